What follows belongs to an exercise in optimizing a design on an open flow for small area; a production flow would make more cautious choices.
The RTL was checked by simulation tests, not by an equivalence proof against the original design.
The runs stand in the order in which they began. Some may have run side by side, so a run need not build on the results above it, and the first need not be the original design.
The series may have gaps, and a smaller design here may also do less where the tests do not look.
The flow treats the clock pin as an ideal source, which a real chip does not have.
Power and IR drop assume default switching activity.

### flow/run.sh
#!/bin/bash
# synth_recipe.tcl (not shown) runs the flow's synth.tcl, then flattens the netlist and writes it again
# the make line also repeats each setting of config.mk as NAME=value (left out here)
make -C /OpenROAD-flow-scripts/flow DESIGN_CONFIG=/design/flow/config.mk WORK_HOME=/design/flow/orfs CLKGATE_MAP_FILE= SYNTH_SCRIPT=/design/flow/synth_recipe.tcl finish
### flow/config.mk
export PLATFORM = sky130hd
export DESIGN_NAME = battleship
export DESIGN_NICKNAME = battleship
export VERILOG_FILES = /design/flow/design.v
export SDC_FILE = /design/flow/constraint.sdc
export NUM_CORES = 4
export LEC_CHECK = 0
export CAP_MARGIN = 20
export CORE_MARGIN = 2
export CORE_UTILIZATION = 40
export SLEW_MARGIN = 20
### flow/constraint.sdc
create_clock -name core_clock -period 10.0 [get_ports {clk}]
set_input_delay 2.0000 -clock core_clock [delete_from_list [all_inputs] [get_ports {clk}]]
set_output_delay 2.0000 -clock core_clock [all_outputs]
set_load 0.01 [all_outputs]
### flow/design.v
module battleship (
  input            clk,
  input            rst,
  input            start,
  input      [1:0] X,
  input      [1:0] Y,
  input            pAb,
  input            pBb,
  output reg [7:0] disp0,
  output reg [7:0] disp1,
  output reg [7:0] disp2,
  output reg [7:0] disp3,
  output reg [7:0] led
);
parameter IDLE = 8'd0;         
parameter SHOW_A = 8'd1;       
parameter A_IN = 8'd2;         
parameter ERROR_A = 8'd3;      
parameter SHOW_B = 8'd4;       
parameter B_IN = 8'd5;         
parameter ERROR_B = 8'd6;      
parameter SHOW_SCORE = 8'd7;   
parameter A_SHOOT = 8'd8;      
parameter A_SINK = 8'd9;      
parameter A_WIN = 8'd10;       
parameter B_SHOOT = 8'd11;     
parameter B_SINK = 8'd12;      
parameter B_WIN = 8'd13;       
parameter ROUND_SCORE = 8'd14; 
parameter A_GAME_OVER = 8'd15; 
parameter A_GAME_OVER1 = 8'd16;
parameter B_GAME_OVER = 8'd17; 
parameter B_GAME_OVER1 = 8'd18;
reg [1:0] z;
reg [4:0] state; 
reg [4:0] next_state;
reg [15:0]mapA;
reg [15:0]mapB;
reg [2:0] score_A; 
reg [2:0]score_B;
reg [15:0] timer;  
reg [15:0] timer_winner;
reg [1:0] input_count_A;
reg [1:0] input_count_B;
reg [3:0] index; 
reg [2:0] A_game;        
reg [2:0] B_game;        
reg [2:0] player_will_start;   
always @(*) begin
disp0 = 8'b00000000;
disp1 = 8'b00000000;
disp2 = 8'b00000000;
disp3 = 8'b00000000;
led = 8'b00000000;
case (state)
  IDLE: begin
    disp3 = 8'b00000110;  
    disp2 = 8'b01011110;  
    disp1 = 8'b00111000; 
    disp0 = 8'b01111001;  
    led = 8'b10011001;
  end
  SHOW_A: begin
    disp3 = 8'b01110111; 
    led = 8'b10011001;
  end
  A_IN: begin
    led = 8'b10000000;
    led[7:4] = {1'b1,1'b0, input_count_A};
    case (X)
      2'b00: disp1 = 8'b00111111; 
      2'b01: disp1 = 8'b00000110; 
      2'b10: disp1 = 8'b01011011; 
      2'b11: disp1 = 8'b01001111; 
      default: disp1 = 8'b11111111; 
    endcase
    case (Y)
      2'b00: disp0 = 8'b00111111; 
      2'b01: disp0 = 8'b00000110; 
      2'b10: disp0 = 8'b01011011; 
      2'b11: disp0 = 8'b01001111; 
      default: disp0 = 8'b11111111; 
    endcase
  end
  ERROR_A: begin
    disp3 = 8'b01111001;  
    disp2 = 8'b01010000;  
    disp1 = 8'b01010000;  
    disp0 = 8'b01011100;  
    led = 8'b10011001;
  end
  SHOW_B: begin
    disp3 = 8'b01111100;  
    led = 8'b10011001;
  end
  B_IN: begin
    led[4:0] = {input_count_B,1'b0,1'b1};
    case (X)
      2'b00: disp1 = 8'b00111111; 
      2'b01: disp1 = 8'b00000110; 
      2'b10: disp1 = 8'b01011011; 
      2'b11: disp1 = 8'b01001111; 
      default: disp1 = 8'b11111111; 
    endcase
    case (Y)
      2'b00: disp0 = 8'b00111111; 
      2'b01: disp0 = 8'b00000110; 
      2'b10: disp0 = 8'b01011011; 
      2'b11: disp0 = 8'b01001111;
      default: disp0 = 8'b11111111; 
    endcase
  end
  ERROR_B: begin
    disp3 = 8'b01111001;  
    disp2 = 8'b01010000;  
    disp1 = 8'b01010000;  
    disp0 = 8'b01011100;  
    led = 8'b10011001;
  end
  SHOW_SCORE: begin
    case (A_game)
    3'b000: disp2 = 8'b00111111; 
    3'b001: disp2 = 8'b00000110;
    3'b010: disp2 = 8'b01011011; 
    default: disp2 = 8'b11111111; 
  endcase
  disp1 = 8'b01000000;  
  case (B_game)
  3'b000: disp0 = 8'b00111111; 
  3'b001: disp0 = 8'b00000110; 
  3'b010: disp0 = 8'b01011011; 
    default: disp0 = 8'b11111111; 
  endcase
  led = 8'b10101010;
  end
  A_SHOOT:begin
    led[7]={1'b1};
    led[6:4] = {1'b0,score_A};
    led[3:2]={score_B};
    case (X)
      2'b00: disp1 = 8'b00111111; 
      2'b01: disp1 = 8'b00000110; 
      2'b10: disp1 = 8'b01011011; 
      2'b11: disp1 = 8'b01001111; 
      default: disp1 = 8'b11111111; 
    endcase
    case (Y)
      2'b00: disp0 = 8'b00111111; 
      2'b01: disp0 = 8'b00000110; 
      2'b10: disp0 = 8'b01011011; 
      2'b11: disp0 = 8'b01001111; 
      default: disp0 = 8'b11111111; 
    endcase
  end
  A_SINK:begin
    if (z) begin
      led = 8'b11111111; 
    end
else begin
  led = 8'b00000000; 
end
    case (score_A)
    3'b000: disp2 = 8'b00111111; 
    3'b001: disp2 = 8'b00000110; 
    3'b010: disp2 = 8'b01011011; 
    3'b011: disp2 = 8'b01001111; 
    3'b100: disp2 = 8'b01100110; 
    default: disp2 = 8'b11111111; 
  endcase
  disp1 = 8'b01000000;  
  case (score_B)
  3'b000: disp0 = 8'b00111111; 
  3'b001: disp0 = 8'b00000110; 
  3'b010: disp0 = 8'b01011011;
  3'b011: disp0 = 8'b01001111; 
  3'b100: disp0 = 8'b01100110; 
    default: disp0 = 8'b11111111; 
  endcase
end
  B_SINK:begin
    if (z) begin
      led = 8'b11111111; 
    end
else begin
  led = 8'b00000000; 
end
    case (score_A)
    3'b000: disp2 = 8'b00111111; 
    3'b001: disp2 = 8'b00000110; 
    3'b010: disp2 = 8'b01011011; 
    3'b011: disp2 = 8'b01001111; 
    3'b100: disp2 = 8'b01100110;
    default: disp2 = 8'b11111111; 
  endcase
  disp1 = 8'b01000000;  
  case (score_B)
  3'b000: disp0 = 8'b00111111; 
  3'b001: disp0 = 8'b00000110; 
  3'b010: disp0 = 8'b01011011; 
  3'b011: disp0 = 8'b01001111; 
  3'b100: disp0 = 8'b01100110; 
    default: disp0 = 8'b11111111; 
  endcase
  end
  B_SHOOT:begin
    led[0]={1'b1};
    led[1]={1'b0};
    led[3:2]={score_B};
    led[5:4]={score_A}; 
    case (X)
      2'b00: disp1 = 8'b00111111; 
      2'b01: disp1 = 8'b00000110; 
      2'b10: disp1 = 8'b01011011; 
      2'b11: disp1 = 8'b01001111; 
      default: disp1 = 8'b11111111; 
    endcase
    case (Y)
      2'b00: disp0 = 8'b00111111; 
      2'b01: disp0 = 8'b00000110; 
      2'b10: disp0 = 8'b01011011; 
      2'b11: disp0 = 8'b01001111; 
      default: disp0 = 8'b11111111;
    endcase
  end
  A_WIN: begin
  disp3 = 8'b01110111;  
  case (score_A)
    3'b000: disp2 = 8'b00111111; 
    3'b001: disp2 = 8'b00000110;
    3'b010: disp2 = 8'b01011011; 
    3'b011: disp2 = 8'b01001111; 
    3'b100: disp2 = 8'b01100110; 
    default: disp2 = 8'b11111111; 
  endcase
  disp1 = 8'b01000000;  
  case (score_B)
  3'b000: disp0 = 8'b00111111; 
  3'b001: disp0 = 8'b00000110; 
  3'b010: disp0 = 8'b01011011; 
  3'b011: disp0 = 8'b01001111; 
  3'b100: disp0 = 8'b01100110; 
    default: disp0 = 8'b11111111; 
  endcase
  led = 8'b10101010;
  end
  B_WIN: begin
    disp3 = 8'b01111100;  
    case (score_A)
      3'b000: disp2 = 8'b00111111; 
      3'b001: disp2 = 8'b00000110;
      3'b010: disp2 = 8'b01011011; 
      3'b011: disp2 = 8'b01001111; 
      3'b100: disp2 = 8'b01100110; 
      default: disp2 = 8'b11111111; 
    endcase
    disp1 = 8'b01000000;  
    case (score_B)
    3'b000: disp0 = 8'b00111111; 
    3'b001: disp0 = 8'b00000110; 
    3'b010: disp0 = 8'b01011011; 
    3'b011: disp0 = 8'b01001111; 
    3'b100: disp0 = 8'b01100110; 
      default: disp0 = 8'b11111111; 
    endcase
    led = 8'b10101010;
    end
    ROUND_SCORE:begin
      if(player_will_start==0)begin
        disp3 = 8'b01110111; 
      end
       else begin
        disp3 = 8'b01111100;  
      end
      case (A_game)
        3'b000: disp2 = 8'b00111111; 
        3'b001: disp2 = 8'b00000110;
        3'b010: disp2 = 8'b01011011; 
        default: disp2 = 8'b11111111; 
      endcase
      disp1 = 8'b01000000;  
      case (B_game)
      3'b000: disp0 = 8'b00111111; 
      3'b001: disp0 = 8'b00000110; 
      3'b010: disp0 = 8'b01011011; 
        default: disp0 = 8'b11111111; 
      endcase
      led = 8'b10101010;
    end
  A_GAME_OVER: begin
    disp3 = 8'b01110111;  
    case (A_game)
      3'b000: disp2 = 8'b00111111; 
      3'b001: disp2 = 8'b00000110;
      3'b010: disp2 = 8'b01011011;
      default: disp2 = 8'b11111111; 
    endcase
    disp1 = 8'b01000000;  
    case (B_game)
    3'b000: disp0 = 8'b00111111; 
    3'b001: disp0 = 8'b00000110; 
    3'b010: disp0 = 8'b01011011; 
      default: disp0 = 8'b11111111; 
    endcase
    led = 8'b10101010;
    end
    A_GAME_OVER1:begin
      disp3 = 8'b01110111;  
      case (A_game)
        3'b000: disp2 = 8'b00111111; 
        3'b001: disp2 = 8'b00000110; 
        3'b010: disp2 = 8'b01011011;  
        default: disp2 = 8'b11111111; 
      endcase
      disp1 = 8'b01000000;  
      case (B_game)
      3'b000: disp0 = 8'b00111111; 
      3'b001: disp0 = 8'b00000110; 
      3'b010: disp0 = 8'b01011011; 
        default: disp0 = 8'b11111111; 
      endcase
      led = 8'b01010101;
    end
    B_GAME_OVER: begin
    disp3 = 8'b01111100;  
    case (A_game)
      3'b000: disp2 = 8'b00111111; 
      3'b001: disp2 = 8'b00000110; 
      3'b010: disp2 = 8'b01011011; 
      default: disp2 = 8'b11111111; 
    endcase
    disp1 = 8'b01000000;  
    case (B_game)
      3'b000: disp0 = 8'b00111111; 
      3'b001: disp0 = 8'b00000110; 
      3'b010: disp0 = 8'b01011011; 
      default: disp0 = 8'b11111111; 
    endcase
    led = 8'b10101010;
end
  B_GAME_OVER1:begin
    disp3 = 8'b01111100;  
    case (A_game)
      3'b000: disp2 = 8'b00111111; 
      3'b001: disp2 = 8'b00000110; 
      3'b010: disp2 = 8'b01011011;
      default: disp2 = 8'b11111111; 
    endcase
    disp1 = 8'b01000000;  
    case (B_game)
      3'b000: disp0 = 8'b00111111; 
      3'b001: disp0 = 8'b00000110; 
      3'b010: disp0 = 8'b01011011; 
      default: disp0 = 8'b11111111; 
    endcase
    led = 8'b01010101;
  end
  endcase
end
always @(posedge clk or posedge rst) begin
if (rst) begin
  state <= IDLE;
  next_state <= IDLE;
  score_A <= 0;
  A_game<=0;
  score_B <= 0;
  B_game<=0;
  input_count_A <= 0;
  input_count_B <= 0;
  timer <= 0;
  timer_winner<= 0;
  player_will_start<=0;
  mapA[0] <= 0; mapA[1] <= 0; mapA[2] <= 0; mapA[3] <= 0;
  mapA[4] <= 0; mapA[5] <= 0; mapA[6] <= 0; mapA[7] <= 0;
  mapA[8] <= 0; mapA[9] <= 0; mapA[10] <= 0; mapA[11] <= 0;
  mapA[12] <= 0; mapA[13] <= 0; mapA[14] <= 0; mapA[15] <= 0;
  mapB[0] <= 0; mapB[1] <= 0; mapB[2] <= 0; mapB[3] <= 0;
  mapB[4] <= 0; mapB[5] <= 0; mapB[6] <= 0; mapB[7] <= 0;
  mapB[8] <= 0; mapB[9] <= 0; mapB[10] <= 0; mapB[11] <= 0;
  mapB[12] <= 0; mapB[13] <= 0; mapB[14] <= 0; mapB[15] <= 0;
end else begin
  state <= next_state;
  index <= Y * 4 + X;
  case (state)
  IDLE: if (start) begin
    player_will_start<=0;
    timer <= 0;
    next_state <= SHOW_A;
  end         
  SHOW_A: if (timer == 30) begin 
    next_state <= A_IN ;
    timer <= 0;
  end else begin
    timer <= timer + 1;
  end 
  A_IN: begin
    timer <= 0;
    if (pAb && mapA[index] == 0) begin
      mapA[index] <= 1;
      if (input_count_A == 3) 
        if (player_will_start==0)begin
          next_state <= SHOW_B;
        end
        else begin
          next_state<=SHOW_SCORE;
        end
      else 
        input_count_A <= input_count_A + 1;
    end else if (pAb && mapA[index] == 1) 
      next_state <= ERROR_A;
  end
  ERROR_A: if (timer == 30) begin 
    next_state <= A_IN;
    timer <= 0;
  end else begin
    timer <= timer + 1;
  end
  SHOW_B: if (timer == 30) begin
    next_state <= B_IN ;
    timer <= 0;
  end else begin
    timer <= timer + 1;
  end 
  B_IN: begin
    timer <= 0;
    if (pBb) begin
      if (mapB[index] == 0) begin
        mapB[index] <= 1;
        if (input_count_B < 3) begin
          input_count_B <= input_count_B + 1;
          next_state <= B_IN;
        end else begin
          input_count_B <= input_count_B + 1; 
          if(player_will_start==1)begin
            next_state<=SHOW_A;
          end else begin
            next_state <= SHOW_SCORE;
          end
        end
      end else begin
        next_state <= ERROR_B;
      end
    end
  end
  ERROR_B: if (timer == 30) begin 
    next_state <= B_IN;
    timer <= 0;
  end else begin
    timer <= timer + 1;
  end
  SHOW_SCORE: if (timer == 50)begin
    if(player_will_start==1)begin
      next_state <= B_SHOOT;
    end else begin
      next_state <= A_SHOOT;
    end 
  end
  else begin
    timer <= timer + 1;
  end 
  A_SHOOT: if (pAb) begin
    timer <= 0;
    if (mapB[index]) begin
      score_A <= score_A + 1;
      mapB[index] <= 0;
      z <= 1; 
      next_state <= A_SINK;
    end else 
      z <= 0; 
      next_state <= A_SINK;
  end
  A_SINK: if (timer == 50) begin 
    timer_winner <= timer_winner + 1;
    timer <= 0;
    if (score_A >= 4) 
      next_state <= A_WIN;
    else 
      next_state <= B_SHOOT;
  end else timer <= timer + 1;
  B_SHOOT: if (pBb) begin
    timer<=0;
    if (mapA[index]) begin
      score_B <= score_B + 1;
      mapA[index] <= 0;
      z <= 1; 
      next_state <= B_SINK;
    end else 
      z <= 0; 
      next_state <= B_SINK;
  end
  B_SINK: if (timer == 50) begin 
    timer<=0;
    timer_winner<=0;
    if (score_B >=4) 
      next_state <= B_WIN;
    else 
      next_state <= A_SHOOT;
  end else timer <= timer + 1;
    A_WIN:if(timer==50) begin
      player_will_start <= 0; 
      timer <= 0;
      if (A_game+1==2) begin 
        A_game<=A_game+1;
        next_state <= A_GAME_OVER;
      end else begin
        A_game <= A_game + 1; 
        next_state <= ROUND_SCORE;
      end
    end else begin
        timer <= timer + 1;
    end
    B_WIN: if (timer==50) begin
      player_will_start <= 1; 
      timer <= 0;
      if (B_game +1== 2) begin 
        B_game<=B_game+1;
        next_state <= B_GAME_OVER;
      end else begin
        B_game <= B_game + 1; 
        next_state <= ROUND_SCORE; 
      end
    end else begin
      timer <= timer + 1;
    end
    ROUND_SCORE: if (timer == 100) begin
      score_A <= 0;         
      score_B <= 0;
      input_count_A <= 0;   
      input_count_B <= 0;
      timer <= 0;
      mapA[0] <= 0; mapA[1] <= 0; mapA[2] <= 0; mapA[3] <= 0;
      mapA[4] <= 0; mapA[5] <= 0; mapA[6] <= 0; mapA[7] <= 0;
      mapA[8] <= 0; mapA[9] <= 0; mapA[10] <= 0; mapA[11] <= 0;
      mapA[12] <= 0; mapA[13] <= 0; mapA[14] <= 0; mapA[15] <= 0;
      mapB[0] <= 0; mapB[1] <= 0; mapB[2] <= 0; mapB[3] <= 0;
      mapB[4] <= 0; mapB[5] <= 0; mapB[6] <= 0; mapB[7] <= 0;
      mapB[8] <= 0; mapB[9] <= 0; mapB[10] <= 0; mapB[11] <= 0;
      mapB[12] <= 0; mapB[13] <= 0; mapB[14] <= 0; mapB[15] <= 0;
      if (player_will_start == 0) begin
        next_state <= SHOW_A;
      end else begin
        next_state <= SHOW_B; 
      end
    end else begin
      timer <= timer + 1;
    end
    A_GAME_OVER: if(timer==50)begin
        timer<=0;
        next_state<=A_GAME_OVER1;
      end else begin
        timer<=timer+1;
      end
      A_GAME_OVER1: if(timer==50)begin
        timer<=0;
        next_state<=A_GAME_OVER;
      end else begin
        timer<=timer+1;
      end
      B_GAME_OVER: if(timer==50)begin
        timer<=0;
        next_state<=B_GAME_OVER1;
      end else begin
        timer<=timer+1;
      end
      B_GAME_OVER1: if(timer==50)begin
        timer<=0;
        next_state<=B_GAME_OVER;
      end else begin
        timer<=timer+1;
      end
  endcase
end
end
endmodule
==> results of run 1 <==
-- cells in the final DEF, fill, tap and decap left out, types with 5 or more instances in the layout --
| master | Yosys | final |
|---|---|---|
| clkdlybuf4s50_1 | 0 | 46 |
| buf_4 | 4 | 11 |
| nor3_1 | 23 | 22 |
| a221o_1 | 6 | 6 |
| mux2_1 | 5 | 5 |
| nand3b_1 | 5 | 5 |
| ha_1 | 29 | 29 |
| clkbuf_16 | 0 | 10 |
| nand2b_1 | 12 | 12 |
| o211ai_1 | 9 | 9 |
| nand3_1 | 27 | 27 |
| o31ai_1 | 17 | 17 |
| or3_1 | 11 | 11 |
| xor2_1 | 5 | 5 |
| mux2i_1 | 14 | 14 |
| dfrtp_1 | 75 | 75 |
| xnor2_1 | 13 | 13 |
| a21o_1 | 7 | 7 |
| nand2_1 | 75 | 75 |
| edfxtp_1 | 5 | 5 |
| o22ai_1 | 8 | 8 |
| nor3b_1 | 6 | 6 |
| a31oi_1 | 9 | 9 |
| nand4_1 | 9 | 9 |
| o21ai_0 | 74 | 74 |
| inv_1 | 28 | 27 |
| nor2b_1 | 6 | 6 |
| mux4_2 | 5 | 5 |
| a21oi_1 | 48 | 48 |
| o21ai_1 | 28 | 28 |
| nor4_1 | 10 | 10 |
| nor2_1 | 66 | 66 |
-- per-layer routing --
| metal | vias to the layer above | share of wire [%] |
|---|---|---|
| met1 | 2816 | 45 |
| met5 | - | 0 |
| met4 | 0 | 2.9 |
| li1 | 2756 | - |
| met2 | 180 | 47 |
| met3 | 39 | 4.8 |
-- sequential cells by signal, indices dropped and copies added, names as in the netlist --
signal and flops:
A_game 3, z 1, mapA 16, input_count_A 2, state 5, B_game 3
timer 16, score_B 3, next_state 5, player_will_start 1, score_A 3, index 4
mapB 16, input_count_B 2
-- power by group --
part           switching [mW]  internal (mW)
clock                   0.140          0.241
combinational           0.872          0.655
sequential             0.0769          0.412
-- final timing paths --
path	end	slack, ns	cells after the start
worst max-delay path	disp1[6]	4.13	6
worst min-delay path	state[1]	0.37	0
worst max register to register	mapB[14]	6.45	8
max in group asynchronous	mapA[6]	6.97	3
worst min register to register	state[1]	0.37	0
min in group asynchronous	A_game[2]	1.90	2
-- layout make-up --
type	count	area, sq um	share of cell area (%)
timing repair buffer	57	543.0	7.852
inverter	28	106.4	1.538
sequential	80	2027	29.31
tap	188	235.2	3.401
clock inverter	4	73.82	1.067
multi-input combinational	589	3662	52.96
clock buffer	12	267.8	3.872
-- kinds of logic (layout without fill, tap and decap cells) --
| group | count (synthesis) | in the layout | synth area share [%] |
|---|---|---|---|
| mux | 26 | 26 | 5.468 |
| fa+ha+maj | 29 | 29 | 5.984 |
| xor+xnor | 18 | 18 | 2.600 |
| compound gates | 243 | 243 | 24.45 |
| flops | 80 | 80 | 33.43 |
| simple gates | 271 | 271 | 21.69 |
| other cells | 1 | 2 | 0.06185 |
| buf+inv | 88 | 101 | 6.315 |
==> flow_metrics.tcl, run 1 <==
set metrics [dict create \
    top_level_ports 49 \
    end_kind "output port" \
    synth.top_cells.by_area "dfrtp_1 (31%), o21ai_0 (6.1%), ha_1 (6.0%)" \
    grt.met2_usage_pct 37.92 \
    yosysTopAreaCellShare_pct 30.95 \
    drv_slew 0 \
    cts_setup_buffers 0 \
    rows 45 \
    yosysUniqueCellTypes 66 \
    grt_pass1_wl_um 30060 \
    worst_r2r_startpoint "index[3]" \
    cp.arrival_ns 3.87 \
    cp.required_ns 8.00 \
    layout_setup_ws_ns 4.132 \
    postCtsHoldBufs 0 \
    die_area_sq_um 16160 \
    io_buffer_count 46 \
    setup_viol 0 \
    crit_chain "clkdlybuf4s50_1 -> inv_1 -> a21oi_1 -> o21ai_0 -> a221oi_1 -> clkdlybuf4s50_1" \
    tightest_slew_ns 1.040 \
    min_from "next_state[1]" \
    grtUsageMet3_pct 5.151 \
    cts_tree "done" \
    hold_path_class "register to register" \
    ys_seq_elements 80 \
    syn_inst 756 \
    dpl-instance-area_sq_um 6569 \
    drt-wirelength-per-cell_um 19.38 \
    synth_edf_count 5 \
    dp.cells 942 \
    cts_root_buf "clkbuf_16" \
    die_h_um 127.1 \
    initial_core_util_pct 40.33 \
    grt_antenna_before_repair 0 \
    path_clk_slew_ns 0.06 \
    tns_ns 0 \
    cp_slowest_cell "clkdlybuf4s50_1" \
    p_total_mw 2.398 \
    fillers 1466 \
    antenna_left 0 \
    critical_path.top_delay_family "buffers and inverters" \
    finalNetCount 803 \
    grt_busiest_layer "met2" \
    first_iter_violations 455 \
    gp_congestion 0.9692 \
    cts_max_level 3 \
    hold_violations 0 \
    stdcell_count 958 \
    num_vias 5791 \
    synth-async-reset-ratio_pct 93.75 \
    post-route-period-util_pct 58.68 \
    synthTopCellsByCount "dfrtp_1 (75), nand2_1 (75), o21ai_0 (74)" \
    avgSynthCellArea_sq_um 8.020 \
    relSlewSlack_pct 29.94 \
    peakVddDrop_uv 169.4 \
    max_freq_mhz 170.4 \
    yosysWarnings 1 \
    hpwl_um 13470 \
    p_leak_nw 2.808 \
    postCtsResizedCells 0 \
    synth_top_area_cell "dfrtp_1" \
    cp-startpoint "X[1]" \
    rsz0062_at_grt "false" \
    netlist_area_sq_um 6063 \
    final.setup_skew_ns 0.009993 \
    crit_path_max_incr_delay_ns 0.61 \
    fin_util_pct 46.00 \
    grt_pass1_vias 5593 \
    pre_cts_slack_ns 4.170 \
    gr-total-overflow 0 \
    status "finished clean" \
    syn2layout_area_growth_pct 14.05 \
    met1_usage_pct 31.28 \
    yosysSeqAreaShare_pct 33.43 \
    clockBufferDepth 2 \
    critPathKind "input port to output port" \
    dr.pass1.iters 5 \
    whs_ns 0.3744 \
    ys.flop_type "dfrtp_1" \
    die_w_um 127.1 \
    clock_sinks 80 \
    cp_max_fo 5 \
    power_density_nw_per_um2 346.7 \
    path_buf_inv 3 \
    insertion_delay_ns 0.35 \
    startpoint_type "input port" \
    drv_cap 0 \
    core_area_sq_um 15030 \
    track_usage_pct 23.55 \
    min_period_ns 5.868 \
    layout-drive-gt1-share_pct 5.195 \
    cp_common_cell "clkdlybuf4s50_1" \
    num_antenna_cells 0 \
    grt_max_degree 73 \
    fin_area_sq_um 6915 \
    vias_per_cell 6.045 \
    drc 0 \
    drt-total-wl_um 18570 \
    numCtsBuffers 9 \
]
==> run 2: changes to the inputs <==
==> flow/design.v (replaced) <==
module battleship (
  input            clk,
  input            rst,
  input            start,
  input      [1:0] X,
  input      [1:0] Y,
  input            pAb,
  input            pBb,
  output reg [7:0] disp0,
  output reg [7:0] disp1,
  output reg [7:0] disp2,
  output reg [7:0] disp3,
  output reg [7:0] led
);
localparam [4:0] IDLE         = 5'd0;
localparam [4:0] SHOW_A       = 5'd1;
localparam [4:0] A_IN         = 5'd2;
localparam [4:0] ERROR_A      = 5'd3;
localparam [4:0] SHOW_B       = 5'd4;
localparam [4:0] B_IN         = 5'd5;
localparam [4:0] ERROR_B      = 5'd6;
localparam [4:0] SHOW_SCORE   = 5'd7;
localparam [4:0] A_SHOOT      = 5'd8;
localparam [4:0] A_SINK       = 5'd9;
localparam [4:0] A_WIN        = 5'd10;
localparam [4:0] B_SHOOT      = 5'd11;
localparam [4:0] B_SINK       = 5'd12;
localparam [4:0] B_WIN        = 5'd13;
localparam [4:0] ROUND_SCORE  = 5'd14;
localparam [4:0] A_GAME_OVER  = 5'd15;
localparam [4:0] A_GAME_OVER1 = 5'd16;
localparam [4:0] B_GAME_OVER  = 5'd17;
localparam [4:0] B_GAME_OVER1 = 5'd18;
function [7:0] seg;
  input [2:0] v;
  case (v)
    3'd0: seg = 8'b00111111;
    3'd1: seg = 8'b00000110;
    3'd2: seg = 8'b01011011;
    3'd3: seg = 8'b01001111;
    3'd4: seg = 8'b01100110;
    default: seg = 8'b11111111;
  endcase
endfunction
reg [4:0]  state;
reg [4:0]  next_state;
reg [4:0]  nxt;
reg [15:0] mapA;
reg [15:0] mapB;
reg [2:0]  score_A;
reg [2:0]  score_B;
reg [6:0]  timer;
reg [1:0]  input_count_A;
reg [1:0]  input_count_B;
reg [3:0]  index;
reg        A_won;      
reg        B_won;
reg        player_will_start;
reg        z;
wire s_idle   = state == IDLE;
wire s_show_a = state == SHOW_A;
wire s_a_in   = state == A_IN;
wire s_err_a  = state == ERROR_A;
wire s_show_b = state == SHOW_B;
wire s_b_in   = state == B_IN;
wire s_err_b  = state == ERROR_B;
wire s_score  = state == SHOW_SCORE;
wire s_a_sh   = state == A_SHOOT;
wire s_a_sink = state == A_SINK;
wire s_a_win  = state == A_WIN;
wire s_b_sh   = state == B_SHOOT;
wire s_b_sink = state == B_SINK;
wire s_b_win  = state == B_WIN;
wire s_round  = state == ROUND_SCORE;
wire s_a_go   = state == A_GAME_OVER || state == A_GAME_OVER1;
wire s_b_go   = state == B_GAME_OVER || state == B_GAME_OVER1;
wire t30  = &timer[4:1];
wire t50  = timer[5] & timer[4] & timer[1];
wire t100 = timer[6] & timer[5] & timer[2];
wire lim30 = s_show_a | s_err_a | s_show_b | s_err_b;
wire done  = s_round ? t100 : lim30 ? t30 : t50;
wire hitA = mapA[index];
wire hitB = mapB[index];
wire pressA_in = s_a_in & pAb;
wire pressB_in = s_b_in & pBb;
wire shootA = s_a_sh & pAb;
wire shootB = s_b_sh & pBb;
wire clr_round = s_round & t100;
wire clr_all = s_idle | clr_round;
wire [1:0] A_game = s_a_go ? 2'd2 : {1'b0, A_won};
wire [1:0] B_game = s_b_go ? 2'd2 : {1'b0, B_won};
always @(*) begin
  nxt = next_state;
  case (state)
    IDLE:    if (start) nxt = SHOW_A;
    SHOW_A:  if (t30) nxt = A_IN;
    A_IN:    if (pAb) begin
               if (hitA) nxt = ERROR_A;
               else if (input_count_A == 2'd3) nxt = player_will_start ? SHOW_SCORE : SHOW_B;
             end
    ERROR_A: if (t30) nxt = A_IN;
    SHOW_B:  if (t30) nxt = B_IN;
    B_IN:    if (pBb) begin
               if (hitB) nxt = ERROR_B;
               else if (input_count_B != 2'd3) nxt = B_IN;
               else nxt = player_will_start ? SHOW_A : SHOW_SCORE;
             end
    ERROR_B: if (t30) nxt = B_IN;
    SHOW_SCORE: if (t50) nxt = player_will_start ? B_SHOOT : A_SHOOT;
    A_SHOOT: if (pAb) nxt = A_SINK;
    A_SINK:  if (t50) nxt = score_A[2] ? A_WIN : B_SHOOT;
    B_SHOOT: if (pBb) nxt = B_SINK;
    B_SINK:  if (t50) nxt = score_B[2] ? B_WIN : A_SHOOT;
    A_WIN:   if (t50) nxt = A_won ? A_GAME_OVER : ROUND_SCORE;
    B_WIN:   if (t50) nxt = B_won ? B_GAME_OVER : ROUND_SCORE;
    ROUND_SCORE:  if (t100) nxt = player_will_start ? SHOW_B : SHOW_A;
    A_GAME_OVER:  if (t50) nxt = A_GAME_OVER1;
    A_GAME_OVER1: if (t50) nxt = A_GAME_OVER;
    B_GAME_OVER:  if (t50) nxt = B_GAME_OVER1;
    B_GAME_OVER1: if (t50) nxt = B_GAME_OVER;
    default: ;
  endcase
end
always @(posedge clk or posedge rst) begin
  if (rst) begin
    state <= IDLE;
    next_state <= IDLE;
  end else begin
    state <= next_state;
    next_state <= nxt;
  end
end
integer i;
always @(posedge clk) begin
  index <= {Y, X};
  if (s_idle | s_a_in | s_b_in | s_a_sh | s_b_sh | done) timer <= 7'd0;
  else timer <= timer + 7'd1;
  if (s_idle) player_will_start <= 1'b0;
  else if (s_a_win & t50) player_will_start <= 1'b0;
  else if (s_b_win & t50) player_will_start <= 1'b1;
  if (s_idle) A_won <= 1'b0;
  else if (s_a_win & t50) A_won <= 1'b1;
  if (s_idle) B_won <= 1'b0;
  else if (s_b_win & t50) B_won <= 1'b1;
  if (shootA) z <= hitB;
  else if (shootB) z <= hitA;
  if (clr_all) score_A <= 3'd0;
  else if (shootA & hitB) score_A <= score_A + 3'd1;
  if (clr_all) score_B <= 3'd0;
  else if (shootB & hitA) score_B <= score_B + 3'd1;
  if (clr_all) input_count_A <= 2'd0;
  else if (pressA_in & ~hitA & input_count_A != 2'd3) input_count_A <= input_count_A + 2'd1;
  if (clr_all) input_count_B <= 2'd0;
  else if (pressB_in & ~hitB) input_count_B <= input_count_B + 2'd1;
  for (i = 0; i < 16; i = i + 1) begin
    if (clr_all) mapA[i] <= 1'b0;
    else if (index == i) begin
      if (pressA_in) mapA[i] <= 1'b1;
      else if (shootB) mapA[i] <= 1'b0;
    end
    if (clr_all) mapB[i] <= 1'b0;
    else if (index == i) begin
      if (pressB_in) mapB[i] <= 1'b1;
      else if (shootA) mapB[i] <= 1'b0;
    end
  end
end
wire coord_st = s_a_in | s_b_in | s_a_sh | s_b_sh;
wire sc_st    = s_a_sink | s_b_sink | s_a_win | s_b_win;
wire game_st  = s_score | s_round | s_a_go | s_b_go;
always @(*) begin
  disp0 = 8'b00000000;
  disp1 = 8'b00000000;
  disp2 = 8'b00000000;
  disp3 = 8'b00000000;
  led   = 8'b00000000;
  if (coord_st) begin
    disp1 = seg({1'b0, X});
    disp0 = seg({1'b0, Y});
  end
  if (sc_st | game_st) begin
    disp1 = 8'b01000000;
    disp2 = seg(sc_st ? score_A : {1'b0, A_game});
    disp0 = seg(sc_st ? score_B : {1'b0, B_game});
  end
  if (s_idle) begin
    disp3 = 8'b00000110;
    disp2 = 8'b01011110;
    disp1 = 8'b00111000;
    disp0 = 8'b01111001;
  end
  if (s_err_a | s_err_b) begin
    disp3 = 8'b01111001;
    disp2 = 8'b01010000;
    disp1 = 8'b01010000;
    disp0 = 8'b01011100;
  end
  if (s_show_a | s_a_win | s_a_go | (s_round & ~player_will_start)) disp3 = 8'b01110111;
  if (s_show_b | s_b_win | s_b_go | (s_round & player_will_start))  disp3 = 8'b01111100;
  if (s_idle | s_show_a | s_show_b | s_err_a | s_err_b) led = 8'b10011001;
  if (s_score | s_a_win | s_b_win | s_round
      | state == A_GAME_OVER | state == B_GAME_OVER) led = 8'b10101010;
  if (state == A_GAME_OVER1 | state == B_GAME_OVER1) led = 8'b01010101;
  if (s_a_in) led = {2'b10, input_count_A, 4'b0000};
  if (s_b_in) led = {4'b0000, input_count_B, 2'b01};
  if (s_a_sh) led = {1'b1, score_A, score_B[1:0], 2'b00};
  if (s_b_sh) led = {2'b00, score_A[1:0], score_B[1:0], 2'b01};
  if (s_a_sink | s_b_sink) led = {8{z}};
end
endmodule
--- a/flow/config.mk
+++ b/flow/config.mk
@@ -7,5 +7,6 @@
 export LEC_CHECK = 0
+export ABC_AREA = 1
 export CAP_MARGIN = 20
 export CORE_MARGIN = 2
-export CORE_UTILIZATION = 40
+export CORE_UTILIZATION = 60
 export SLEW_MARGIN = 20
==> flow_metrics.tcl, run 2 <==
set metrics [dict create \
    status "finished clean" \
    fillers 594 \
    top_level_ports 49 \
    dr.pass1.iters 6 \
    netlist_area_sq_um 4198 \
    power_density_nw_per_um2 300.2 \
    synth_edf_count 1 \
    grt_pass1_wl_um 19420 \
    crit_path_max_incr_delay_ns 0.57 \
    die_h_um 87.65 \
    setup_viol 0 \
    final.setup_skew_ns 0.01263 \
    path_clk_slew_ns 0.08 \
    io_buffer_count 46 \
    dpl-instance-area_sq_um 4683 \
    min_period_ns 5.507 \
    critical_path.top_delay_family "buffers and inverters" \
    cp_max_fo 3 \
    critPathKind "input port to output port" \
    track_usage_pct 31.91 \
    drt-total-wl_um 11860 \
    reg.largest.list "mapA (16), mapB (16), timer (7)" \
    grt_max_degree 36 \
    power_frac_comb_pct 58.5 \
    drv_cap 0 \
    fin_area_sq_um 4938 \
    seqPwrFrac_pct 22.2 \
    syn2layout_area_growth_pct 17.65 \
    drc 0 \
    switchingPower_uw 641.1 \
    numCtsBuffers 9 \
    tns_ns 0 \
    ys_seq_elements 67 \
    netSwitchingFraction_pct 43.25 \
    num_antenna_cells 0 \
    max_freq_mhz 181.6 \
    clkPwrFrac_pct 19.3 \
    drt-wirelength-per-cell_um 14.43 \
    grt_antenna_before_repair 0 \
    final_common_cell "nand2_1" \
    postCtsResizedCells 0 \
    peakVddDrop_uv 292.3 \
    postCtsHoldBufs 0 \
    hpwl_um 8694 \
    syn_inst 679 \
    yosysTopAreaCellShare_pct 26.71 \
    rows 30 \
    p_leak_nw 2.394 \
    initial_core_util_pct 61.79 \
    clock_sinks 67 \
    tightest_slew_ns 0.8254 \
    path_buf_inv 2 \
    yosysUniqueCellTypes 43 \
    gp_congestion 0.9718 \
    relSlewSlack_pct 44.91 \
    yosysSeqAreaShare_pct 33.38 \
    synthTopCellsByCount "nand2_1 (238), inv_1 (75), nor2_1 (69)" \
    layout_setup_ws_ns 4.493 \
    insertion_delay_ns 0.35 \
    hold_violations 0 \
    crit_chain "clkdlybuf4s50_1 -> or2_1 -> nor2_1 -> nor2_1 -> o21ai_1 -> clkdlybuf4s50_1" \
    first_iter_violations 339 \
    synth.top_cells.by_area "dfxtp_1 (27%), nand2_1 (21%), inv_1 (6.7%)" \
    p_total_mw 1.482 \
    layout_common_cells "nand2_1 (238), inv_1 (75), nor2_1 (69)" \
    core_area_sq_um 6794 \
    finalNetCount 735 \
    cts_tree "done" \
    cts_root_buf "clkbuf_8" \
    cts_setup_buffers 0 \
    layout-drive-gt1-share_pct 7.851 \
    cp.required_ns 8.00 \
    gr-total-overflow 0 \
    drv_slew 0 \
    hold_path_class "register to register" \
    pre_cts_slack_ns 4.502 \
    synth-async-reset-ratio_pct 14.93 \
    synth_top_area_cell "dfxtp_1" \
    clockBufferDepth 2 \
    ys.flop_type "dfxtp_1" \
    vias_per_cell 5.442 \
    post-route-period-util_pct 55.07 \
    die_w_um 87.65 \
    fin_util_pct 72.69 \
    num_vias 4473 \
    end_kind "output port" \
    grt_pass1_vias 4266 \
    rsz0062_at_grt "false" \
    p_int_uw 841.2 \
    yosysWarnings 1 \
    startpoint_type "input port" \
    antenna_left 0 \
    yosysMostFrequentCell "nand2_1" \
    die_area_sq_um 7682 \
    cp_slowest_cell "clkdlybuf4s50_1" \
    avgSynthCellArea_sq_um 6.182 \
    cp.arrival_ns 3.51 \
    cts_max_level 3 \
]
-- run 2: layer usage --
metal,vias to the layer above,global-route usage [%],routed length [um]
li1,2231,-,-
met1,2029,38.20,4895
met2,178,56.75,5915
met3,35,6.221,817
met4,0,11.33,234
met5,-,0,0
-- run 2: power groups by stage --
stage	combinational, mW	clock [mW]	sequential [mW]
after floorplan	0.504	0	0.324
after global placement	0.847	0	0.332
after detailed placement	0.857	0	0.333
after CTS	0.862	0.285	0.328
after global routing	0.942	0.300	0.333
final	0.867	0.286	0.329
-- run 2: cell type report --
class,count,area (sq um),share of cell area [%]
Sequential cell,67,1401,28.38
Inverter,87,329.1,6.663
Multi-Input combinational cell,510,2372,48.04
Clock inverter,4,77.57,1.571
Clock buffer,12,177.7,3.598
Timing Repair Buffer,46,460.4,9.324
Tap cell,96,120.1,2.432
-- run 2: final timing paths --
path | from | to | slack, ns | cells past startpoint
max | Y[0] | disp0[5] | 4.49 | 6
min | next_state[3] | state[3] | 0.39 | 0
max reg2reg | state[0] | timer[2] | 7.18 | 6
min reg2reg | next_state[3] | state[3] | 0.39 | 0
max in group asynchronous | rst | next_state[3] | 7.82 | 2
min in group asynchronous | rst | state[0] | 1.91 | 2
-- run 2: stage by stage --
step / cells / hold WS, ns
2_1_floorplan: 680 / 0.3540
5_1_grt: 822 / 0.4030
4_1_cts: 822 / 0.3866
3_3_place_gp: 806 / 0.3566
3_5_place_dp: 806 / 0.3668
6_report: 822 / 0.3873
-- run 2: cell families after synthesis --
kind of cell / after synthesis / share of synthesized area, %
buf+inv: 103 / 10.19
other cells: 1 / 0.08933
compound gates: 109 / 13.98
simple gates: 390 / 40.03
xor+xnor: 4 / 0.8347
flops: 67 / 33.38
fa+ha+maj: 5 / 1.490
==> run 3: changes to the inputs <==
==> flow/design.v (replaced) <==
module battleship (
  input            clk,
  input            rst,
  input            start,
  input      [1:0] X,
  input      [1:0] Y,
  input            pAb,
  input            pBb,
  output reg [7:0] disp0,
  output reg [7:0] disp1,
  output reg [7:0] disp2,
  output reg [7:0] disp3,
  output reg [7:0] led
);
function [7:0] seg;
  input [2:0] v;
  case (v)
    3'd0: seg = 8'b00111111;
    3'd1: seg = 8'b00000110;
    3'd2: seg = 8'b01011011;
    3'd3: seg = 8'b01001111;
    3'd4: seg = 8'b01100110;
    default: seg = 8'b11111111;
  endcase
endfunction
reg [4:0]  state;
reg [4:0]  next_state;
reg [4:0]  nxt;
reg [15:0] mapA;
reg [15:0] mapB;
reg [2:0]  score_A;
reg [2:0]  score_B;
reg [6:0]  timer;
reg [1:0]  input_count_A;
reg [1:0]  input_count_B;
reg [3:0]  index;
reg        A_won;
reg        B_won;
reg        z;
reg        player_will_start;
wire       p = state[4];
wire [3:0] k = state[3:0];
wire is_IDLE = (~k[0] & ~k[1] & ~k[2] & ~k[3]);
wire is_SHOW = (k[0] & ~k[1] & ~k[2] & ~k[3]);
wire is_IN = (~k[0] & k[1] & ~k[2] & ~k[3]);
wire is_ERR = (k[0] & k[1] & ~k[2]);
wire is_SCORE = (~k[0] & ~k[1] & k[2]);
wire is_SHOOT = (k[0] & ~k[1] & k[2]);
wire is_SINK = (~k[0] & k[1] & k[2]);
wire is_WIN = (k[0] & k[1] & k[2]);
wire is_ROUND = (~k[0] & ~k[1] & k[3]);
wire is_GO = (k[0] & k[3]);
wire is_GO1 = (k[1] & k[3]);
wire g_show  = (k[0] & ~k[1] & ~k[2] & ~k[3]);
wire g_in    = (~k[0] & k[1] & ~k[2] & ~k[3]);
wire g_err   = (k[0] & k[1] & ~k[2]);
wire g_lim30 = (k[0] & ~k[2] & ~k[3]);
wire g_tz    = (~k[0] & ~k[2] & ~k[3]) | (k[0] & ~k[1] & k[2]);
wire g_act   = (~k[0] & k[1] & ~k[2] & ~k[3]) | (k[0] & ~k[1] & k[2]);
wire g_sc    = (k[1] & k[2]);
wire g_game  = (~k[0] & ~k[1] & k[2]) | (k[3]);
wire g_d140  = (~k[0] & k[2]) | (k[1] & k[2]) | (k[3]);
wire g_let   = (k[0] & ~k[1] & ~k[2]) | (k[0] & k[1] & k[2]) | (k[3]);
wire g_l99   = (k[0] & k[1] & ~k[2]) | (~k[1] & ~k[2] & ~k[3]);
wire g_lAA   = (~k[0] & ~k[1] & k[2]) | (k[0] & k[1] & k[2]) | (~k[1] & k[3]);
wire g_go    = (k[0] & k[3]) | (k[1] & k[3]);
wire t30  = &timer[4:1];
wire t50  = timer[5] & timer[4] & timer[1];
wire t100 = timer[6] & timer[5] & timer[2];
wire done = g_lim30 ? t30 : is_ROUND ? t100 : t50;
wire btn  = p ? pBb : pAb;
wire tgtB = p ^ is_SHOOT;                  
wire hit  = tgtB ? mapB[index] : mapA[index];
wire cnt3 = p ? (input_count_B == 2'd3) : (input_count_A == 2'd3);
wire act  = g_act & btn;
wire won  = p ? B_won : A_won;
wire sc2  = p ? score_B[2] : score_A[2];
wire first = player_will_start == p;
wire clr_all = is_IDLE | (is_ROUND & t100);
always @(*) begin
  nxt = next_state;
  if (is_IDLE & start) nxt = {1'b0, 4'd1};
  if (g_lim30 & t30) nxt = {p, 4'd2};
  if (g_in & btn) begin
    if (hit) nxt = {p, 4'd3};
    else if (cnt3) nxt = first ? {~p, 4'd1} : {~p, 4'd4};
    else if (p) nxt = {p, 4'd2};
  end
  if (is_SCORE & t50) nxt = {p, 4'd5};
  if (is_SHOOT & btn) nxt = {p, 4'd6};
  if (is_SINK & t50) nxt = sc2 ? {p, 4'd7} : {~p, 4'd5};
  if (is_WIN & t50) nxt = won ? {p, 4'd9} : {p, 4'd8};
  if (is_ROUND & t100) nxt = {p, 4'd1};
  if (is_GO & t50) nxt = {p, 4'd10};
  if (is_GO1 & t50) nxt = {p, 4'd9};
end
always @(posedge clk or posedge rst) begin
  if (rst) begin
    state <= 5'd0;
    next_state <= 5'd0;
  end else begin
    state <= next_state;
    next_state <= nxt;
  end
end
wire [3:0] row = clr_all ? 4'b1111 : (4'b0001 << index[3:2]);
wire [3:0] col = clr_all ? 4'b1111 : (4'b0001 << index[1:0]);
wire wA = clr_all | (act & ~tgtB);
wire wB = clr_all | (act &  tgtB);
wire vset = g_in & ~clr_all;               
integer i;
always @(posedge clk) begin
  index <= {Y, X};
  if (g_tz | done) timer <= 7'd0;
  else timer <= timer + 7'd1;
  if (is_IDLE) player_will_start <= 1'b0;
  else if (is_WIN & t50) player_will_start <= p;
  if (is_IDLE) A_won <= 1'b0;
  else if (is_WIN & t50 & ~p) A_won <= 1'b1;
  if (is_IDLE) B_won <= 1'b0;
  else if (is_WIN & t50 & p) B_won <= 1'b1;
  if (is_SHOOT & btn) z <= hit;
  if (clr_all) score_A <= 3'd0;
  else if (is_SHOOT & btn & ~p & hit) score_A <= score_A + 3'd1;
  if (clr_all) score_B <= 3'd0;
  else if (is_SHOOT & btn & p & hit) score_B <= score_B + 3'd1;
  if (clr_all) input_count_A <= 2'd0;
  else if (g_in & btn & ~p & ~hit & ~cnt3) input_count_A <= input_count_A + 2'd1;
  if (clr_all) input_count_B <= 2'd0;
  else if (g_in & btn & p & ~hit) input_count_B <= input_count_B + 2'd1;
  for (i = 0; i < 16; i = i + 1) begin
    if (wA & row[i/4] & col[i%4]) mapA[i] <= vset;
    if (wB & row[i/4] & col[i%4]) mapB[i] <= vset;
  end
end
wire [1:0] A_game = (g_go & ~p) ? 2'd2 : {1'b0, A_won};
wire [1:0] B_game = (g_go &  p) ? 2'd2 : {1'b0, B_won};
always @(*) begin
  disp0 = 8'b00000000;
  disp1 = 8'b00000000;
  disp2 = 8'b00000000;
  disp3 = 8'b00000000;
  led   = 8'b00000000;
  if (g_act) begin
    disp1 = seg({1'b0, X});
    disp0 = seg({1'b0, Y});
  end
  if (g_d140) begin
    disp1 = 8'b01000000;
    disp2 = seg(g_sc ? score_A : {1'b0, A_game});
    disp0 = seg(g_sc ? score_B : {1'b0, B_game});
  end
  if (is_IDLE) begin
    disp3 = 8'b00000110;
    disp2 = 8'b01011110;
    disp1 = 8'b00111000;
    disp0 = 8'b01111001;
  end
  if (g_err) begin
    disp3 = 8'b01111001;
    disp2 = 8'b01010000;
    disp1 = 8'b01010000;
    disp0 = 8'b01011100;
  end
  if (g_let) disp3 = p ? 8'b01111100 : 8'b01110111;
  if (g_l99) led = 8'b10011001;
  if (g_lAA) led = 8'b10101010;
  if (is_GO1) led = 8'b01010101;
  if (g_in) led = p ? {4'b0000, input_count_B, 2'b01} : {2'b10, input_count_A, 4'b0000};
  if (is_SHOOT) led = p ? {2'b00, score_A[1:0], score_B[1:0], 2'b01}
                        : {1'b1, score_A, score_B[1:0], 2'b00};
  if (is_SINK) led = {8{z}};
end
endmodule
--- a/flow/config.mk
+++ b/flow/config.mk
@@ -10,3 +10,4 @@
 export CORE_MARGIN = 2
-export CORE_UTILIZATION = 60
+export CORE_UTILIZATION = 40
+export CTS_BUF_LIST = sky130_fd_sc_hd__clkbuf_4
 export SLEW_MARGIN = 20
==> flow_metrics.tcl, run 3 <==
set metrics [dict create \
    status "finished clean" \
    drt-wirelength-per-cell_um 14.35 \
    synth.top_cells.by_area "edfxtp_1 (26%), dfxtp_1 (12%), nand2_1 (12%)" \
    ys_seq_elements 67 \
    synth_top_family_by_area "simple AND/OR/NAND/NOR gates" \
    track_usage_pct 20.21 \
    power_density_nw_per_um2 248.5 \
    die_area_sq_um 10440 \
    rr_worst_depth 7 \
    synth-async-reset-ratio_pct 14.93 \
    min_to "state[1]" \
    first_iter_violations 248 \
    insertion_delay_ns 0.43 \
    hold_violations 0 \
    layout-drive-gt1-share_pct 5.498 \
    die_h_um 102.2 \
    num_antenna_cells 0 \
    gr-total-overflow 0 \
    yosysWarnings 1 \
    grt_pass1_wl_um 16030 \
    cp_max_fo 4 \
    stdcell_count 711 \
    yosysUniqueCellTypes 41 \
    netlist_area_sq_um 3856 \
    reg2reg_slack_ns 6.53 \
    synth_compound_area_share_pct 9.734 \
    drc 0 \
    numCtsBuffers 9 \
    cp_slowest_cell "clkdlybuf4s50_1" \
    max_freq_mhz 180.4 \
    reg.largest.list "mapA (16), mapB (16), timer (7)" \
    gp_congestion 0.8531 \
    hold_path_class "register to register" \
    vias_per_cell 5.087 \
    layout_common_cells "nand2_1 (123), nor2_1 (113), inv_1 (59)" \
    initial_core_util_pct 41.54 \
    yosysMostFrequentCell "nand2_1" \
    final.setup_skew_ns 0.01758 \
    crit_chain "clkdlybuf4s50_1 -> inv_1 -> o21ai_0 -> nor3b_1 -> nor2_1 -> clkdlybuf4s50_1" \
    relSlewSlack_pct 49.23 \
    core_area_sq_um 9284 \
    tns_ns 0 \
    cp.required_ns 8.00 \
    drv_slew 0 \
    yosysSeqAreaShare_pct 44.65 \
    drt-total-wl_um 10200 \
    whs_ns 0.3837 \
    die_w_um 102.2 \
    post-route-period-util_pct 55.42 \
    startpoint_type "input port" \
    worst_r2r_startpoint "state[0]" \
    ys.flop_type "edfxtp_1" \
    end_kind "output port" \
    grt_pass1_vias 3327 \
    final_common_cell "nand2_1" \
    min_path_cells 0 \
    drv_cap 0 \
    synthTopCellsByCount "nand2_1 (123), nor2_1 (113), inv_1 (59)" \
    min_period_ns 5.542 \
    clock_sinks 67 \
    postCtsResizedCells 0 \
    cp_common_cell "clkdlybuf4s50_1" \
    io_buffer_count 46 \
    min_from "next_state[1]" \
    crit_path_max_incr_delay_ns 0.50 \
    synthSimpleGateAreaFrac_pct 34.59 \
    dr.pass1.iters 4 \
    rows 35 \
    cts_tree "done" \
    clockBufferDepth 2 \
    synth.area.mux_share_pct 0 \
    postCtsHoldBufs 0 \
    antenna_left 0 \
    finalNetCount 589 \
    synth_fa_ha_area_share_pct 0.9734 \
    avgSynthCellArea_sq_um 7.248 \
    syn_inst 532 \
    synth_edf_count 33 \
    cp.arrival_ns 3.54 \
    grt_antenna_before_repair 0 \
    synth_xor_xnor_area_share_pct 1.590 \
    peakVddDrop_uv 137.0 \
    cts_root_buf "clkbuf_4" \
    reg2reg_to "mapB[11]" \
    setup_viol 0 \
    critPathKind "input port to output port" \
    hpwl_um 7544 \
    top_level_ports 49 \
    dp.cells 695 \
    grt_max_degree 35 \
    syn2layout_area_growth_pct 17.62 \
    p_leak_nw 1.947 \
    synth_top_area_cell "edfxtp_1" \
    num_vias 3617 \
    path_clk_slew_ns 0.10 \
    rsz0062_at_grt "false" \
    tightest_slew_ns 0.7587 \
    cts_max_level 3 \
    cts_setup_buffers 0 \
    yosysTopAreaCellShare_pct 25.70 \
]
## run 3: cell types whose count changed in the layout (fill, tap and decap cells not counted), moves of 11 or more
cell / before / now
nand2_1: 238 / 123
nor2_1: 69 / 113
dfxtp_1: 56 / 24
edfxtp_1: 1 / 33
a21oi_1: 46 / 16
inv_1: 75 / 59
nand2_2: 14 / 1
clkbuf_4: 0 / 11
nand3_1: 35 / 46
## run 3: how the worst max path moves through the flow
stage | startpoint | to | slack (ns) | depth (start not counted)
after floorplan | state[2] | disp0[5] | 5.10 | 12
after global routing | state[2] | disp0[0] | 4.30 | 13
after global placement | Y[1] | disp0[0] | 4.50 | 6
final | Y[1] | disp0[0] | 4.46 | 6
after CTS | Y[1] | disp0[0] | 4.47 | 6
after detailed placement | Y[1] | disp0[0] | 4.48 | 6
## run 3: metrics by stage
step	utilization, %	area, sq um	worst slack (ns)	total power, mW
after global placement	47.47	4407	4.502	0.9532
after detailed placement	47.47	4407	4.482	0.9571
final	48.85	4536	4.458	1.127
after floorplan	-	3860	5.099	0.7182
after CTS	48.85	4536	4.465	1.130
after global routing	48.85	4536	4.304	1.204
## run 3: cell families after synthesis
| family | count (synthesis) |
|---|---|
| compound gates | 68 |
| simple gates | 309 |
| xor+xnor | 7 |
| flops | 67 |
| fa+ha+maj | 3 |
| buf+inv | 77 |
| other cells | 1 |
## run 3: where the power goes
group	internal (mW)	switching (mW)	total (mW)
Combinational	0.231	0.354	0.584
Clock	0.0794	0.0946	0.174
Sequential	0.342	0.0270	0.369
## run 3: final cells by class
cell class | instances | area (sq um)
clock inverters | 5 | 46.29
flip-flops and latches | 67 | 1722
clock buffers | 11 | 82.58
multi-input cells | 389 | 1815
inverters | 62 | 232.7
well taps | 129 | 161.4
repair buffers | 48 | 475.5
fillers | 963 | 4748
## run 3: critical path, delay by kind of cell
kind                   cells  cell delay (ns)
AOI/OAI and AO/OA          1             0.10
buffers and inverters      3             1.07
and+or+nand+nor            2             0.36
## run 3: per-layer routing
metal,up-vias,part of all wire (%),global-route usage [%]
met1,1664,48,27.59
met2,117,45,31.98
li1,1820,-,-
met5,-,0,0
met4,0,1.7,8.103
met3,16,4.9,3.557
==> run 4: changes to the inputs <==
==> flow/design.v (replaced) <==
module battleship (
  input            clk,
  input            rst,
  input            start,
  input      [1:0] X,
  input      [1:0] Y,
  input            pAb,
  input            pBb,
  output reg [7:0] disp0,
  output reg [7:0] disp1,
  output reg [7:0] disp2,
  output reg [7:0] disp3,
  output reg [7:0] led
);
function [7:0] seg;
  input [2:0] v;
  case (v)
    3'd0: seg = 8'b00111111;
    3'd1: seg = 8'b00000110;
    3'd2: seg = 8'b01011011;
    3'd3: seg = 8'b01001111;
    3'd4: seg = 8'b01100110;
    default: seg = 8'b11111111;
  endcase
endfunction
reg [4:0]  state;
reg [4:0]  next_state;
reg [4:0]  nxt;
reg [15:0] mapA;
reg [15:0] mapB;
reg [2:0]  cs_A;
reg [2:0]  cs_B;
reg [6:0]  timer;
reg [3:0]  index;
reg        A_won;
reg        B_won;
reg        z;
wire       p = state[4];
wire [3:0] k = state[3:0];
wire is_IDLE = (~k[0] & ~k[1] & ~k[2] & ~k[3]);
wire is_SHOW1 = (k[1] & ~k[2] & k[3]);
wire is_IN1 = (~k[1] & ~k[2] & k[3]);
wire is_ERR1 = (k[0] & k[1] & ~k[2]);
wire is_SHOW2 = (~k[0] & ~k[1] & k[2] & k[3]);
wire is_IN2 = (k[0] & ~k[1] & ~k[2]);
wire is_ERR2 = (k[0] & k[1] & k[3]);
wire is_SCORE = (k[0] & k[1] & k[2] & ~k[3]);
wire is_SHOOT = (k[0] & ~k[1] & k[3]);
wire is_SINK = (~k[0] & k[1] & k[2] & ~k[3]);
wire is_WIN = (~k[0] & k[1] & ~k[2] & ~k[3]);
wire is_ROUND = (k[0] & ~k[1] & k[2] & ~k[3]);
wire is_GO = (~k[0] & k[1] & k[2] & k[3]);
wire is_GO1 = (~k[0] & ~k[1] & k[2] & ~k[3]);
wire g_show  = (~k[0] & ~k[1] & k[2] & k[3]) | (k[1] & ~k[2] & k[3]);
wire g_in    = (k[0] & ~k[1] & ~k[2]) | (~k[1] & ~k[2] & k[3]);
wire g_err   = (k[0] & k[1] & ~k[2]) | (k[0] & k[1] & k[3]);
wire g_lim30 = (~k[0] & ~k[1] & k[2] & k[3]) | (k[0] & k[1] & ~k[2]) | (k[0] & k[1] & k[3]) | (k[1] & ~k[2] & k[3]);
wire g_tz    = (k[0] & ~k[1] & k[3]) | (~k[1] & ~k[2]);
wire g_act   = (k[0] & ~k[1] & ~k[2]) | (k[0] & ~k[1] & k[3]) | (~k[1] & ~k[2] & k[3]);
wire g_sc    = (~k[0] & k[1] & ~k[3]);
wire g_game  = (~k[0] & k[1] & k[2] & k[3]) | (k[0] & k[2] & ~k[3]) | (~k[1] & k[2] & ~k[3]);
wire g_d140  = (~k[0] & k[1] & k[2]) | (~k[0] & k[1] & ~k[3]) | (k[2] & ~k[3]);
wire g_let   = (~k[0] & k[1] & ~k[2]) | (~k[0] & k[2] & k[3]) | (~k[1] & k[2] & ~k[3]);
wire g_l99   = (~k[0] & ~k[1] & ~k[2] & ~k[3]) | (~k[0] & ~k[1] & k[2] & k[3]) | (k[0] & k[1] & ~k[2]) | (k[0] & k[1] & k[3]) | (k[1] & ~k[2] & k[3]);
wire g_lAA   = (~k[0] & k[1] & ~k[2] & ~k[3]) | (~k[0] & k[1] & k[2] & k[3]) | (k[0] & k[2] & ~k[3]);
wire g_go    = (~k[0] & ~k[1] & k[2] & ~k[3]) | (~k[0] & k[1] & k[2] & k[3]);
wire t30  = timer[0] & timer[3] & timer[4] & timer[5];
wire t50  = timer[0] & ~timer[1] & timer[2] & ~timer[3];
wire t100 = ~timer[0] & ~timer[1] & ~timer[2] & ~timer[3] & timer[6];
wire done = g_lim30 ? t30 : is_ROUND ? t100 : t50;
wire btn  = p ? pBb : pAb;
wire tgtB = p ^ is_SHOOT;                  
wire hit  = tgtB ? mapB[index] : mapA[index];
wire cnt3 = p ? (cs_B[1:0] == 2'd3) : (cs_A[1:0] == 2'd3);
wire act  = g_act & btn;
wire won  = p ? B_won : A_won;
wire sc2  = p ? cs_B[2] : cs_A[2];
wire first = is_IN1;
wire clr_all = is_IDLE | (is_ROUND & t100);
always @(*) begin
  nxt = next_state;
  if (is_IDLE & start) nxt = {1'b0, 4'd10};
  if ((is_SHOW1 | is_ERR1) & t30) nxt = {p, 4'd8};
  if ((is_SHOW2 | is_ERR2) & t30) nxt = {p, 4'd1};
  if (g_in & btn) begin
    if (hit) nxt = first ? {p, 4'd3} : {p, 4'd15};
    else if (cnt3) nxt = first ? {~p, 4'd12} : {~p, 4'd7};
    else if (p) nxt = first ? {p, 4'd8} : {p, 4'd1};
  end
  if (is_SCORE & t50) nxt = {p, 4'd13};
  if (is_SHOOT & btn) nxt = {p, 4'd6};
  if (is_SINK & t50) nxt = sc2 ? {p, 4'd2} : {~p, 4'd13};
  if (is_WIN & t50) nxt = won ? {p, 4'd14} : {p, 4'd5};
  if (is_ROUND & t100) nxt = {p, 4'd10};
  if (is_GO & t50) nxt = {p, 4'd4};
  if (is_GO1 & t50) nxt = {p, 4'd14};
end
always @(posedge clk or posedge rst) begin
  if (rst) begin
    state <= 5'd0;
    next_state <= 5'd0;
  end else begin
    state <= next_state;
    next_state <= nxt;
  end
end
wire [3:0] row = clr_all ? 4'b1111 : (4'b0001 << index[3:2]);
wire [3:0] col = clr_all ? 4'b1111 : (4'b0001 << index[1:0]);
wire wA = clr_all | (act & ~tgtB);
wire wB = clr_all | (act &  tgtB);
wire vset = g_in & ~clr_all;               
integer i;
always @(posedge clk) begin
  index <= {Y, X};
  if (g_tz | done) timer <= 7'd0;
  else timer <= {timer[5:0], ~(timer[3] ^ timer[6])};
  if (is_IDLE) A_won <= 1'b0;
  else if (is_WIN & t50 & ~p) A_won <= 1'b1;
  if (is_IDLE) B_won <= 1'b0;
  else if (is_WIN & t50 & p) B_won <= 1'b1;
  if (is_SHOOT & btn) z <= hit;
  if (clr_all | (is_SCORE & t50)) cs_A <= 3'd0;
  else if (btn & ~p & ((is_SHOOT & hit) | (g_in & ~hit & ~cnt3))) cs_A <= cs_A + 3'd1;
  if (clr_all | (is_SCORE & t50)) cs_B <= 3'd0;
  else if (btn & p & ((is_SHOOT & hit) | (g_in & ~hit))) cs_B <= cs_B + 3'd1;
  for (i = 0; i < 16; i = i + 1) begin
    if (wA & row[i/4] & col[i%4]) mapA[i] <= vset;
    if (wB & row[i/4] & col[i%4]) mapB[i] <= vset;
  end
end
wire [1:0] A_game = (g_go & ~p) ? 2'd2 : {1'b0, A_won};
wire [1:0] B_game = (g_go &  p) ? 2'd2 : {1'b0, B_won};
always @(*) begin
  disp0 = 8'b00000000;
  disp1 = 8'b00000000;
  disp2 = 8'b00000000;
  disp3 = 8'b00000000;
  led   = 8'b00000000;
  if (g_act) begin
    disp1 = seg({1'b0, X});
    disp0 = seg({1'b0, Y});
  end
  if (g_d140) begin
    disp1 = 8'b01000000;
    disp2 = seg(g_sc ? cs_A : {1'b0, A_game});
    disp0 = seg(g_sc ? cs_B : {1'b0, B_game});
  end
  if (is_IDLE) begin
    disp3 = 8'b00000110;
    disp2 = 8'b01011110;
    disp1 = 8'b00111000;
    disp0 = 8'b01111001;
  end
  if (g_err) begin
    disp3 = 8'b01111001;
    disp2 = 8'b01010000;
    disp1 = 8'b01010000;
    disp0 = 8'b01011100;
  end
  if (g_let) disp3 = p ? 8'b01111100 : 8'b01110111;
  if (g_l99) led = 8'b10011001;
  if (g_lAA) led = 8'b10101010;
  if (is_GO1) led = 8'b01010101;
  if (g_in) led = p ? {4'b0000, cs_B[1:0], 2'b01} : {2'b10, cs_A[1:0], 4'b0000};
  if (is_SHOOT) led = p ? {2'b00, cs_A[1:0], cs_B[1:0], 2'b01}
                        : {1'b1, cs_A, cs_B[1:0], 2'b00};
  if (is_SINK) led = {8{z}};
end
endmodule
==> flow/flow/run.sh (new file) <==
#!/bin/bash
# Layout flow: the standard synthesis, then the combinational logic between
# the registers is mapped again by ABC for area (registers, their names and
# cell types untouched), then the standard layout from floorplan on, with
# the smallest buffer on the ports and no dummy loads on the clock tree. Each tool's output goes to a log here.
set -euo pipefail
W=$PWD
PLAT=${FLOW_PLATFORM:-sky130hd}
RES=$W/orfs/results/$PLAT/battleship/base
LIB=$FLOW_HOME/platforms/$PLAT/lib/sky130_fd_sc_hd__tt_025C_1v80.lib

# 1. standard synthesis
bash standard.sh synth > $W/run_synth.log 2>&1
cp $RES/1_2_yosys.v $W/synth_standard.v

# 2. remap the combinational logic
cat > $W/reopt.ys <<EOY
read_liberty -ignore_miss_func $LIB
read_verilog -defer $W/synth_standard.v
hierarchy -top $FLOW_TOP
setattr -mod -set keep_hierarchy 1 sky130_fd_sc_hd__df* sky130_fd_sc_hd__edf* sky130_fd_sc_hd__sdf*
flatten
delete t:\$scopeinfo
opt_clean
abc -liberty $LIB -dont_use *probe* -dont_use *lpflow* -dont_use *clkdly* -dont_use *dlygate* -dont_use *clkbuf* -dont_use *bufinv* -script $W/flow/reopt.abc
opt_clean -purge
setundef -zero
splitnets
hilomap -singleton -hicell sky130_fd_sc_hd__conb_1 HI -locell sky130_fd_sc_hd__conb_1 LO
insbuf -buf sky130_fd_sc_hd__buf_1 A X
opt_clean -purge
blackbox sky130_fd_sc_hd__*
tee -o $W/reopt_stat.txt stat -liberty $LIB
write_verilog -noattr -nohex -nodec $W/synth_reopt.v
EOY
yosys -s $W/reopt.ys > $W/run_reopt.log 2>&1
cp $W/synth_reopt.v $RES/1_2_yosys.v
rm -f $RES/1_synth.odb $RES/1_synth.sdc

# 3. standard layout from the remapped netlist
bash standard.sh BUFFER_PORTS_ARGS="-buffer_cell sky130_fd_sc_hd__buf_1" \
  CTS_ARGS="-sink_clustering_enable -repair_clock_nets -buf_list sky130_fd_sc_hd__clkbuf_8 -dont_use_dummy_load" \
  finish > $W/run_layout.log 2>&1
test -f $W/out/final.def
==> flow/flow/reopt.abc (new file) <==
strash
dc2
balance
rewrite
refactor
balance
rewrite
rewrite -z
balance
refactor -z
rewrite -z
balance
dc2
balance
rewrite
refactor
balance
rewrite
rewrite -z
balance
refactor -z
rewrite -z
balance
&get -n
&dch -f
&nf -R 1000
&put
topo
==> flow/standard.sh (new file) <==
#!/bin/bash
# synth_recipe.tcl (not shown) runs the flow's synth.tcl, then flattens the netlist and writes it again
# the make line also repeats each setting of config.mk as NAME=value (left out here)
make -C /OpenROAD-flow-scripts/flow DESIGN_CONFIG=/design/flow/config.mk WORK_HOME=/design/flow/orfs CLKGATE_MAP_FILE= SYNTH_SCRIPT=/design/flow/synth_recipe.tcl "${@:-finish}"
--- a/flow/config.mk
+++ b/flow/config.mk
@@ -11,3 +11,3 @@
 export CORE_UTILIZATION = 40
-export CTS_BUF_LIST = sky130_fd_sc_hd__clkbuf_4
+export CTS_BUF_LIST = sky130_fd_sc_hd__clkbuf_8
 export SLEW_MARGIN = 20
removed: flow/run.sh
==> flow_metrics.tcl, run 4 <==
set metrics [dict create \
    status "finished clean" \
    gp_congestion 0.9222 \
    cp.required_ns 8.00 \
    crit_chain "nor2_1 -> nor3_2 -> buf_4 -> nor2_1 -> clkinv_1 -> nand2_1 -> nand2_1 -> a221o_1 -> buf_1" \
    postCtsResizedCells 0 \
    rsz0062_at_grt "false" \
    fin_util_pct 47.07 \
    avgSynthCellArea_sq_um 8.393 \
    reg2reg_to "mapA[4]" \
    p_leak_nw 1.332 \
    numCtsBuffers 9 \
    syn2layout_area_growth_pct 13.43 \
    core_area_sq_um 7767 \
    rows 32 \
    drv_cap 0 \
    hpwl_um 6652 \
    clockBufferDepth 2 \
    gr-total-overflow 0 \
    die_w_um 93.77 \
    grt_antenna_before_repair 0 \
    dr.pass1.iters 5 \
    cts_max_level 3 \
    reg2reg_slack_ns 6.87 \
    power_density_nw_per_um2 288.0 \
    num_vias 3065 \
    num_antenna_cells 0 \
    clock_sinks 62 \
    min_path_cells 0 \
    grt_pass1_vias 2929 \
    cts_setup_buffers 0 \
    yosysWarnings 1 \
    min_period_ns 5.316 \
    critPathKind "register to output port" \
    drt-total-wl_um 9206 \
    min_to "state[4]" \
    reg.largest.list "mapA (16), mapB (16), timer (7)" \
    netlist_area_sq_um 3223 \
    vias_per_cell 5.676 \
    cts_tree "done" \
    setup_viol 0 \
    grt_pass1_wl_um 14680 \
    post-route-period-util_pct 53.16 \
    final_common_cell "nor2_1" \
    pre_cts_slack_ns 5.104 \
    die_h_um 93.77 \
    max_freq_mhz 188.1 \
    first_iter_violations 271 \
    insertion_delay_ns 0.34 \
    syn_inst 384 \
    cp_max_fo 37 \
    peakVddDrop_uv 123.7 \
    finalNetCount 449 \
    drv_slew 0 \
    worst_r2r_startpoint "state[0]" \
    initial_core_util_pct 41.49 \
    top_level_ports 49 \
    drt-wirelength-per-cell_um 17.05 \
    fillers 806 \
    tightest_slew_ns 0.8897 \
    end_kind "output port" \
    final.setup_skew_ns 0.01959 \
    cts_root_buf "clkbuf_8" \
    track_usage_pct 21.88 \
    relSlewSlack_pct 40.14 \
    drc 0 \
    layout_common_cells "nor2_1 (71), nand2_1 (57), buf_1 (46)" \
    hold_violations 0 \
    rr_worst_depth 9 \
    cp.arrival_ns 3.32 \
    postCtsHoldBufs 0 \
    tns_ns 0 \
    io_buffer_count 46 \
    layout-drive-gt1-share_pct 2.740 \
    crit_path_max_incr_delay_ns 0.57 \
    hold_path_class "register to register" \
    path_clk_slew_ns 0.06 \
    layout_setup_ws_ns 4.684 \
    startpoint_type "register" \
    min_from "next_state[4]" \
    p_total_mw 1.053 \
    antenna_left 0 \
    die_area_sq_um 8792 \
    cp_slowest_cell "nor2_1" \
    grt_max_degree 38 \
]
run 4: cell types whose count changed in the layout (fill, tap and decap cells not counted), moves of 13 or more:
cell / before / now
inv_1: 59 / 0
nor2_1: 113 / 71
buf_1: 0 / 46
nand3_1: 46 / 21
clkdlybuf4s50_1: 46 / 0
and2_0: 0 / 13
nand2_1: 123 / 57
o22ai_1: 2 / 19
run 4: how the worst max path moves through the flow:
stage                          end  slack (ns)      from
after global routing        led[3]        4.41  state[0]
after floorplan           disp1[3]        4.70  state[0]
after detailed placement    led[3]        5.10  state[0]
after CTS                   led[3]        4.74  state[0]
final                       led[3]        4.68  state[0]
after global placement    disp0[3]        5.23      Y[0]
run 4: per-stage QoR:
stage	hold slack [ns]	cell area (sq um)	cells
finish	0.3821	3656	540
global placement	0.3572	3532	531
floorplan	0.3533	3227	385
CTS	0.3844	3656	540
global route	0.3962	3656	540
detailed placement	0.3641	3532	531
run 4: layer usage:
metal,routed length [um],up-vias,track usage [%],part of all wire [%]
met4,172,0,8.937,1.9
met2,4629,101,36.79,50
li1,-,1495,-,-
met3,522,21,5.377,5.7
met5,0,-,0,0
met1,3881,1448,26.82,42
run 4: report_power, final:
| group | internal, mW | switching (mW) | total (mW) |
|---|---|---|---|
| Clock | 0.0799 | 0.0831 | 0.163 |
| Combinational | 0.167 | 0.342 | 0.509 |
| Sequential | 0.321 | 0.0598 | 0.381 |
| Total | 0.568 | 0.485 | 1.05 |
run 4: worst max-delay path: cells and delay by family (launching register included):
kind            cells  cell delay [ns]
buf+inv             3             0.81
simple gates        5             1.33
compound gates      1             0.30
flops               1             0.52
run 4: layout make-up:
class	count	area [sq um]	share of cell area [%]
inverters	7	26.28	0.7187
repair buffers	48	187.7	5.133
flip-flops and latches	62	1622	44.35
well taps	102	127.6	3.491
multi-input cells	312	1569	42.92
clock buffers	9	123.9	3.388
==> run 5: changes to the inputs <==
--- a/flow/design.v
+++ b/flow/design.v
@@ -27,3 +27,2 @@
 reg [4:0]  next_state;
-reg [4:0]  nxt;
 reg [15:0] mapA;
@@ -34,3 +33,3 @@
 reg [3:0]  index;
-reg        A_won;
+reg        A_won;      
 reg        B_won;
@@ -40,28 +39,27 @@
 wire is_IDLE = (~k[0] & ~k[1] & ~k[2] & ~k[3]);
-wire is_SHOW1 = (k[1] & ~k[2] & k[3]);
+wire is_SHOW1 = (~k[0] & k[1] & ~k[2] & ~k[3]);
 wire is_IN1 = (~k[1] & ~k[2] & k[3]);
-wire is_ERR1 = (k[0] & k[1] & ~k[2]);
-wire is_SHOW2 = (~k[0] & ~k[1] & k[2] & k[3]);
-wire is_IN2 = (k[0] & ~k[1] & ~k[2]);
+wire is_ERR1 = (~k[0] & k[1] & k[2] & k[3]);
+wire is_SHOW2 = (k[0] & ~k[1] & ~k[2]);
+wire is_IN2 = (~k[0] & ~k[1] & k[2] & k[3]);
 wire is_ERR2 = (k[0] & k[1] & k[3]);
-wire is_SCORE = (k[0] & k[1] & k[2] & ~k[3]);
+wire is_SCORE = (~k[0] & k[1] & k[2] & ~k[3]);
 wire is_SHOOT = (k[0] & ~k[1] & k[3]);
-wire is_SINK = (~k[0] & k[1] & k[2] & ~k[3]);
-wire is_WIN = (~k[0] & k[1] & ~k[2] & ~k[3]);
-wire is_ROUND = (k[0] & ~k[1] & k[2] & ~k[3]);
-wire is_GO = (~k[0] & k[1] & k[2] & k[3]);
-wire is_GO1 = (~k[0] & ~k[1] & k[2] & ~k[3]);
-wire g_show  = (~k[0] & ~k[1] & k[2] & k[3]) | (k[1] & ~k[2] & k[3]);
-wire g_in    = (k[0] & ~k[1] & ~k[2]) | (~k[1] & ~k[2] & k[3]);
-wire g_err   = (k[0] & k[1] & ~k[2]) | (k[0] & k[1] & k[3]);
-wire g_lim30 = (~k[0] & ~k[1] & k[2] & k[3]) | (k[0] & k[1] & ~k[2]) | (k[0] & k[1] & k[3]) | (k[1] & ~k[2] & k[3]);
-wire g_tz    = (k[0] & ~k[1] & k[3]) | (~k[1] & ~k[2]);
-wire g_act   = (k[0] & ~k[1] & ~k[2]) | (k[0] & ~k[1] & k[3]) | (~k[1] & ~k[2] & k[3]);
-wire g_sc    = (~k[0] & k[1] & ~k[3]);
-wire g_game  = (~k[0] & k[1] & k[2] & k[3]) | (k[0] & k[2] & ~k[3]) | (~k[1] & k[2] & ~k[3]);
-wire g_d140  = (~k[0] & k[1] & k[2]) | (~k[0] & k[1] & ~k[3]) | (k[2] & ~k[3]);
-wire g_let   = (~k[0] & k[1] & ~k[2]) | (~k[0] & k[2] & k[3]) | (~k[1] & k[2] & ~k[3]);
-wire g_l99   = (~k[0] & ~k[1] & ~k[2] & ~k[3]) | (~k[0] & ~k[1] & k[2] & k[3]) | (k[0] & k[1] & ~k[2]) | (k[0] & k[1] & k[3]) | (k[1] & ~k[2] & k[3]);
-wire g_lAA   = (~k[0] & k[1] & ~k[2] & ~k[3]) | (~k[0] & k[1] & k[2] & k[3]) | (k[0] & k[2] & ~k[3]);
-wire g_go    = (~k[0] & ~k[1] & k[2] & ~k[3]) | (~k[0] & k[1] & k[2] & k[3]);
+wire is_SINK = (k[0] & k[1] & k[2] & ~k[3]);
+wire is_WIN = (k[0] & ~k[1] & k[2] & ~k[3]);
+wire is_ROUND = (k[1] & ~k[2] & k[3]);
+wire is_GO = (~k[0] & ~k[1] & k[2] & ~k[3]);
+wire is_GO1 = (k[0] & k[1] & ~k[2]);
+wire g_show  = (k[0] & ~k[1] & ~k[2]) | (~k[0] & k[1] & ~k[2] & ~k[3]);
+wire g_in    = (~k[0] & ~k[1] & k[3]);
+wire g_err   = (k[1] & k[2] & k[3]);
+wire g_act   = (~k[1] & k[3]);
+wire g_sc    = (k[0] & k[2] & ~k[3]);
+wire g_d140  = (k[2] & ~k[3]) | (k[1] & ~k[2] & k[3]) | (k[0] & k[1] & ~k[2]);
+wire g_let   = (k[1] & ~k[2]) | (~k[1] & k[2] & ~k[3]) | (k[0] & ~k[2]);
+wire g_l99   = (~k[0] & ~k[2] & ~k[3]) | (k[1] & k[2] & k[3]) | (~k[1] & ~k[2] & ~k[3]);
+wire g_lAA   = (k[1] & ~k[2] & k[3]) | (~k[1] & k[2] & ~k[3]) | (~k[0] & k[2] & ~k[3]);
+wire g_go    = (k[0] & k[1] & ~k[2]) | (~k[0] & ~k[1] & k[2] & ~k[3]);
+wire sel30   = (~k[1] & ~k[2]) | (~k[0] & ~k[2] & ~k[3]) | (k[2] & k[3]);
+wire sel100  = k[3];
 wire t30  = timer[0] & timer[3] & timer[4] & timer[5];
@@ -69,3 +67,3 @@
 wire t100 = ~timer[0] & ~timer[1] & ~timer[2] & ~timer[3] & timer[6];
-wire done = g_lim30 ? t30 : is_ROUND ? t100 : t50;
+wire done = sel30 ? t30 : sel100 ? t100 : t50;
 wire btn  = p ? pBb : pAb;
@@ -77,22 +75,11 @@
 wire sc2  = p ? cs_B[2] : cs_A[2];
-wire first = is_IN1;
 wire clr_all = is_IDLE | (is_ROUND & t100);
-always @(*) begin
-  nxt = next_state;
-  if (is_IDLE & start) nxt = {1'b0, 4'd10};
-  if ((is_SHOW1 | is_ERR1) & t30) nxt = {p, 4'd8};
-  if ((is_SHOW2 | is_ERR2) & t30) nxt = {p, 4'd1};
-  if (g_in & btn) begin
-    if (hit) nxt = first ? {p, 4'd3} : {p, 4'd15};
-    else if (cnt3) nxt = first ? {~p, 4'd12} : {~p, 4'd7};
-    else if (p) nxt = first ? {p, 4'd8} : {p, 4'd1};
-  end
-  if (is_SCORE & t50) nxt = {p, 4'd13};
-  if (is_SHOOT & btn) nxt = {p, 4'd6};
-  if (is_SINK & t50) nxt = sc2 ? {p, 4'd2} : {~p, 4'd13};
-  if (is_WIN & t50) nxt = won ? {p, 4'd14} : {p, 4'd5};
-  if (is_ROUND & t100) nxt = {p, 4'd10};
-  if (is_GO & t50) nxt = {p, 4'd4};
-  if (is_GO1 & t50) nxt = {p, 4'd14};
-end
+wire fire = is_IDLE ? start : g_act ? (btn & (is_SHOOT | hit | cnt3 | p)) : done;
+wire [4:0] tgt;
+assign tgt[0] = (k[1] & k[2] & ~k[3]) | (k[0] & ~k[1] & k[3]) | (~k[0] & k[2] & ~k[3]) | (~k[0] & ~k[1] & k[2] & hit) | (~k[1] & ~k[2] & k[3] & ~hit & cnt3);
+assign tgt[1] = (k[1] & ~k[2] & k[3]) | (~k[0] & ~k[1] & ~k[3]) | (k[0] & ~k[1] & k[3]) | (~k[0] & ~k[1] & hit) | (~k[1] & k[2] & ~k[3] & ~won) | (~k[0] & ~k[1] & k[2] & cnt3);
+assign tgt[2] = (k[0] & ~k[2]) | (k[1] & k[2] & ~k[3]) | (~k[1] & k[2] & k[3]) | (~k[1] & k[3] & hit) | (k[0] & won) | (k[0] & k[1]);
+assign tgt[3] = (~k[0] & k[1] & ~k[3]) | (k[0] & ~k[1] & ~k[3] & ~won) | (k[0] & ~k[1] & ~k[2]) | (k[1] & k[2] & ~sc2) | (k[1] & k[2] & k[3]) | (~k[0] & ~k[1] & k[3] & hit) | (~k[0] & ~k[1] & k[3] & ~cnt3);
+wire flip = (k[0] & k[1] & k[2] & ~k[3] & ~sc2) | (~k[0] & ~k[1] & k[3] & ~hit & cnt3);
+assign tgt[4] = p ^ flip;
 always @(posedge clk or posedge rst) begin
@@ -103,3 +90,3 @@
     state <= next_state;
-    next_state <= nxt;
+    if (fire) next_state <= tgt;
   end
@@ -114,3 +101,3 @@
   index <= {Y, X};
-  if (g_tz | done) timer <= 7'd0;
+  if (is_IDLE | g_act | done) timer <= 7'd0;
   else timer <= {timer[5:0], ~(timer[3] ^ timer[6])};
--- a/flow/flow/run.sh
+++ b/flow/flow/run.sh
@@ -1,6 +1,7 @@
 #!/bin/bash
-# Layout flow: the standard synthesis, then the combinational logic between
+# Layout flow: the standard synthesis; then the combinational logic between
 # the registers is mapped again by ABC for area (registers, their names and
-# cell types untouched), then the standard layout from floorplan on, with
-# the smallest buffer on the ports and no dummy loads on the clock tree. Each tool's output goes to a log here.
+# cell types untouched); then the standard layout, with the smallest buffer
+# on the ports and, in place of TritonCTS, a clock tree of one buffer level
+# (flow/clock.tcl). Each tool's output goes to a log file here.
 set -euo pipefail
@@ -9,3 +10,7 @@
 RES=$W/orfs/results/$PLAT/battleship/base
-LIB=$FLOW_HOME/platforms/$PLAT/lib/sky130_fd_sc_hd__tt_025C_1v80.lib
+PDIR=$FLOW_HOME/platforms/$PLAT
+LIB=$PDIR/lib/sky130_fd_sc_hd__tt_025C_1v80.lib
+NCLK=${NCLK:-4}
+CLKBUF=${CLKBUF:-sky130_fd_sc_hd__clkbuf_8}
+PORTBUF="BUFFER_PORTS_ARGS=-buffer_cell sky130_fd_sc_hd__buf_1"
 
@@ -39,6 +44,12 @@
 
-# 3. standard layout from the remapped netlist
-bash standard.sh BUFFER_PORTS_ARGS="-buffer_cell sky130_fd_sc_hd__buf_1" \
-  CTS_ARGS="-sink_clustering_enable -repair_clock_nets -buf_list sky130_fd_sc_hd__clkbuf_8 -dont_use_dummy_load" \
-  finish > $W/run_layout.log 2>&1
+# 3. floorplan and placement
+bash standard.sh "$PORTBUF" place > $W/run_place.log 2>&1
+
+# 4. clock buffers
+RES=$RES LIB=$LIB PLATFORM_DIR=$PDIR CLKBUF=$CLKBUF NCLK=$NCLK CLKNET=clk \
+  openroad -no_init -exit $W/flow/clock.tcl > $W/run_clock.log 2>&1
+test -f $RES/4_1_cts.odb
+
+# 5. routing and the rest of the standard layout
+bash standard.sh "$PORTBUF" finish > $W/run_layout.log 2>&1
 test -f $W/out/final.def
==> flow/flow/clock.tcl (new file) <==
# Clock buffering in place of TritonCTS: the registers are split into NCLK
# groups by location (k-means), and the clock port drives one buffer per
# group, placed at the group's centre, which drives the group's registers.
# Reads 3_place.odb, writes 4_1_cts.odb and 4_cts.sdc like ORFS's cts step.
set res $::env(RES)
set k $::env(NCLK)
read_liberty $::env(LIB)
read_db $res/3_place.odb
read_sdc $res/3_place.sdc
source $::env(PLATFORM_DIR)/setRC.tcl

set block [ord::get_db_block]
set dbu [$block getDbUnitsPerMicron]
set pts {}
foreach inst [$block getInsts] {
  if {[[$inst getMaster] isSequential]} {
    set b [$inst getBBox]
    set cp ""
    foreach it [$inst getITerms] {
      set net [$it getNet]
      if {$net != "NULL" && [$net getName] eq $::env(CLKNET)} { set cp "[$inst getName]/[[$it getMTerm] getName]" }
    }
    if {$cp eq ""} { error "no clock pin on [$inst getName]" }
    lappend pts [list [expr {([$b xMin] + [$b xMax]) / 2.0 / $dbu}] [expr {([$b yMin] + [$b yMax]) / 2.0 / $dbu}] $cp]
  }
}
set n [llength $pts]
puts "registers: $n, groups: $k"
# k-means, started from points spread along the sorted x order
set sorted [lsort -real -index 0 $pts]
set cs {}
for {set i 0} {$i < $k} {incr i} {
  set p [lindex $sorted [expr {int(($i + 0.5) * $n / $k)}]]
  lappend cs [list [lindex $p 0] [lindex $p 1]]
}
for {set iter 0} {$iter < 50} {incr iter} {
  set groups {}
  for {set i 0} {$i < $k} {incr i} { lappend groups {} }
  foreach p $pts {
    set best 0; set bd 1e18
    for {set i 0} {$i < $k} {incr i} {
      set c [lindex $cs $i]
      set d [expr {pow([lindex $p 0] - [lindex $c 0], 2) + pow([lindex $p 1] - [lindex $c 1], 2)}]
      if {$d < $bd} { set bd $d; set best $i }
    }
    lset groups $best [concat [lindex $groups $best] [list $p]]
  }
  set ncs {}
  for {set i 0} {$i < $k} {incr i} {
    set g [lindex $groups $i]
    if {[llength $g] == 0} { lappend ncs [lindex $cs $i]; continue }
    set sx 0; set sy 0
    foreach p $g { set sx [expr {$sx + [lindex $p 0]}]; set sy [expr {$sy + [lindex $p 1]}] }
    lappend ncs [list [expr {$sx / [llength $g]}] [expr {$sy / [llength $g]}]]
  }
  set cs $ncs
}
for {set i 0} {$i < $k} {incr i} {
  set g [lindex $groups $i]
  if {[llength $g] == 0} { continue }
  set pins {}
  foreach p $g { lappend pins [get_pins [lindex $p 2]] }
  set c [lindex $cs $i]
  puts "group $i: [llength $g] registers, buffer at $c"
  insert_buffer -buffer_cell $::env(CLKBUF) -net $::env(CLKNET) -load_pins $pins \
    -buffer_name clkbuf_$i -net_name clknet_$i -location $c
}
set nb 0
foreach inst [$block getInsts] {
  if {[string match clkbuf_* [$inst getName]]} {
    incr nb
    foreach it [$inst getITerms] {
      set net [$it getNet]
      if {$net != "NULL" && ![$net isSpecial]} { $net setSigType CLOCK }
    }
  }
}
if {$nb == 0} { error "no clock buffer inserted" }
detailed_placement
check_placement -verbose
write_db $res/4_1_cts.odb
write_sdc -no_timestamp $res/4_cts.sdc
--- a/flow/config.mk
+++ b/flow/config.mk
@@ -10,4 +10,3 @@
 export CORE_MARGIN = 2
-export CORE_UTILIZATION = 40
-export CTS_BUF_LIST = sky130_fd_sc_hd__clkbuf_8
+export CORE_UTILIZATION = 70
 export SLEW_MARGIN = 20
==> flow_metrics.tcl, run 5 <==
set metrics [dict create \
    drv_cap 0 \
    power_density_nw_per_um2 295.9 \
    grt_max_degree 35 \
    hold_path_class "register to register" \
    cp_slowest_cell "dfrtp_1" \
    drt-wirelength-per-cell_um 16.70 \
    core_area_sq_um 4264 \
    cp.required_ns 8.00 \
    tightest_slew_ns 0.9792 \
    rsz0062_at_grt "false" \
    startpoint_type "register" \
    insertion_delay_ns 0.16 \
    min_period_ns 4.886 \
    end_kind "output port" \
    layout-drive-gt1-share_pct 1.282 \
    max_freq_mhz 204.7 \
    avgSynthCellArea_sq_um 8.916 \
    status "finished clean" \
    syn_inst 342 \
    final.setup_skew_ns 0.01549 \
    path_clk_slew_ns 0.08 \
    crit_path_max_incr_delay_ns 0.64 \
    die_h_um 70 \
    grt_pass1_vias 2507 \
    critPathKind "register to output port" \
    grt_pass1_wl_um 11920 \
    cp.arrival_ns 2.89 \
    gp_congestion 0.8655 \
    peakVddDrop_uv 217.9 \
    setup_viol 0 \
    dpl-instance-area_sq_um 3283 \
    num_antenna_cells 0 \
    antenna_left 0 \
    reg.largest.list "mapA (16), mapB (16), timer (7)" \
    num_vias 2820 \
    cp_max_fo 15 \
    drt-total-wl_um 7383 \
    vias_per_cell 6.380 \
    hold_violations 0 \
    final_common_cell "nor2_1" \
    fillers 300 \
    tns_ns 0 \
    io_buffer_count 46 \
    yosysWarnings 1 \
    drv_slew 0 \
    first_iter_violations 477 \
    die_w_um 70 \
    fin_area_sq_um 3338 \
    gr-total-overflow 0 \
    finalNetCount 401 \
    p_leak_nw 1.219 \
    dr.pass1.iters 6 \
    relSlewSlack_pct 34.22 \
    top_level_ports 49 \
    hpwl_um 5257 \
    track_usage_pct 29.79 \
    layout_common_cells "nor2_1 (61), buf_1 (46), nand2_1 (42)" \
    syn2layout_area_growth_pct 9.479 \
    drc 0 \
    netlist_area_sq_um 3049 \
    die_area_sq_um 4900 \
    grt_antenna_before_repair 0 \
    rows 24 \
    initial_core_util_pct 71.51 \
    post-route-period-util_pct 48.86 \
    crit_chain "nor2b_1 -> and2_0 -> nor2_1 -> a22oi_1 -> a21oi_1 -> o21ai_0 -> nand4_1 -> nand2b_1 -> buf_1" \
]
==> run 5: cell count changes in the layout (fill, tap and decap cells not counted), moves of 5 or more <==
cell,previous run,this run
nand2_1,57,42
a21oi_1,28,18
nor2_1,71,61
nand3_1,21,15
and2_0,13,8
clkbuf_8,9,4
clkinv_1,7,12
nor2b_1,6,11
o21ai_0,32,27
==> run 5: worst max-delay path: cells and delay by family, from the launching register on <==
kind            cells  cell delay (ns)
buf+inv             1             0.13
compound gates      3             0.67
flops               1             0.64
simple gates        5             1.30
==> run 5: routing by layer <==
metal | up-vias | global-route usage, % | wire (um)
li1 | 1320 | - | -
met1 | 1304 | 38.71 | 2800
met2 | 166 | 54.50 | 3774
met3 | 30 | 2.742 | 651
met4 | 0 | 6.197 | 157
met5 | - | 0 | 0
==> run 5: power breakdown <==
part | total (mW) | internal (mW) | switching (mW)
clock network | 0.0959 | 0.0370 | 0.0590
logic | 0.503 | 0.171 | 0.332
registers | 0.388 | 0.327 | 0.0611
==> run 5: path summary, 6_finish.rpt <==
| check | from | to | slack, ns | depth (start not counted) |
|---|---|---|---|---|
| min reg2reg | next_state[4] | state[4] | 0.38 | 0 |
| max reg2reg | state[1] | next_state[0] | 6.03 | 10 |
| max | state[2] | disp0[3] | 5.11 | 9 |
| min in group asynchronous | rst | state[0] | 1.73 | 2 |
| max in group asynchronous | rst | state[1] | 8.07 | 2 |
| min | next_state[4] | state[4] | 0.38 | 0 |
==> run 5: final cells by class <==
type | instances | area [sq um] | share of cell area, %
inverters | 12 | 45.04 | 1.349
clock buffers | 4 | 55.05 | 1.649
repair buffers | 47 | 180.2 | 5.397
well taps | 52 | 65.06 | 1.949
flip-flops and latches | 62 | 1622 | 48.58
multi-input cells | 265 | 1371 | 41.08
==> run 5: through the flow <==
step	power (mW)	hold slack [ns]	util, %	setup WS (ns)	instances
6_report	0.9876	0.3801	78.29	5.114	442
3_3_place_gp	0.8782	0.3585	77.00	5.260	438
5_1_grt	1.055	0.3997	78.29	4.798	442
2_1_floorplan	0.7226	0.3542	-	5.449	343
3_5_place_dp	0.8870	0.3652	77.00	5.227	438
==> run 6: changes to the inputs <==
--- a/flow/flow/run.sh
+++ b/flow/flow/run.sh
@@ -2,6 +2,7 @@
 # Layout flow: the standard synthesis; then the combinational logic between
-# the registers is mapped again by ABC for area (registers, their names and
-# cell types untouched); then the standard layout, with the smallest buffer
-# on the ports and, in place of TritonCTS, a clock tree of one buffer level
-# (flow/clock.tcl). Each tool's output goes to a log file here.
+# the registers is mapped again by ABC for area with a few scripts
+# (flow/reopt*.abc; registers, their names and cell types untouched) and the
+# smallest result is kept; then the standard layout, with the smallest
+# buffer on the ports and, in place of TritonCTS, a clock tree of one buffer
+# level (flow/clock.tcl). Each tool's output goes to a log file here.
 set -euo pipefail
@@ -20,4 +21,6 @@
 
-# 2. remap the combinational logic
-cat > $W/reopt.ys <<EOY
+# 2. remap the combinational logic, one run per script, in parallel
+for s in $W/flow/reopt*.abc; do
+  n=$(basename $s .abc)
+  cat > $W/$n.ys <<EOY
 read_liberty -ignore_miss_func $LIB
@@ -29,3 +32,3 @@
 opt_clean
-abc -liberty $LIB -dont_use *probe* -dont_use *lpflow* -dont_use *clkdly* -dont_use *dlygate* -dont_use *clkbuf* -dont_use *bufinv* -script $W/flow/reopt.abc
+abc -liberty $LIB -dont_use *probe* -dont_use *lpflow* -dont_use *clkdly* -dont_use *dlygate* -dont_use *clkbuf* -dont_use *bufinv* -script $s
 opt_clean -purge
@@ -37,7 +40,18 @@
 blackbox sky130_fd_sc_hd__*
-tee -o $W/reopt_stat.txt stat -liberty $LIB
-write_verilog -noattr -nohex -nodec $W/synth_reopt.v
+tee -o $W/${n}_stat.txt stat -liberty $LIB
+write_verilog -noattr -nohex -nodec $W/synth_$n.v
 EOY
-yosys -s $W/reopt.ys > $W/run_reopt.log 2>&1
-cp $W/synth_reopt.v $RES/1_2_yosys.v
+  (timeout 600 yosys -s $W/$n.ys > $W/run_$n.log 2>&1 || true) &
+done
+wait
+best=""; barea=""
+for s in $W/flow/reopt*.abc; do
+  n=$(basename $s .abc)
+  a=$(grep -o "Chip area for module '\\\\$FLOW_TOP': [0-9.]*" $W/${n}_stat.txt 2>/dev/null | awk '{print $NF}' || true)
+  echo "$n: ${a:-failed}" >> $W/reopt_choice.log
+  if [[ -n "$a" && -s $W/synth_$n.v ]] && { [[ -z "$barea" ]] || awk "BEGIN{exit !($a < $barea)}"; }; then best=$n; barea=$a; fi
+done
+echo "kept $best ($barea)" >> $W/reopt_choice.log
+test -n "$best"
+cp $W/synth_$best.v $RES/1_2_yosys.v
 rm -f $RES/1_synth.odb $RES/1_synth.sdc
--- a/flow/flow/clock.tcl
+++ b/flow/flow/clock.tcl
@@ -1,3 +1,3 @@
 # Clock buffering in place of TritonCTS: the registers are split into NCLK
-# groups by location (k-means), and the clock port drives one buffer per
+# groups of equal size by location (balanced k-means), and the clock port drives one buffer per
 # group, placed at the group's centre, which drives the group's registers.
@@ -35,13 +35,24 @@
 }
-for {set iter 0} {$iter < 50} {incr iter} {
-  set groups {}
-  for {set i 0} {$i < $k} {incr i} { lappend groups {} }
-  foreach p $pts {
-    set best 0; set bd 1e18
+# balanced k-means: each group takes at most ceil(n/k) registers, assigned
+# greedily by distance to the group centres
+set cap [expr {int(ceil(double($n) / $k))}]
+for {set iter 0} {$iter < 30} {incr iter} {
+  set pairs {}
+  for {set j 0} {$j < $n} {incr j} {
+    set p [lindex $pts $j]
     for {set i 0} {$i < $k} {incr i} {
       set c [lindex $cs $i]
-      set d [expr {pow([lindex $p 0] - [lindex $c 0], 2) + pow([lindex $p 1] - [lindex $c 1], 2)}]
-      if {$d < $bd} { set bd $d; set best $i }
+      lappend pairs [list [expr {pow([lindex $p 0] - [lindex $c 0], 2) + pow([lindex $p 1] - [lindex $c 1], 2)}] $j $i]
     }
-    lset groups $best [concat [lindex $groups $best] [list $p]]
+  }
+  set pairs [lsort -real -index 0 $pairs]
+  set groups {}; set size {}
+  for {set i 0} {$i < $k} {incr i} { lappend groups {}; lappend size 0 }
+  array unset done; array set done {}
+  foreach pr $pairs {
+    set j [lindex $pr 1]; set i [lindex $pr 2]
+    if {[info exists done($j)] || [lindex $size $i] >= $cap} { continue }
+    set done($j) 1
+    lset size $i [expr {[lindex $size $i] + 1}]
+    lset groups $i [concat [lindex $groups $i] [list [lindex $pts $j]]]
   }
==> flow/flow/reopt0.abc (new file) <==
strash
dc2
balance
rewrite
refactor
balance
rewrite
rewrite -z
balance
refactor -z
rewrite -z
balance
dc2
balance
rewrite
refactor
balance
rewrite
rewrite -z
balance
refactor -z
rewrite -z
balance
dc2
balance
rewrite
refactor
balance
rewrite
rewrite -z
balance
refactor -z
rewrite -z
balance
&get -n
&dch -f
&nf -R 1000
&put
topo
==> flow/flow/reopt1.abc (new file) <==
strash
dc2
balance
rewrite
refactor
balance
rewrite
rewrite -z
balance
refactor -z
rewrite -z
balance
dc2
balance
rewrite
refactor
balance
rewrite
rewrite -z
balance
refactor -z
rewrite -z
balance
&get -n
&dch -f
&nf -R 1000
&put
topo
==> flow/flow/reopt2.abc (new file) <==
strash
dc2
balance
rewrite
refactor
balance
rewrite
rewrite -z
balance
refactor -z
rewrite -z
balance
&get -n
&dch -f
&nf -R 1000
&put
topo
--- a/flow/config.mk
+++ b/flow/config.mk
@@ -10,3 +10,3 @@
 export CORE_MARGIN = 2
-export CORE_UTILIZATION = 70
+export CORE_UTILIZATION = 78
 export SLEW_MARGIN = 20
removed: flow/flow/reopt.abc
==> flow_metrics.tcl, run 6 <==
set metrics [dict create \
    p_total_mw 1.021 \
    initial_core_util_pct 81.89 \
    final.setup_skew_ns 0.01175 \
    top_level_ports 49 \
    dpl-instance-area_sq_um 3277 \
    rr_worst_depth 14 \
    fin_area_sq_um 3332 \
    reg.largest.list "mapA (16), mapB (16), timer (7)" \
    dp.cells 436 \
    critPathKind "register to output port" \
    tightest_slew_ns 0.8284 \
    path_clk_slew_ns 0.10 \
    avgSynthCellArea_sq_um 8.846 \
    yosysWarnings 1 \
    pre_cts_slack_ns 5.256 \
    layout-drive-gt1-share_pct 1.531 \
    status "finished clean" \
    tns_ns 0 \
    finalNetCount 403 \
    crit_path_max_incr_delay_ns 0.66 \
    startpoint_type "register" \
    post-route-period-util_pct 49.73 \
    layout_setup_ws_ns 5.027 \
    grt_pass1_wl_um 13170 \
    power_density_nw_per_um2 306.5 \
    whs_ns 0.3781 \
    hpwl_um 5744 \
    first_iter_violations 493 \
    grt_max_degree 33 \
    cp.required_ns 8.00 \
    drt-wirelength-per-cell_um 19.33 \
    hold_path_class "register to register" \
    die_area_sq_um 4417 \
    min_path_cells 0 \
    rows 22 \
    syn2layout_area_growth_pct 9.499 \
    fin_util_pct 89.66 \
    syn_inst 344 \
    num_vias 3039 \
    layout_common_cells "nor2_1 (63), buf_1 (46), nand2_1 (43)" \
    drv_cap 0 \
    core_area_sq_um 3716 \
    gr-total-overflow 0 \
    max_freq_mhz 201.1 \
    min_period_ns 4.973 \
    grt_antenna_before_repair 0 \
    stdcell_count 440 \
    track_usage_pct 39.60 \
    io_buffer_count 46 \
    crit_chain "nor2b_1 -> and2_0 -> a21oi_1 -> nand2_1 -> nand3_1 -> a21oi_1 -> nor2_1 -> nand3_1 -> buf_1" \
    die_w_um 66.46 \
    setup_viol 0 \
    insertion_delay_ns 0.16 \
    gp_congestion 0.9202 \
    cp_slowest_cell "dfrtp_1" \
    final_common_cell "nor2_1" \
    hold_violations 0 \
    drc 0 \
    fillers 183 \
    vias_per_cell 6.907 \
    end_kind "output port" \
    peakVddDrop_uv 252.2 \
    dr.pass1.iters 6 \
    cp.arrival_ns 2.97 \
    cp_max_fo 17 \
    num_antenna_cells 0 \
    relSlewSlack_pct 44.47 \
    antenna_left 0 \
    netlist_area_sq_um 3043 \
    drv_slew 0 \
    p_leak_nw 1.214 \
    grt_pass1_vias 2751 \
    die_h_um 66.46 \
    rsz0062_at_grt "false" \
    drt-total-wl_um 8505 \
]
## run 6: power breakdown
group          switching (mW)  internal [mW]
Clock                  0.0619         0.0371
Combinational           0.359          0.172
Sequential             0.0635          0.328
Total                   0.485          0.537
## run 6: area by class of cell
type                    count  area (sq um)  share of cell area (%)
repair buffers             47         180.2                   5.407
flip-flops and latches     62          1622                   48.67
clock buffers               4         55.05                   1.652
inverters                   9         33.78                   1.014
multi-input cells         270          1381                   41.46
well taps                  48         60.06                   1.802
## run 6: critical path, delay by kind of cell (launching register included)
family	cells	cell delay (ns)
compound gates	2	0.56
flops	1	0.66
buf+inv	1	0.16
simple gates	6	1.43
## run 6: worst paths after layout
path	from	endpoint	slack [ns]
worst max-delay path	state[2]	disp0[0]	5.03
worst min-delay path	next_state[4]	state[4]	0.38
worst max register to register	state[1]	cs_B[2]	6.09
worst min register to register	next_state[4]	state[4]	0.38
max in group asynchronous	rst	state[3]	8.06
min in group asynchronous	rst	state[4]	1.72
## run 6: metal layers
metal,up-vias,track usage [%],routed length (um)
met5,-,0,0
met4,0,17.86,369
met3,61,7.601,1102
met2,308,64.88,3968
met1,1338,51.34,3065
li1,1332,-,-
==> run 7: changes to the inputs <==
--- a/flow/design.v
+++ b/flow/design.v
@@ -39,8 +39,8 @@
 wire is_IDLE = (~k[0] & ~k[1] & ~k[2] & ~k[3]);
-wire is_SHOW1 = (~k[0] & k[1] & ~k[2] & ~k[3]);
+wire is_SHOW1 = (~k[0] & ~k[1] & k[2] & ~k[3]);
 wire is_IN1 = (~k[1] & ~k[2] & k[3]);
-wire is_ERR1 = (~k[0] & k[1] & k[2] & k[3]);
+wire is_ERR1 = (k[0] & k[1] & k[3]);
 wire is_SHOW2 = (k[0] & ~k[1] & ~k[2]);
 wire is_IN2 = (~k[0] & ~k[1] & k[2] & k[3]);
-wire is_ERR2 = (k[0] & k[1] & k[3]);
+wire is_ERR2 = (~k[0] & k[1] & k[2] & k[3]);
 wire is_SCORE = (~k[0] & k[1] & k[2] & ~k[3]);
@@ -49,6 +49,6 @@
 wire is_WIN = (k[0] & ~k[1] & k[2] & ~k[3]);
-wire is_ROUND = (k[1] & ~k[2] & k[3]);
-wire is_GO = (~k[0] & ~k[1] & k[2] & ~k[3]);
-wire is_GO1 = (k[0] & k[1] & ~k[2]);
-wire g_show  = (k[0] & ~k[1] & ~k[2]) | (~k[0] & k[1] & ~k[2] & ~k[3]);
+wire is_ROUND = (~k[0] & k[1] & ~k[2] & ~k[3]);
+wire is_GO = (k[0] & k[1] & ~k[2]);
+wire is_GO1 = (k[1] & ~k[2] & k[3]);
+wire g_show  = (k[0] & ~k[1] & ~k[2]) | (~k[0] & ~k[1] & k[2] & ~k[3]);
 wire g_in    = (~k[0] & ~k[1] & k[3]);
@@ -57,9 +57,9 @@
 wire g_sc    = (k[0] & k[2] & ~k[3]);
-wire g_d140  = (k[2] & ~k[3]) | (k[1] & ~k[2] & k[3]) | (k[0] & k[1] & ~k[2]);
+wire g_d140  = (k[0] & k[2] & ~k[3]) | (k[1] & ~k[3]) | (k[1] & ~k[2]);
 wire g_let   = (k[1] & ~k[2]) | (~k[1] & k[2] & ~k[3]) | (k[0] & ~k[2]);
-wire g_l99   = (~k[0] & ~k[2] & ~k[3]) | (k[1] & k[2] & k[3]) | (~k[1] & ~k[2] & ~k[3]);
-wire g_lAA   = (k[1] & ~k[2] & k[3]) | (~k[1] & k[2] & ~k[3]) | (~k[0] & k[2] & ~k[3]);
-wire g_go    = (k[0] & k[1] & ~k[2]) | (~k[0] & ~k[1] & k[2] & ~k[3]);
-wire sel30   = (~k[1] & ~k[2]) | (~k[0] & ~k[2] & ~k[3]) | (k[2] & k[3]);
-wire sel100  = k[3];
+wire g_l99   = (~k[0] & ~k[1] & ~k[3]) | (k[1] & k[2] & k[3]) | (~k[1] & ~k[2] & ~k[3]);
+wire g_lAA   = (k[0] & ~k[1] & k[2] & ~k[3]) | (~k[0] & k[1] & ~k[3]) | (k[0] & k[1] & ~k[2]);
+wire g_go    = (k[1] & ~k[2] & k[3]) | (k[0] & k[1] & ~k[2]);
+wire sel30   = (~k[1] & ~k[2]) | (~k[0] & ~k[1]) | (k[2] & k[3]);
+wire sel100  = (~k[0] & ~k[2] & ~k[3]);
 wire t30  = timer[0] & timer[3] & timer[4] & timer[5];
@@ -78,6 +78,6 @@
 wire [4:0] tgt;
-assign tgt[0] = (k[1] & k[2] & ~k[3]) | (k[0] & ~k[1] & k[3]) | (~k[0] & k[2] & ~k[3]) | (~k[0] & ~k[1] & k[2] & hit) | (~k[1] & ~k[2] & k[3] & ~hit & cnt3);
-assign tgt[1] = (k[1] & ~k[2] & k[3]) | (~k[0] & ~k[1] & ~k[3]) | (k[0] & ~k[1] & k[3]) | (~k[0] & ~k[1] & hit) | (~k[1] & k[2] & ~k[3] & ~won) | (~k[0] & ~k[1] & k[2] & cnt3);
-assign tgt[2] = (k[0] & ~k[2]) | (k[1] & k[2] & ~k[3]) | (~k[1] & k[2] & k[3]) | (~k[1] & k[3] & hit) | (k[0] & won) | (k[0] & k[1]);
-assign tgt[3] = (~k[0] & k[1] & ~k[3]) | (k[0] & ~k[1] & ~k[3] & ~won) | (k[0] & ~k[1] & ~k[2]) | (k[1] & k[2] & ~sc2) | (k[1] & k[2] & k[3]) | (~k[0] & ~k[1] & k[3] & hit) | (~k[0] & ~k[1] & k[3] & ~cnt3);
+assign tgt[0] = (k[1] & k[2] & ~k[3]) | (k[1] & ~k[2] & k[3]) | (k[0] & ~k[1] & k[3]) | (~k[2] & k[3] & hit) | (k[0] & k[2] & ~k[3] & won) | (~k[2] & k[3] & cnt3);
+assign tgt[1] = (k[0] & k[1] & ~k[2]) | (k[0] & ~k[1] & k[2]) | (k[1] & ~k[2] & k[3]) | (~k[1] & k[3] & hit) | (~k[1] & k[2] & k[3] & cnt3);
+assign tgt[2] = (k[1] & k[2] & ~k[3]) | (~k[0] & k[2] & k[3]) | (~k[0] & ~k[2] & ~k[3]) | (~k[1] & ~k[2] & hit) | (k[0] & ~k[1] & k[3]) | (~k[1] & ~k[2] & ~k[3]);
+assign tgt[3] = (k[0] & ~k[2]) | (~k[0] & k[2] & ~k[3]) | (k[1] & k[2] & k[3]) | (~k[0] & ~k[1] & k[3] & hit) | (k[0] & k[1] & ~sc2) | (~k[0] & ~k[1] & k[3] & ~cnt3);
 wire flip = (k[0] & k[1] & k[2] & ~k[3] & ~sc2) | (~k[0] & ~k[1] & k[3] & ~hit & cnt3);
==> flow_metrics.tcl, run 7 <==
set metrics [dict create \
    track_usage_pct 43.55 \
    end_kind "output port" \
    cp.arrival_ns 2.96 \
    grt_pass1_vias 2952 \
    syn_inst 336 \
    core_area_sq_um 3689 \
    vias_per_cell 7.359 \
    crit_path_max_incr_delay_ns 0.60 \
    layout_setup_ws_ns 5.037 \
    initial_core_util_pct 82.33 \
    crit_chain "nor2b_1 -> and2_0 -> nor2_1 -> nor2_1 -> nor2_1 -> o22a_1 -> nand4_1 -> nand2b_1 -> buf_1" \
    critPathKind "register to output port" \
    final_common_cell "nor2_1" \
    rows 22 \
    antenna_left 0 \
    post-route-period-util_pct 49.63 \
    pre_cts_slack_ns 5.255 \
    hpwl_um 6153 \
    netlist_area_sq_um 3037 \
    relSlewSlack_pct 38.89 \
    num_vias 3179 \
    avgSynthCellArea_sq_um 9.038 \
    drv_slew 0 \
    gp_congestion 0.9703 \
    peakVddDrop_uv 248.5 \
    reg.largest.list "mapA (16), mapB (16), timer (7)" \
    power_density_nw_per_um2 323.4 \
    final.setup_skew_ns 0.01665 \
    min_period_ns 4.963 \
    gr-total-overflow 0 \
    fillers 168 \
    status "finished clean" \
    path_buf_inv 1 \
    critical_path.top_delay_family "simple AND/OR/NAND/NOR gates" \
    dr.pass1.iters 8 \
    stdcell_count 432 \
    syn2layout_area_growth_pct 9.353 \
    drt-total-wl_um 9282 \
    drc 0 \
    layout_common_cells "nor2_1 (60), buf_1 (46), nand2_1 (38)" \
    finalNetCount 395 \
    cp_slowest_cell "dfrtp_1" \
    drt-wirelength-per-cell_um 21.49 \
    fin_util_pct 90.03 \
    grt_max_degree 36 \
    io_buffer_count 46 \
    grt_antenna_before_repair 0 \
    p_leak_nw 1.182 \
    top_level_ports 49 \
    startpoint_type "register" \
    cp_common_cell "nor2_1" \
    setup_viol 0 \
    first_iter_violations 725 \
    tns_ns 0 \
    die_h_um 66.40 \
    drv_cap 0 \
    dp.cells 428 \
    path_clk_slew_ns 0.12 \
    cp.required_ns 8.00 \
    reg2reg_slack_ns 5.59 \
    insertion_delay_ns 0.17 \
    grt_pass1_wl_um 14330 \
    yosysWarnings 1 \
    max_freq_mhz 201.5 \
    rsz0062_at_grt "false" \
    cp_max_fo 16 \
    hold_path_class "register to register" \
    tightest_slew_ns 0.9082 \
    num_antenna_cells 0 \
    hold_violations 0 \
    layout-drive-gt1-share_pct 1.302 \
    die_w_um 66.40 \
    die_area_sq_um 4408 \
]
## run 7: layer usage
metal	up-vias	routed length, um	global-route usage (%)
li1	1314	-	-
met5	-	0	0
met2	363	4246	74.38
met1	1406	3059	52.07
met4	0	614	20.66
met3	96	1363	9.540
## run 7: area by class of cell
class | instances | area, sq um | area share (%)
repair buffers | 47 | 180.2 | 5.426
clock buffers | 4 | 55.05 | 1.658
flip-flops and latches | 62 | 1622 | 48.83
well taps | 48 | 60.06 | 1.809
inverters | 8 | 30.03 | 0.9043
multi-input cells | 263 | 1374 | 41.37
## run 7: path summary, 6_finish.rpt
kind / from / end / cells past startpoint
max: state[2] / disp0[3] / 9
min: next_state[1] / state[1] / 0
max reg2reg: state[1] / cs_A[2] / 12
min reg2reg: next_state[1] / state[1] / 0
max in group asynchronous: rst / state[0] / 2
min in group asynchronous: rst / state[1] / 2
## run 7: report_power, final
group | leakage, nW | switching (mW) | internal [mW]
clock network | 0.0288 | 0.0709 | 0.0373
registers | 0.567 | 0.0766 | 0.330
logic | 0.586 | 0.379 | 0.180
## run 7: through the flow
step / hold WS (ns) / total power, mW / area, sq um
floorplan: 0.3542 / 0.7506 / 3040
global placement: 0.3616 / 0.9076 / 3266
detailed placement: 0.3584 / 0.9409 / 3266
global route: 0.3994 / 1.125 / 3321
finish: 0.3893 / 1.074 / 3321
## run 7: worst reg2reg max path, stage by stage (launching register included)
cell	delay, ns
dfrtp_1	0.66
nand2b_1	0.64
clkinv_1	0.45
nand2_1	0.38
xnor2_1	0.31
nor2_1	0.14
nand4_1	0.12
o21a_1	0.32
a21oi_1	0.19
nor3b_1	0.43
and2_0	0.31
a21oi_1	0.11
a311oi_1	0.26
==> run 8: changes to the inputs <==
--- a/flow/design.v
+++ b/flow/design.v
@@ -41,9 +41,9 @@
 wire is_IN1 = (~k[1] & ~k[2] & k[3]);
-wire is_ERR1 = (k[0] & k[1] & k[3]);
-wire is_SHOW2 = (k[0] & ~k[1] & ~k[2]);
+wire is_ERR1 = (~k[0] & k[1] & k[2] & ~k[3]);
+wire is_SHOW2 = (k[0] & k[1] & k[2] & ~k[3]);
 wire is_IN2 = (~k[0] & ~k[1] & k[2] & k[3]);
 wire is_ERR2 = (~k[0] & k[1] & k[2] & k[3]);
-wire is_SCORE = (~k[0] & k[1] & k[2] & ~k[3]);
+wire is_SCORE = (k[0] & k[1] & k[3]);
 wire is_SHOOT = (k[0] & ~k[1] & k[3]);
-wire is_SINK = (k[0] & k[1] & k[2] & ~k[3]);
+wire is_SINK = (k[0] & ~k[1] & ~k[2]);
 wire is_WIN = (k[0] & ~k[1] & k[2] & ~k[3]);
@@ -52,14 +52,14 @@
 wire is_GO1 = (k[1] & ~k[2] & k[3]);
-wire g_show  = (k[0] & ~k[1] & ~k[2]) | (~k[0] & ~k[1] & k[2] & ~k[3]);
+wire g_show  = (~k[0] & ~k[1] & k[2] & ~k[3]) | (k[0] & k[1] & k[2] & ~k[3]);
 wire g_in    = (~k[0] & ~k[1] & k[3]);
-wire g_err   = (k[1] & k[2] & k[3]);
+wire g_err   = (~k[0] & k[1] & k[2]);
 wire g_act   = (~k[1] & k[3]);
-wire g_sc    = (k[0] & k[2] & ~k[3]);
-wire g_d140  = (k[0] & k[2] & ~k[3]) | (k[1] & ~k[3]) | (k[1] & ~k[2]);
-wire g_let   = (k[1] & ~k[2]) | (~k[1] & k[2] & ~k[3]) | (k[0] & ~k[2]);
-wire g_l99   = (~k[0] & ~k[1] & ~k[3]) | (k[1] & k[2] & k[3]) | (~k[1] & ~k[2] & ~k[3]);
-wire g_lAA   = (k[0] & ~k[1] & k[2] & ~k[3]) | (~k[0] & k[1] & ~k[3]) | (k[0] & k[1] & ~k[2]);
+wire g_sc    = (k[0] & ~k[1] & ~k[3]);
+wire g_d140  = (k[1] & ~k[2]) | (k[0] & ~k[1] & ~k[3]) | (k[0] & k[1] & k[3]);
+wire g_let   = (k[1] & ~k[2]) | (~k[1] & k[2] & ~k[3]) | (k[0] & k[1] & ~k[3]);
+wire g_l99   = (~k[0] & ~k[1] & ~k[3]) | (k[1] & k[2] & ~k[3]) | (~k[0] & k[1] & k[2]);
+wire g_lAA   = (k[1] & ~k[2] & ~k[3]) | (k[0] & ~k[1] & k[2] & ~k[3]) | (k[0] & k[1] & k[3]);
 wire g_go    = (k[1] & ~k[2] & k[3]) | (k[0] & k[1] & ~k[2]);
-wire sel30   = (~k[1] & ~k[2]) | (~k[0] & ~k[1]) | (k[2] & k[3]);
-wire sel100  = (~k[0] & ~k[2] & ~k[3]);
+wire sel30   = (~k[0] & k[2]) | (k[1] & k[2] & ~k[3]);
+wire sel100  = (~k[0] & ~k[3]);
 wire t30  = timer[0] & timer[3] & timer[4] & timer[5];
@@ -78,7 +78,7 @@
 wire [4:0] tgt;
-assign tgt[0] = (k[1] & k[2] & ~k[3]) | (k[1] & ~k[2] & k[3]) | (k[0] & ~k[1] & k[3]) | (~k[2] & k[3] & hit) | (k[0] & k[2] & ~k[3] & won) | (~k[2] & k[3] & cnt3);
-assign tgt[1] = (k[0] & k[1] & ~k[2]) | (k[0] & ~k[1] & k[2]) | (k[1] & ~k[2] & k[3]) | (~k[1] & k[3] & hit) | (~k[1] & k[2] & k[3] & cnt3);
-assign tgt[2] = (k[1] & k[2] & ~k[3]) | (~k[0] & k[2] & k[3]) | (~k[0] & ~k[2] & ~k[3]) | (~k[1] & ~k[2] & hit) | (k[0] & ~k[1] & k[3]) | (~k[1] & ~k[2] & ~k[3]);
-assign tgt[3] = (k[0] & ~k[2]) | (~k[0] & k[2] & ~k[3]) | (k[1] & k[2] & k[3]) | (~k[0] & ~k[1] & k[3] & hit) | (k[0] & k[1] & ~sc2) | (~k[0] & ~k[1] & k[3] & ~cnt3);
-wire flip = (k[0] & k[1] & k[2] & ~k[3] & ~sc2) | (~k[0] & ~k[1] & k[3] & ~hit & cnt3);
+assign tgt[0] = (k[0] & ~k[1] & ~k[2]) | (k[0] & k[3]) | (k[1] & ~k[2] & k[3]) | (~k[1] & k[3] & ~hit & cnt3) | (k[0] & ~k[1] & won);
+assign tgt[1] = (k[0] & k[1] & ~k[2]) | (k[0] & ~k[1] & k[2] & ~k[3]) | (k[1] & ~k[2] & k[3]) | (~k[0] & ~k[1] & k[3] & hit) | (~k[0] & ~k[1] & k[3] & cnt3);
+assign tgt[2] = (~k[0] & ~k[2] & ~k[3]) | (k[0] & k[1] & k[2]) | (~k[0] & k[2] & k[3]) | (~k[1] & ~k[2] & hit) | (~k[1] & ~k[2] & cnt3) | (~k[1] & ~k[2] & ~k[3]);
+assign tgt[3] = (k[0] & ~k[2] & ~sc2) | (~k[0] & k[2]) | (k[0] & k[1]) | (~k[0] & ~k[1] & p & ~hit & ~cnt3);
+wire flip = (k[0] & ~k[1] & ~k[2] & ~sc2) | (~k[0] & ~k[1] & k[3] & ~hit & cnt3);
 assign tgt[4] = p ^ flip;
--- a/flow/flow/run.sh
+++ b/flow/flow/run.sh
@@ -15,2 +15,4 @@
 CLKBUF=${CLKBUF:-sky130_fd_sc_hd__clkbuf_8}
+CLKBUF_BIG=${CLKBUF_BIG:-sky130_fd_sc_hd__clkbuf_16}
+CLKSLEW_PS=${CLKSLEW_PS:-75}
 PORTBUF="BUFFER_PORTS_ARGS=-buffer_cell sky130_fd_sc_hd__buf_1"
@@ -63,2 +65,3 @@
 RES=$RES LIB=$LIB PLATFORM_DIR=$PDIR CLKBUF=$CLKBUF NCLK=$NCLK CLKNET=clk \
+  CLKBUF_BIG=$CLKBUF_BIG CLKSLEW_PS=$CLKSLEW_PS \
   openroad -no_init -exit $W/flow/clock.tcl > $W/run_clock.log 2>&1
--- a/flow/flow/clock.tcl
+++ b/flow/flow/clock.tcl
@@ -90,2 +90,30 @@
 detailed_placement
+# a buffer whose registers see a slow clock edge (placement estimate) is
+# replaced by the next larger size
+estimate_parasitics -placement
+set_propagated_clock [all_clocks]
+set up 0
+foreach inst [$block getInsts] {
+  if {![string match clkbuf_* [$inst getName]]} { continue }
+  set worst 0
+  foreach it [$inst getITerms] {
+    if {![$it isOutputSignal]} { continue }
+    foreach sink [[$it getNet] getITerms] {
+      if {$sink eq $it} { continue }
+      set pin [get_pins [$sink getName]]
+      foreach edge {rise fall} {
+        set s [expr {[sta::time_ui_sta [get_property $pin slew_max_$edge]] * 1e12}]
+        set worst [expr {max($worst, $s)}]
+      }
+    }
+  }
+  puts "[$inst getName] [[$inst getMaster] getName]: estimated clock slew [format %.1f $worst] ps"
+  if {$worst > $::env(CLKSLEW_PS)} {
+    replace_cell $inst $::env(CLKBUF_BIG)
+    puts "  replaced by $::env(CLKBUF_BIG)"
+    incr up
+  }
+}
+unset_propagated_clock [all_clocks]
+if {$up} { detailed_placement }
 check_placement -verbose
==> flow_metrics.tcl, run 8 <==
set metrics [dict create \
    rows 22 \
    gr-total-overflow 0 \
    core_area_sq_um 3689 \
    die_w_um 66.15 \
    syn_inst 341 \
    drv_cap 0 \
    drv_slew 0 \
    vias_per_cell 6.897 \
    syn2layout_area_growth_pct 9.676 \
    cp.required_ns 8.00 \
    final_common_cell "nor2_1" \
    drt-wirelength-per-cell_um 19.01 \
    power_density_nw_per_um2 322.3 \
    first_iter_violations 593 \
    num_vias 3021 \
    yosysWarnings 1 \
    layout-drive-gt1-share_pct 1.538 \
    rr_worst_depth 11 \
    antenna_left 0 \
    dr.pass1.iters 6 \
    dpl-instance-area_sq_um 3249 \
    finalNetCount 401 \
    path_buf_inv 1 \
    reg2reg_slack_ns 6.13 \
    relSlewSlack_pct 32.98 \
    num_antenna_cells 0 \
    drt-total-wl_um 8328 \
    critical_path_depth 10 \
    cp_common_cell "nor2_1" \
    crit_path_max_incr_delay_ns 0.64 \
    path_clk_slew_ns 0.09 \
    min_from "next_state[0]" \
    layout_common_cells "nor2_1 (65), buf_1 (46), nand2_1 (44)" \
    drc 0 \
    fin_util_pct 89.59 \
    min_period_ns 4.761 \
    critPathKind "register to output port" \
    grt_antenna_before_repair 0 \
    pre_cts_slack_ns 5.285 \
    gp_congestion 1.011 \
    fin_area_sq_um 3304 \
    layout_setup_ws_ns 5.239 \
    min_path_cells 0 \
    startpoint_type "register" \
    reg.largest.list "mapA (16), mapB (16), timer (7)" \
    grt_pass1_wl_um 13030 \
    cp_max_fo 12 \
    netlist_area_sq_um 3013 \
    rsz0062_at_grt "false" \
    hold_violations 0 \
    crit_chain "nand2_1 -> nor2_1 -> nor2_1 -> a22oi_1 -> nand2_1 -> nand3_1 -> a21oi_1 -> nor2_1 -> nand3_1 -> buf_1" \
    track_usage_pct 39.23 \
    setup_viol 0 \
    tightest_slew_ns 0.9992 \
    insertion_delay_ns 0.16 \
    post-route-period-util_pct 47.61 \
    avgSynthCellArea_sq_um 8.835 \
    cp_slowest_cell "nor2_1" \
    end_kind "output port" \
    grt_max_degree 21 \
    worst_r2r_startpoint "index[1]" \
    top_level_ports 49 \
    initial_core_util_pct 81.68 \
    final.setup_skew_ns 0.01279 \
    max_freq_mhz 210.0 \
    min_to "state[0]" \
    reg2reg_to "next_state[1]" \
    critical_path.top_delay_family "simple AND/OR/NAND/NOR gates" \
    die_area_sq_um 4376 \
    hold_path_class "register to register" \
    hpwl_um 6115 \
    grt_pass1_vias 2666 \
    cp.arrival_ns 2.76 \
    io_buffer_count 46 \
    tns_ns 0 \
    status "finished clean" \
    peakVddDrop_uv 206.6 \
    die_h_um 66.15 \
    p_leak_nw 1.250 \
]
-- run 8: how the worst max path moves through the flow --
stage          slack (ns)     start  endpoint
6_report             5.24  state[0]  disp0[3]
5_1_grt              4.98  state[0]  disp0[3]
3_5_place_dp         5.29      Y[0]  disp0[5]
2_1_floorplan        5.48      X[0]  disp1[3]
3_3_place_gp         5.32      Y[0]  disp0[5]
-- run 8: area by class of cell --
class                      count  area, sq um
sequential                    62         1622
multi-input combinational    264         1335
fill                         188        384.1
timing repair buffer          48        187.7
tap                           48        60.06
clock buffer                   4        55.05
inverter                      12        45.04
-- run 8: stage by stage --
stage               power (mW)  hold slack (ns)  std cells
global route             1.128           0.4035        438
detailed placement      0.9523           0.3703        434
finish                   1.065           0.3923        438
global placement        0.9177           0.3525        434
floorplan               0.7567           0.3501        342
-- run 8: power breakdown --
| part | total [mW] | internal (mW) | switching [mW] |
|---|---|---|---|
| clock network | 0.0984 | 0.0370 | 0.0614 |
| registers | 0.409 | 0.355 | 0.0540 |
| logic | 0.558 | 0.163 | 0.394 |
-- run 8: layer usage --
metal | vias up | routed length [um] | part of all wire (%) | global-route usage, %
li1 | 1325 | - | - | -
met1 | 1351 | 2910 | 35 | 53.27
met2 | 298 | 4015 | 48 | 65.50
met3 | 47 | 1100 | 13 | 5.451
met4 | 0 | 301 | 3.6 | 12.76
met5 | - | 0 | 0 | 0

separate check: timing with driven ports:
The results above use ideal ports. As a check the final layouts listed here were re-extracted and re-timed, cells and wires unchanged.
Step 1 (the two cells are an assumption about what drives the block):
set clk [get_ports {clk}]
set_driving_cell -lib_cell sky130_fd_sc_hd__clkbuf_16 $clk
set_driving_cell -lib_cell sky130_fd_sc_hd__buf_2 [delete_from_list [all_inputs] $clk]
Step 2 adds t to the input delays and takes it off the output delays; t is the mean of the earliest and latest rising clock arrival at the registers after step 1. Input paths then give back, and output paths get back, about the clock's delay inside the block.
a / b / c = ideal / step 1 / step 2; a / b = the first two.
run	t, ns	setup slack, ns	hold slack, ns	worst setup path at the end	worst register clock-pin slew, ns
run 1	0.387	4.132 / 4.106 / 4.106	0.374 / 0.374 / 0.374	input to output	0.07 / 0.07
run 2	0.378	4.493 / 4.471 / 4.471	0.387 / 0.387 / 0.387	input to output	0.08 / 0.08
run 3	0.448	4.458 / 4.434 / 4.434	0.384 / 0.384 / 0.384	input to output	0.11 / 0.11
run 4	0.360	4.684 / 4.653 / 5.013	0.382 / 0.382 / 0.382	register to output	0.07 / 0.07
run 5	0.210	5.114 / 5.055 / 5.177	0.380 / 0.380 / 0.380	input to output	0.10 / 0.10
run 6	0.214	5.027 / 4.965 / 5.179	0.378 / 0.378 / 0.378	register to output	0.10 / 0.10
run 7	0.223	5.037 / 4.974 / 5.197	0.389 / 0.389 / 0.389	register to output	0.12 / 0.12
run 8	0.213	5.239 / 5.177 / 5.244	0.392 / 0.392 / 0.392	input to output	0.10 / 0.10
After both steps every run listed still meets setup and hold. For run 1, which loses most, drivers alone change the setup slack by -0.026 ns; drivers and shift together by -0.026 ns.
